From an optimization exercise on the open Yosys and OpenROAD flow, aimed at small area; shortcuts taken in it are not production practice. At most, simulation tests tie the RTL to the original design; equivalence was not proved. The runs stand in the order in which they began. Some may have run side by side, so a run need not build on the results above it, and the first need not be the original design. The series may have gaps, and a smaller design here may also do less where the tests do not look. No functional check of the RTL was part of runs 1 to 3. In runs 6 to 12 the design's own scripts or RTL, not TritonCTS, make the clock network. The clock input has no modelled driver; a real chip could not lean on it and would need a root buffer or a full tree. Power is estimated from default activity; no workload was simulated.

`design/flow/design.v`:
```
`timescale 1ns / 1ps
module matrix (
	input clk, rst,          
	input enable,
	input [3:0] in,          
	input [3:0] row,
	output buzzer,
	output [3:0] col,
	output [3:0] ctrl,
	output [7:0] segment
);
reg a0, a1, a2;
reg [2:0] c;
reg [9:0] h;
wire m4_3 = a1 & ~a0;
wire m5_4 = c[2] & ~c[1];
wire tick_disp = ~a2 & m4_3 & m5_4;
wire h_wrap = (h == 10'd1000);
wire started = (h != 10'd0);
wire tick_sec = a2 & m4_3 & m5_4 & (h == 10'd500);
always @(posedge clk) begin
	if (rst) begin
		a0 <= 1'b0; a1 <= 1'b0; a2 <= 1'b0;
		c <= 3'b000;
		h <= 10'd0;
	end
	else begin
		a0 <= ~a1;
		a1 <= a0;
		a2 <= a2 ^ m4_3;
		c <= {c[1:0], ~(c[2] | c[1])};
		if (tick_disp) begin
			if (h_wrap) h <= 10'd1;
			else h <= h + 10'd1;
		end
	end
end
wire [2:0] p = h[2:0];
wire [1:0] cidx = {a1, a1 ^ a0};
assign col = 4'b0001 << cidx;
reg [3:0] val;
always @(posedge clk) begin
	if (rst) val <= 4'h0;
	else if (row[0]) val <= {2'd0, cidx};
	else if (row[1]) val <= {2'd1, cidx};
	else if (row[2]) val <= {2'd2, cidx};
	else if (row[3]) val <= {2'd3, cidx};
end
reg [3:0] d0, d1, d2, d3;
reg buz, count;
wire ld_any = tick_sec & ~enable;
wire s0 = (in == 4'b0001), s1 = (in == 4'b0010), s2 = (in == 4'b0100), s3 = (in == 4'b1000);
wire arm = ld_any & ~(s0 | s1 | s2 | s3);
wire dec = tick_sec & enable & count;
wire b0 = (d0 == 4'd0);
wire [3:0] x1 = d1 - b0;
wire b1 = (x1 == 4'd15);
wire [3:0] x2 = d2 - b1;
wire b2 = (x2 == 4'd15);
wire [3:0] x3 = d3 - b2;
wire b3 = (x3 == 4'd15);
wire [3:0] v0 = b0 ? 4'd9 : d0 - 4'd1;
wire [3:0] v1 = b1 ? 4'd5 : x1;
wire [3:0] v2 = b2 ? 4'd9 : x2;
wire [3:0] v3 = b3 ? 4'd9 : x3;
wire zero = ({d3, d2, d1, d0} == 16'h0001);
always @(posedge clk) begin
	if (rst) begin
		d0 <= 4'd0; d1 <= 4'd0; d2 <= 4'd0; d3 <= 4'd0;
		buz <= 1'b0; count <= 1'b0;
	end
	else begin
		if (ld_any & s0) d0 <= val; else if (dec) d0 <= v0;
		if (ld_any & s1) d1 <= val; else if (dec) d1 <= v1;
		if (ld_any & s2) d2 <= val; else if (dec) d2 <= v2;
		if (ld_any & s3) d3 <= val; else if (dec) d3 <= v3;
		if (arm) begin buz <= 1'b0; count <= 1'b1; end
		else if (dec & zero) begin buz <= 1'b1; count <= 1'b0; end
	end
end
assign buzzer = buz;
reg [3:0] digit;
always @(*) begin
	case (p[1:0])
		2'b00: digit = d0;
		2'b01: digit = d1;
		2'b10: digit = d2;
		default: digit = d3;
	endcase
end
reg [3:0] sc;
always @(posedge clk) begin
	if (rst) sc <= 4'd15;
	else if (tick_disp && digit <= 4'd9) sc <= digit;
end
wire [1:0] lastp = p[1:0] - 2'd1;
assign ctrl = started ? ~(4'b0001 << lastp) : 4'b1111;
wire [6:0] seg =
	(sc == 4'd0) ? 7'b1111110 :
	(sc == 4'd1) ? 7'b0110000 :
	(sc == 4'd2) ? 7'b1101101 :
	(sc == 4'd3) ? 7'b1111001 :
	(sc == 4'd4) ? 7'b0110011 :
	(sc == 4'd5) ? 7'b1011011 :
	(sc == 4'd6) ? 7'b1011111 :
	(sc == 4'd7) ? 7'b1110000 :
	(sc == 4'd8) ? 7'b1111111 :
	(sc == 4'd9) ? 7'b1111011 : 7'b0000000;
assign segment = {seg, 1'b0};
endmodule
```
`design/flow/flow/run.sh`:
```
#!/bin/bash
# Own layout flow: the standard ORFS flow, with three changes:
#  - synthesis maps with an area-oriented ABC script (flow/area.abc) instead of
#    ORFS's; everything before and after ABC is ORFS's synthesis unchanged, so the
#    registers are the standard synthesis's;
#  - the port buffers are buf_1 cells;
#  - CTS inserts no dummy loads.
set -euo pipefail
W=$(pwd)
# ORFS synth.tcl with only the ABC script swapped
sed -e "s#log_cmd abc {\*}\$abc_args#lset abc_args 1 $W/flow/area.abc; log_cmd abc {*}\$abc_args#" \
	"$FLOW_HOME/scripts/synth.tcl" > "$W/own_synth.tcl"
grep -q "flow/area.abc" "$W/own_synth.tcl"
sed -e "s#source \$::env(SCRIPTS_DIR)/synth.tcl#source $W/own_synth.tcl#" \
	"$W/synth_recipe.tcl" > "$W/own_synth_recipe.tcl"
grep -q "own_synth.tcl" "$W/own_synth_recipe.tcl"
CTS="-sink_clustering_enable -repair_clock_nets -dont_use_dummy_load"
if [[ -f "$W/flow/cts_args" ]]; then CTS=$(cat "$W/flow/cts_args"); fi
bash "$W/standard.sh" \
	SYNTH_SCRIPT="$W/own_synth_recipe.tcl" \
	BUFFER_PORTS_ARGS="-buffer_cell sky130_fd_sc_hd__buf_1" \
	CTS_ARGS="$CTS" \
	finish > "$W/flow_make.log" 2>&1
```
`design/flow/constraint.sdc`:
```
create_clock -name core_clock -period 10.0 [get_ports {clk}]
set_input_delay 2.0000 -clock core_clock [delete_from_list [all_inputs] [get_ports {clk}]]
set_output_delay 2.0000 -clock core_clock [all_outputs]
set_load 0.01 [all_outputs]
```
`design/flow/config.mk`:
```
export PLATFORM = sky130hd
export DESIGN_NAME = matrix
export DESIGN_NICKNAME = matrix
export VERILOG_FILES = /design/flow/design.v
export SDC_FILE = /design/flow/constraint.sdc
export NUM_CORES = 4
export LEC_CHECK = 0
export ABC_AREA = 1
export CAP_MARGIN = 20
export CORE_MARGIN = 2
export CORE_UTILIZATION = 40
export SLEW_MARGIN = 20
```
`design/flow/standard.sh`:
```
#!/bin/bash
# synth_recipe.tcl (not shown) runs the flow's synth.tcl, then flattens the netlist and writes it again
# the make line also repeats each setting of config.mk as NAME=value (left out here)
make -C /OpenROAD-flow-scripts/flow DESIGN_CONFIG=/design/flow/config.mk WORK_HOME=/design/flow/orfs CLKGATE_MAP_FILE= SYNTH_SCRIPT=/design/flow/synth_recipe.tcl "${@:-finish}"
```
`design/flow/flow/area.abc`:
```
strash
&get -n
&deepsyn -T 30
&put
dch -f
amap
topo
```
==> summary.txt, run 1 <==
gr usage total=17.55%; layout cells sized above 1=1.923%; CTS Sinks=42; EDFF count, synth=0; max_cap viols=0; hold_ws=0.4398 ns; CTS tree=done; hold_buf cts=0; 1st-iter DRT viols=119; HPWL after DPL=3.957 mm; Mapped Cells=281; clk slew on worst S/H paths=0.08 ns; Top cell by count, worst path=ha_1; Total Wirelength=5.066 mm; vias in the first global route=1,909; fmax=263.3 MHz; Rows=27; fin crit share=37.98%; highest layer used for signal routing=met4; die height=78.52 um; mux cell area share after synthesis=0%; met2 wire length=2.298 mm; Core Region=5439 sq um; post-synthesis adder-cell area fraction=9.577%; Metal-1 WL=2.448 mm; Power Density=115.7 nW/um^2; clock skew=0.01770 ns; Synth Area in Compound Gates=22.03%; Worst setup EP type=register; Clk Latency, worst-skew pair=0.30 ns; Syn Nets=309; RSZ-0062 raised after global routing=no; post-synthesis cell type count=36; Worst EP required=10.16 ns; startpoint types=register; Crit Path Max Fanout=5; total grt overflow=0; worst hold stages=1; main combinational cell family by area after synthesis=simple AND/OR/NAND/NOR gates; total CTS buffers=5; H-tree depth=2; residual DRC count=0; Pleak=0.8914 nW; Synth Warn #=1; Max Root-Sink Buffers=2; Resize count post-CTS=0; reg2reg path depth=14; full die area=6165 sq um; fin. max-slew vios=0; TNS Setup=0 ns; crit-path max cell delay=0.48 ns; # Post-CTS Setup Buffers=0; Detail Route Antenna Nets=0; Slowest cell on crit path=nor4_1; Synth Register Bits=42; WL per Instance=13.19 um; largest net degree at the start of global routing=20; async set-reset flop share out of synthesis=0%; WS Path Type=reg -> reg; Least-Margin Pin Slew=0.5633 ns; sequential share of the synthesized area=37.86%; initial antenna violation count=0; Hold/Removal Path Class=reg -> reg; dpl cells=379; mapped cell area=2221 sq um; count of final setup violators=0; ys flop type=dfxtp_1; CP Data Arrival Time=3.96 ns; port bufs=26; worst-path cell chain=nor4_1, ha_1, ha_1, nor4_1, ha_1, ha_1, nor4_1, ha_1, nand3_1, nor2_1, a21oi_1, or2_0, o21ai_0, o221ai_1; drt pass-1 iters=4; Avg Cell Area, Syn=7.903 sq um; final hold viol count=0; diodes inserted=0; maximum vdd drop=0.00005826 V; via count=2,094; Final Util=45.55%; xor/xnor share of the synthesized area=0%; synth-to-layout area growth=11.55%; Initial Util=40.83%; Nets=342; die width=78.52 um; Slew HR=61.48%; Ports=28; Post-Layout Cell Count=384; routed wl met3=247 um; outcome=finished clean; vias per std cell=5.453; Routability Congestion=0.8148; root buffer cell=clkbuf_8; fin crit period=3.798 ns; first-pass GRT wire length=8.549 mm; Synth Area in Simple Gates=23.61%
==> metal layers <==
metal | vias up | global-route usage [%]
met2 | 55 | 29.06
met4 | 0 | 6.842
met1 | 928 | 22.20
met3 | 7 | 3.793
met5 | - | 0
li1 | 1104 | -
==> where the power goes <==
part | total (mW) | switching (mW) | internal, mW
logic | 0.0158 | 0.0106 | 0.00518
clock network | 0.0986 | 0.0535 | 0.0450
registers | 0.172 | 0.00232 | 0.170
==> flip-flops by register name (all words and copies together), names as in the netlist, 3 cells and up <==
register / cells
d1: 4
d2: 4
d0: 4
d3: 4
val: 4
sc: 4
c: 3
h: 10
==> worst max-delay path, delay by kind of cell (launching register included) <==
| family | cells | cell delay, ns |
|---|---|---|
| AOI/OAI and AO/OA | 3 | 0.34 |
| and+or+nand+nor | 6 | 1.69 |
| adders and majority gates | 5 | 1.28 |
| DFF | 1 | 0.35 |
==> layout make-up <==
class,instances,area (sq um)
sequential,42,840.8
tap,72,90.09
fill,569,2962
timing repair buffer,27,105.1
clock buffer,5,68.82
multi-input combinational,200,1230
inverter,38,142.6
==> kinds of logic (layout without fill, tap and decap cells) <==
| kind of cell | count (synthesis) | count (layout) |
|---|---|---|
| AND/OR/NAND/NOR | 111 | 111 |
| AO/OA/AOI/OAI | 71 | 71 |
| flip-flops | 42 | 42 |
| buffers and inverters | 39 | 70 |
| adder cells (fa/ha/maj) | 17 | 17 |
| other | 1 | 1 |
==> final timing paths <==
check,from,end,slack [ns]
worst max-delay path,d0[3],d3[2],6.20
worst min-delay path,c[1],c[0],0.44
worst max register to register,d0[3],d3[2],6.20
worst min register to register,c[1],c[0],0.44
==> cell usage after synthesis, drive strengths merged, types with 3 or more instances <==
library cell  instances  area [sq um]
nor2                 43         161.4
dfxtp                42         840.8
clkinv               38         142.6
a21oi                19         95.09
ha                   17         212.7
nand2                16         60.06
nand3                12         60.06
nor3                 12         60.06
o21ai                10         50.05
o221ai                9         78.83
nor4                  6         37.54
o22ai                 6         37.54
a211oi                5         37.54
nand4                 5         31.28
or2                   5         31.28
or3                   5         31.28
a222oi                4         40.04
o22a                  3         26.28
==> layout by cell type (no fill, tap or decap), types with 3 or more instances in the layout <==
cell type	count
a211oi_1	5
a21oi_1	19
a222oi_1	4
buf_1	26
clkbuf_8	5
clkinv_1	38
dfxtp_1	42
ha_1	17
nand2_1	16
nand3_1	12
nand4_1	5
nor2_1	43
nor3_1	12
nor4_1	6
o21ai_0	10
o221ai_1	9
o22a_1	3
o22ai_1	6
or2_0	5
or3_1	5
==> stage by stage <==
stage	worst slack, ns	instance area (sq um)	power (mW)
final	6.202	2477	0.2867
after global placement	6.222	2409	0.1920
after floorplan	6.654	2221	0.1852
after detailed placement	6.279	2409	0.1921
after global routing	5.724	2477	0.2987
after CTS	6.249	2477	0.2904
==> inputs of run 2 (changes only) <==
==> design/flow/flow/run.sh (replaced) <==
#!/bin/bash
# Own layout flow: the standard ORFS flow (standard.sh), with these changes:
#  - synthesis maps with an area-oriented ABC script (flow/area.abc) and without
#    the adder-cell step; everything else in synthesis is ORFS's, unchanged, so the
#    registers are the standard synthesis's;
#  - the port buffers are buf_1 cells;
#  - CTS uses the arguments in flow/cts_args (no dummy loads).
# Each tool's output goes to the ORFS logs under orfs/logs/; make's to flow_make.log.
set -euo pipefail
W=$(pwd)
sed -e "s#log_cmd abc {\*}\$abc_args#set abc_args [list -script $W/flow/area.abc {*}\$lib_args {*}\$lib_dont_use_args]; log_cmd abc {*}\$abc_args#" \
	"$FLOW_HOME/scripts/synth.tcl" > "$W/own_synth.tcl"
grep -q "flow/area.abc" "$W/own_synth.tcl"
sed -e "s#source \$::env(SCRIPTS_DIR)/synth.tcl#source $W/own_synth.tcl#" \
	"$W/synth_recipe.tcl" > "$W/own_synth_recipe.tcl"
grep -q "own_synth.tcl" "$W/own_synth_recipe.tcl"
bash "$W/standard.sh" \
	SYNTH_SCRIPT="$W/own_synth_recipe.tcl" \
	ADDER_MAP_FILE= \
	BUFFER_PORTS_ARGS="-buffer_cell sky130_fd_sc_hd__buf_1" \
	CTS_ARGS="$(cat "$W/flow/cts_args")" \
	finish > "$W/flow_make.log" 2>&1
==> design/flow/flow/cts_args (new file) <==
-sink_clustering_enable -sink_clustering_size 50 -sink_clustering_max_diameter 500 -buf_list {sky130_fd_sc_hd__clkbuf_4 sky130_fd_sc_hd__clkbuf_8} -repair_clock_nets -dont_use_dummy_load
==> run 2 against run 1 <==
Sequential power about the same. Clock-buffer cell count did not move. Cell count rose by 2.1%. Still clean. Combinational power is 8% lower. Via count down 1.8%. Power down 0.78%. Non-clock buffer count is the same. Clock skew is 0.0054 ns lower. Flip-flop and latch count is the same. Hold slack got worse by 0.017 ns. Sequential share of layout area up 2.5 points.
==> summary.txt, run 2 <==
outcome=finished clean; total CTS buffers=5 (unchanged); die height=75.67 um (-3.6%); synth-to-layout area growth=12.36%; fin crit period=3.620 ns (-0.1782 ns); Synth Warn #=1 (unchanged); Detail Route Antenna Nets=0 (unchanged); largest area contributor in the netlist=dfxtp_1; reg2reg start=a1; Crit Path Max Fanout=4 (-1); die width=75.67 um (-3.6%); post-synthesis cell type count=33 (-8.3%); final hold viol count=0 (unchanged); fin crit share=36.20% (-1.8 points); synth top area cells=dfxtp_1 41%, nor2_1 12%, clkinv_1 7.7%, o21ai_0 6.1%, nand2_1 4.9%; 1st-iter DRT viols=112 (-5.9%); post-synth top area share=40.93% (+3.1 points); vias in the first global route=1,830 (-4.1%); Worst EP required=8.00 ns (-2.16 ns); Nets=335 (-2.0%); startpoint types=register; Resize count post-CTS=0 (unchanged); most frequent cells after synthesis=64 x nor2_1, 42 x clkinv_1, 42 x dfxtp_1; fmax=276.3 MHz (+4.9%); R2R setup slack=6.58 ns (+0.38 ns); share of power burned in the clock network=34.6% (+0.2 points); reg2reg path depth=14 (unchanged); Ports=28 (unchanged); H-tree depth=2 (unchanged); Slowest cell on crit path=dfxtp_1; async set-reset flop share out of synthesis=0% (unchanged); Max Root-Sink Buffers=2 (unchanged); worst hold stages=1 (unchanged); Initial Util=40.74% (-0.088 points); Syn Nets=302 (-2.3%); full die area=5725 sq um (-7.1%); diodes inserted=0 (unchanged); # Post-CTS Setup Buffers=0 (unchanged); ys flop type=dfxtp_1; Sequential Power Share=60.3% (+0.2 points); hold path startpoint=c[2]; clk slew on worst S/H paths=0.08 ns (about the same); Synth Register Bits=42 (unchanged); Pint=0.2194 mW (-0.34%); CTS tree=done; via count=2,057 (-1.8%); max FFs per register=10 (unchanged); residual DRC count=0 (unchanged); commonest non-fill, non-tap cell in the layout=nor2_1; layout cells sized above 1=1.863% (-0.060 points); Mapped Cells=291 (+3.6%); Power Density=123.2 nW/um^2 (+6.5%); most frequent cells in the layout=64 x nor2_1, 42 x clkinv_1, 42 x dfxtp_1; FILL cells=537 (-5.6%); count of final setup violators=0 (unchanged); port bufs=26 (unchanged); Core Region=5042 sq um (-7.3%); HPWL after DPL=3.958 mm (about the same); Clk Latency, worst-skew pair=0.29 ns (about the same); Hold/Removal Path Class=reg -> reg; CP Data Arrival Time=1.62 ns (-2.34 ns); Worst setup EP type=output port; max_cap viols=0 (unchanged); maximum vdd drop=0.00007688 V (+32%); largest net degree at the start of global routing=19 (-5.0%); hold_buf cts=0 (unchanged); Avg Cell Area, Syn=7.060 sq um (-11%); initial antenna violation count=0 (unchanged); switching share of power=22.85% (-0.34 points); Routability Congestion=0.9350 (+15%); Worst path top cell family by delay=compound AO/OA/AOI/OAI gates; CTS Sinks=42 (unchanged); sequential share of the synthesized area=40.93% (+3.1 points); first-pass GRT wire length=8.383 mm (-1.9%); worst hold endpoint=c[0]; hold_ws=0.4232 ns (-0.01658 ns); root buffer cell=clkbuf_8; worst-path cell chain=clkinv_1, o21ai_0, o21ai_0, clkinv_1, nor2_1, a22oi_1, buf_1; Least-Margin Pin Slew=0.7930 ns (+0.2297 ns); fin. max-slew vios=0 (unchanged); mapped cell area=2054 sq um (-7.5%); largest reg by FF count=h; crit-path max cell delay=0.39 ns (-0.09 ns); Pleak=0.7752 nW (-13%); Combinational Power Share=5.1% (-0.4 points); EDFF count, synth=0 (unchanged); clock skew=0.01234 ns (-0.005355 ns); RSZ-0062 raised after global routing=no; Total Wirelength=4.989 mm (-1.5%); CP bufs+invs=3 (+3); Rows=26 (-3.7%); Slew HR=46.58% (-15 points); WS Path Type=reg -> out; drt pass-1 iters=4 (unchanged); vias per std cell=5.247 (-3.8%); WL per Instance=12.73 um (-3.5%); gr usage total=19.66% (+2.1 points); total grt overflow=0 (unchanged); r2r endpoint=d0[2]; switching power=0.06498 mW (-2.3%); most common cell in the netlist=nor2_1; Final Util=45.78% (+0.23 points); TNS Setup=0 ns (unchanged)
run 2: changes by cell type after synthesis, sizes merged, moves of 3 or more:
cell,previous run,this run
a211oi,5,9
a21oi,19,8
a222oi,4,0
clkinv,38,42
ha,17,0
nand2,16,27
nand3,12,4
nand4,5,2
nor2,43,64
nor3,12,17
o21ai,10,25
o221ai,9,2
run 2: per-layer routing:
metal / vias up / part of all wire [%] / track usage [%] / routed length, um
met5: - / 0 / 0 / 0
met4: 0 / 1.8 / 6.823 / 91
met3: 10 / 5.3 / 3.968 / 262
met2: 56 / 44 / 31.98 / 2220
met1: 913 / 48 / 26.04 / 2414
li1: 1078 / - / - / -
run 2: worst max path at each step:
stage,startpoint,endpoint,cells past startpoint
3_3_place_gp,enable,d0[2],11
6_report,sc[0],segment[6],7
5_1_grt,enable,d0[2],11
4_1_cts,sc[0],segment[6],7
2_1_floorplan,enable,d0[2],10
3_5_place_dp,enable,d0[2],11
run 2: layout make-up:
class / count / area [sq um] / share of cell area [%]
clock buffer: 5 / 68.82 / 2.981
inverter: 42 / 157.7 / 6.829
multi-input combinational: 206 / 1049 / 45.42
sequential: 42 / 840.8 / 36.42
tap: 70 / 87.58 / 3.794
timing repair buffer: 27 / 105.1 / 4.553
run 2: cells by family (layout without fill, tap and decap cells):
group	after synthesis	after routing	synth area share, %
DFF	42	42	40.93
AOI/OAI and AO/OA	71	71	22.29
other	1	1	0.1825
buffers and inverters	43	74	8.039
and+or+nand+nor	134	134	28.56
run 2: power groups by stage:
stage	logic [mW]	registers [mW]	clock network, mW
after floorplan	0.00868	0.175	0
after global placement	0.0146	0.175	0
after detailed placement	0.0147	0.175	0
after CTS	0.0147	0.172	0.100
after global routing	0.0169	0.172	0.107
final	0.0146	0.172	0.0983
run 2: metrics by stage:
stage                     power [mW]  std cells  setup WS [ns]  area (sq um)
after global placement        0.1900        387          6.284          2240
after floorplan               0.1837        291          6.518          2054
after global routing          0.2956        392          6.160          2308
after CTS                     0.2867        392          6.330          2308
after detailed placement      0.1901        387          6.161          2240
final                         0.2844        392          6.380          2308
run 2: worst register-to-register path, stage by stage, from the launching register on:
cell and delay, ns:
dfxtp_1 0.38, clkinv_1 0.12, nor2_1 0.27, nand3_1 0.20, or3_1 0.35, or3_1 0.36, nor2_1 0.38, clkinv_1 0.18
nor2_1 0.15, clkinv_1 0.10, nor2_1 0.17, a21oi_1 0.06, or3_1 0.36, o32ai_1 0.14, o21bai_1 0.15
==> inputs of run 3 (changes only) <==
==> design/flow/flow/cts_args (replaced) <==
-sink_clustering_enable -repair_clock_nets -dont_use_dummy_load
==> run 3 against run 2 <==
Still clean on timing, DRC and antenna. Fmax is the same. Clock-buffer cell count unchanged. Final area unchanged. Utilization unchanged. Via count stayed put. Global-route usage is the same. Non-clock buffer count unchanged. Cell count did not move. Hold slack did not move. Area after synthesis did not move. Combinational power barely moved. Largest power group unchanged.
==> summary.txt, run 3 <==
worst-path cell chain=clkinv_1, o21ai_0, o21ai_0, clkinv_1, nor2_1, a22oi_1, buf_1; Worst setup EP type=output port; CTS tree=done; Detail Route Antenna Nets=0 (unchanged); HPWL after DPL=3.958 mm (unchanged); hold_buf cts=0 (unchanged); sequential share of the synthesized area=40.93% (unchanged); count of final setup violators=0 (unchanged); 1st-iter DRT viols=112 (unchanged); root buffer cell=clkbuf_8; vias in the first global route=1,830 (unchanged); Worst EP required=8.00 ns (about the same); clock skew=0.01234 ns (unchanged); WL per Instance=12.73 um (unchanged); Resize count post-CTS=0 (unchanged); Pleak=0.7752 nW (unchanged); maximum vdd drop=0.00007688 V (unchanged); Synth Register Bits=42 (unchanged); EDFF count, synth=0 (unchanged); die width=75.67 um (unchanged); largest area contributor in the netlist=dfxtp_1; WS Path Type=reg -> out; crit-path max cell delay=0.39 ns (about the same); via count=2,057 (unchanged); FILL cells=537 (unchanged); async set-reset flop share out of synthesis=0% (unchanged); layout cells sized above 1=1.863% (unchanged); Ports=28 (unchanged); Mapped Cells=291 (unchanged); diodes inserted=0 (unchanged); CP Data Arrival Time=1.62 ns (about the same); Clk Latency, worst-skew pair=0.29 ns (about the same); vias per std cell=5.247 (unchanged); commonest non-fill, non-tap cell in the layout=nor2_1; full die area=5725 sq um (unchanged); final hold viol count=0 (unchanged); Total Wirelength=4.989 mm (unchanged); max_cap viols=0 (unchanged); RSZ-0062 raised after global routing=no; total grt overflow=0 (unchanged); post-synthesis cell type count=33 (unchanged); Rows=26 (unchanged); fin crit period=3.620 ns (unchanged); clk slew on worst S/H paths=0.08 ns (about the same); residual DRC count=0 (unchanged); fin. max-slew vios=0 (unchanged); gr usage total=19.66% (unchanged); synth top area cells=dfxtp_1 41%, nor2_1 12%, clkinv_1 7.7%, o21ai_0 6.1%, nand2_1 4.9%; startpoint types=register; fmax=276.3 MHz (unchanged); H-tree depth=2 (unchanged); Syn Nets=302 (unchanged); Slew HR=46.58% (unchanged); # Post-CTS Setup Buffers=0 (unchanged); Least-Margin Pin Slew=0.7930 ns (unchanged); most frequent cells after synthesis=64 x nor2_1, 42 x clkinv_1, 42 x dfxtp_1; drt pass-1 iters=4 (unchanged); CTS Sinks=42 (unchanged); Synth Warn #=1 (unchanged); TNS Setup=0 ns (unchanged); post-synth top area share=40.93% (unchanged); Final Cell Area=2308 sq um (unchanged); die height=75.67 um (unchanged); Total Power=0.2844 mW (unchanged); fin crit share=36.20% (unchanged); mapped cell area=2054 sq um (unchanged); max FFs per register=10 (unchanged); port bufs=26 (unchanged); ys flop type=dfxtp_1; initial antenna violation count=0 (unchanged); largest reg by FF count=h; dpl cells=387 (unchanged); largest net degree at the start of global routing=19 (unchanged); most frequent cells in the layout=64 x nor2_1, 42 x clkinv_1, 42 x dfxtp_1; Routability Congestion=0.9350 (unchanged); synth-to-layout area growth=12.36% (unchanged); multi-input logic area=1049 sq um (unchanged); Initial Util=40.74% (unchanged); Slowest cell on crit path=dfxtp_1; Post-Layout Cell Count=392 (unchanged); Max Root-Sink Buffers=2 (unchanged); Avg Cell Area, Syn=7.060 sq um (unchanged); Crit Path Max Fanout=4 (unchanged); first-pass GRT wire length=8.383 mm (unchanged); total CTS buffers=5 (unchanged); Nets=335 (unchanged); R2R setup slack=6.58 ns (about the same); Power Density=123.2 nW/um^2 (unchanged); most common cell in the netlist=nor2_1; Hold/Removal Path Class=reg -> reg; outcome=finished clean; post-place instance area=2240 sq um (unchanged); Core Region=5042 sq um (unchanged); register area=840.8 sq um (unchanged)
## run 3: worst paths after layout
check / startpoint / to / cells after the start
worst max-delay path: sc[0] / segment[6] / 7
worst min-delay path: c[2] / c[0] / 1
worst max register to register: a1 / d0[2] / 14
worst min register to register: c[2] / c[0] / 1
## run 3: cell type report
type	count	share of cell area, %
clock buffers	5	2.981
inverters	42	6.829
multi-input cells	206	45.42
flip-flops and latches	42	36.42
well taps	70	3.794
repair buffers	27	4.553
## run 3: kinds of logic after synthesis
kind of cell           synth area share [%]
AND/OR/NAND/NOR                       28.56
other                                0.1825
buffers and inverters                 8.039
flip-flops                            40.93
AO/OA/AOI/OAI                         22.29
## run 3: layer usage
metal	vias up	routed length (um)	global-route usage [%]
met1	913	2414	26.04
met3	10	262	3.968
li1	1078	-	-
met5	-	0	0
met4	0	91	6.823
met2	56	2220	31.98
## run 3: through the flow
| step | setup WS (ns) | utilization, % | hold WS, ns |
|---|---|---|---|
| 2_1_floorplan | 6.518 | - | 0.3976 |
| 3_3_place_gp | 6.284 | 44.42 | 0.4199 |
| 3_5_place_dp | 6.161 | 44.42 | 0.4209 |
| 4_1_cts | 6.330 | 45.78 | 0.4295 |
| 5_1_grt | 6.160 | 45.78 | 0.4569 |
| 6_report | 6.380 | 45.78 | 0.4232 |
## run 3: where the power goes
part / internal (mW) / switching, mW / total, mW / leakage (nW)
logic: 0.00465 / 0.00993 / 0.0146 / 0.399
registers: 0.170 / 0.00182 / 0.172 / 0.341
clock network: 0.0450 / 0.0532 / 0.0983 / 0.0359
total: 0.219 / 0.0650 / 0.284 / 0.775
## run 3: worst max-delay path: cells and delay by family (launching register included)
family	cells	cell delay, ns
AO/OA/AOI/OAI	3	0.50
flip-flops	1	0.39
AND/OR/NAND/NOR	1	0.05
buffers and inverters	3	0.39
==> inputs of run 4 (changes only) <==
--- a/design/flow/design.v
+++ b/design/flow/design.v
@@ -13,4 +13,6 @@
 reg [2:0] c;
 reg [9:0] h;
+wire m4_0 = ~a1 & ~a0;
+wire m4_2 = a1 & a0;
 wire m4_3 = a1 & ~a0;
 wire m5_4 = c[2] & ~c[1];
@@ -36,5 +38,4 @@
 	end
 end
-wire [2:0] p = h[2:0];
 wire [1:0] cidx = {a1, a1 ^ a0};
 assign col = 4'b0001 << cidx;
@@ -47,32 +48,40 @@
 	else if (row[3]) val <= {2'd3, cidx};
 end
-reg [3:0] d0, d1, d2, d3;
+reg [3:0] s0, s1, s2, s3;
 reg buz, count;
+reg decw;       
+reg borrow;     
 wire ld_any = tick_sec & ~enable;
-wire s0 = (in == 4'b0001), s1 = (in == 4'b0010), s2 = (in == 4'b0100), s3 = (in == 4'b1000);
-wire arm = ld_any & ~(s0 | s1 | s2 | s3);
+wire ld0 = ld_any & (in == 4'b0001);
+wire ld1 = ld_any & (in == 4'b0010);
+wire ld2 = ld_any & (in == 4'b0100);
+wire ld3 = ld_any & (in == 4'b1000);
+wire arm = ld_any & ~(ld0 | ld1 | ld2 | ld3);
 wire dec = tick_sec & enable & count;
-wire b0 = (d0 == 4'd0);
-wire [3:0] x1 = d1 - b0;
-wire b1 = (x1 == 4'd15);
-wire [3:0] x2 = d2 - b1;
-wire b2 = (x2 == 4'd15);
-wire [3:0] x3 = d3 - b2;
-wire b3 = (x3 == 4'd15);
-wire [3:0] v0 = b0 ? 4'd9 : d0 - 4'd1;
-wire [3:0] v1 = b1 ? 4'd5 : x1;
-wire [3:0] v2 = b2 ? 4'd9 : x2;
-wire [3:0] v3 = b3 ? 4'd9 : x3;
-wire zero = ({d3, d2, d1, d0} == 16'h0001);
+wire zero = ({s3, s2, s1, s0} == 16'h0001);
+wire active = dec | decw;
+wire bin = dec | borrow;
+wire [3:0] x = s0 - {3'b000, bin};
+wire bout = (x == 4'd15);
+wire [3:0] nv = bout ? (m4_0 ? 4'd5 : 4'd9) : x;
+always @(posedge clk) begin
+	s0 <= ld1 ? val : s1;
+	s1 <= ld2 ? val : s2;
+	s2 <= ld3 ? val : s3;
+	if (~started) s3 <= 4'd0;
+	else if (ld0) s3 <= val;
+	else if (active) s3 <= nv;
+	else s3 <= s0;
+end
 always @(posedge clk) begin
 	if (rst) begin
-		d0 <= 4'd0; d1 <= 4'd0; d2 <= 4'd0; d3 <= 4'd0;
-		buz <= 1'b0; count <= 1'b0;
+		decw <= 1'b0;
+		borrow <= 1'b0;
+		buz <= 1'b0;
+		count <= 1'b0;
 	end
 	else begin
-		if (ld_any & s0) d0 <= val; else if (dec) d0 <= v0;
-		if (ld_any & s1) d1 <= val; else if (dec) d1 <= v1;
-		if (ld_any & s2) d2 <= val; else if (dec) d2 <= v2;
-		if (ld_any & s3) d3 <= val; else if (dec) d3 <= v3;
+		decw <= dec | (decw & ~m4_2);
+		borrow <= active & bout;
 		if (arm) begin buz <= 1'b0; count <= 1'b1; end
 		else if (dec & zero) begin buz <= 1'b1; count <= 1'b0; end
@@ -82,9 +91,9 @@
 reg [3:0] digit;
 always @(*) begin
-	case (p[1:0])
-		2'b00: digit = d0;
-		2'b01: digit = d1;
-		2'b10: digit = d2;
-		default: digit = d3;
+	case (h[1:0])
+		2'b00: digit = s0;
+		2'b01: digit = s1;
+		2'b10: digit = s2;
+		default: digit = s3;
 	endcase
 end
@@ -94,5 +103,5 @@
 	else if (tick_disp && digit <= 4'd9) sc <= digit;
 end
-wire [1:0] lastp = p[1:0] - 2'd1;
+wire [1:0] lastp = h[1:0] - 2'd1;
 assign ctrl = started ? ~(4'b0001 << lastp) : 4'b1111;
 wire [6:0] seg =
==> run 4 against run 3 <==
Utilization up 1.7 points. Area after synthesis decreased by 8.3%. Cell count shrank 15%. Combinational power decreased by 3%. Via count fell by 13%. Sequential share of layout area is 5.4 points higher. Synthesized cell count shrank 14%. Final area shrank 8.7%. Critical endpoint is now segment[2].
==> summary.txt, run 4 <==
outcome=finished clean; port bufs=26 (unchanged); most common cell in the netlist=nor2_1; Worst setup EP type=output port; fin crit share=35.73% (-0.47 points); via count=1,780 (-13%); dpl cells=327 (-16%); Mapped Cells=250 (-14%); Final Util=47.44% (+1.7 points); fin crit period=3.573 ns (-0.04694 ns); post-synthesis cell type count=30 (-9.1%); total CTS buffers=5 (unchanged); post-synth top area share=46.75% (+5.8 points); Avg Cell Area, Syn=7.537 sq um (+6.8%); Crit Path Max Fanout=4 (unchanged); synth-to-layout area growth=11.89%; largest reg by FF count=h; fmax=279.9 MHz (+1.3%); FILL cells=472 (-12%); multi-input logic area=894.6 sq um (-15%); Global Route met1 Usage=24.27% (-1.8 points); busiest grt layer=met2; largest area contributor in the netlist=dfxtp_1; Max Root-Sink Buffers=2 (unchanged); Ports=28 (unchanged); vias in the first global route=1,541 (-16%); Synth Register Bits=44 (+4.8%); Total Wirelength=4.059 mm (-19%); HPWL after DPL=3.206 mm (-19%); root buffer cell=clkbuf_8; final hold viol count=0 (unchanged); gr usage total=17.18% (-2.5 points); Combinational Power Share=4.9% (-0.2 points); residual DRC count=0 (unchanged); M3 GR Usage=4.144% (+0.18 points); die width=72.64 um (-4.0%); startpoint types=register; hold_buf cts=0 (unchanged); switching power=0.06411 mW (-1.3%); 1st-iter DRT viols=69 (-38%); M2 GR Usage=25.86% (-6.1 points); Power Density=138.2 nW/um^2 (+12%); clock skew=0.01395 ns (+0.001602 ns); mapped cell area=1884 sq um (-8.3%); WS Path Type=reg -> out; initial antenna violation count=0 (unchanged); switching share of power=21.99% (-0.85 points); Post-Layout Cell Count=332 (-15%); maximum vdd drop=0.00007695 V (about the same); first-pass GRT wire length=7.134 mm (-15%); die height=72.64 um (-4.0%); share of power burned in the clock network=33.6% (-1.0 points); Worst EP required=8.00 ns (about the same); commonest non-fill, non-tap cell in the layout=nor2_1; Pleak=0.7266 nW (-6.3%); most frequent cells in the layout=53 x nor2_1, 44 x dfxtp_1, 28 x nor3_1; Core Region=4444 sq um (-12%); register area=880.8 sq um (+4.8%); Initial Util=42.40% (+1.7 points); sequential share of the synthesized area=46.75% (+5.8 points); Synth Warn #=1 (unchanged); Slew HR=46.10% (-0.48 points); Sequential Power Share=61.6% (+1.3 points); Least-Margin Pin Slew=0.8024 ns (+0.009380 ns); RSZ-0062 raised after global routing=no; count of final setup violators=0 (unchanged); # Post-CTS Setup Buffers=0 (unchanged); hold_ws=0.4308 ns (+0.007635 ns); CTS tree=done; CP Data Arrival Time=1.57 ns (-0.05 ns); Hold/Removal Path Class=reg -> reg; largest net degree at the start of global routing=15 (-4); total grt overflow=0 (unchanged); Rows=24 (-7.7%); ys flop type=dfxtp_1; most frequent cells after synthesis=53 x nor2_1, 44 x dfxtp_1, 28 x nor3_1; full die area=5276 sq um (-7.8%); async set-reset flop share out of synthesis=0% (unchanged); clk slew on worst S/H paths=0.07 ns (about the same); Syn Nets=261 (-14%); Nets=293 (-13%); synth top area cells=dfxtp_1 47%, nor2_1 11%, nor3_1 7.4%, clkinv_1 5.4%, a21oi_1 4.8%; Total Power=0.2915 mW (+2.5%); Resize count post-CTS=0 (unchanged); Detail Route Antenna Nets=0 (unchanged); R2R setup slack=6.76 ns (+0.18 ns); max_cap viols=0 (unchanged); diodes inserted=0 (unchanged); max FFs per register=10 (unchanged); layout cells sized above 1=1.786% (-0.078 points); vias per std cell=5.361 (+2.2%); EDFF count, synth=0 (unchanged); drt pass-1 iters=4 (unchanged); Pint=0.2274 mW (+3.6%); H-tree depth=2 (unchanged); WL per Instance=12.23 um (-3.9%); CTS Sinks=44 (+4.8%); fin. max-slew vios=0 (unchanged); Clk Latency, worst-skew pair=0.29 ns (about the same); TNS Setup=0 ns (unchanged); Routability Congestion=0.7993 (-15%)
run 4: cell types whose count changed after synthesis, moves of 5 or more:
cell	delta
o21ai_0	-16
nand2_1	-9
a211oi_1	-5
a21oi_1	+10
nor2_1	-11
nor3_1	+11
clkinv_1	-15
run 4: layout make-up:
type / instances / area share, %
clock buffer: 5 / 3.264
sequential: 44 / 41.78
inverter: 27 / 4.807
multi-input combinational: 178 / 42.43
timing repair buffer: 26 / 4.629
tap: 52 / 3.086
run 4: power groups by stage:
stage	clock network (mW)	registers, mW	logic (mW)
finish	0.0978	0.179	0.0142
global route	0.110	0.180	0.0164
CTS	0.101	0.179	0.0143
detailed placement	0	0.184	0.0142
global placement	0	0.183	0.0141
floorplan	0	0.183	0.00858
run 4: per-layer routing:
| metal | vias up | part of all wire [%] | wire, um |
|---|---|---|---|
| met5 | - | 0 | 0 |
| met4 | 0 | 1.4 | 56 |
| met3 | 6 | 4.7 | 190 |
| met2 | 36 | 43 | 1741 |
| met1 | 809 | 51 | 2070 |
| li1 | 929 | - | - |
run 4: stage by stage:
step / instance area (sq um) / setup WS [ns]
finish: 2108 / 6.427
global route: 2108 / 6.257
CTS: 2108 / 6.406
detailed placement: 2039 / 6.404
global placement: 2039 / 6.389
floorplan: 1884 / 6.664
run 4: path summary, 6_finish.rpt:
| path | startpoint | endpoint | depth (start not counted) |
|---|---|---|---|
| worst max-delay path | sc[2] | segment[2] | 8 |
| worst min-delay path | c[1] | c[0] | 1 |
| worst max register to register | a1 | s3[3] | 10 |
| worst min register to register | c[1] | c[0] | 1 |
run 4: cells by family after synthesis:
logic type      share of synthesized area [%]
compound gates                          17.33
buf+inv                                 5.777
flops                                   46.75
other cells                            0.1990
simple gates                            29.95
run 4: critical path, stage by stage, from the launching register on:
cell      delay [ns]
dfxtp_1         0.33
clkinv_1        0.08
nand2_1         0.08
nand2_1         0.09
clkinv_1        0.09
a31oi_1         0.20
clkinv_1        0.08
a211oi_1        0.16
buf_1           0.17
==> inputs of run 5 (changes only) <==
--- a/design/flow/design.v
+++ b/design/flow/design.v
@@ -18,12 +18,12 @@
 wire m5_4 = c[2] & ~c[1];
 wire tick_disp = ~a2 & m4_3 & m5_4;
-wire h_wrap = (h == 10'd1000);
-wire started = (h != 10'd0);
-wire tick_sec = a2 & m4_3 & m5_4 & (h == 10'd500);
+wire h_wrap = &h[9:5] & &h[2:0];
+wire notstarted = &h[9:5] & h[3];
+wire tick_sec = a2 & m4_3 & m5_4 & (h == 10'd499);
 always @(posedge clk) begin
 	if (rst) begin
 		a0 <= 1'b0; a1 <= 1'b0; a2 <= 1'b0;
 		c <= 3'b000;
-		h <= 10'd0;
+		h <= 10'd1023;
 	end
 	else begin
@@ -33,5 +33,5 @@
 		c <= {c[1:0], ~(c[2] | c[1])};
 		if (tick_disp) begin
-			if (h_wrap) h <= 10'd1;
+			if (h_wrap) h <= 10'd0;
 			else h <= h + 10'd1;
 		end
@@ -69,5 +69,5 @@
 	s1 <= ld2 ? val : s2;
 	s2 <= ld3 ? val : s3;
-	if (~started) s3 <= 4'd0;
+	if (notstarted) s3 <= 4'd0;
 	else if (ld0) s3 <= val;
 	else if (active) s3 <= nv;
@@ -75,15 +75,19 @@
 end
 always @(posedge clk) begin
+	decw <= dec | (decw & ~m4_2);
+	borrow <= active & bout;
+end
+always @(posedge clk) begin
 	if (rst) begin
-		decw <= 1'b0;
-		borrow <= 1'b0;
 		buz <= 1'b0;
 		count <= 1'b0;
 	end
-	else begin
-		decw <= dec | (decw & ~m4_2);
-		borrow <= active & bout;
-		if (arm) begin buz <= 1'b0; count <= 1'b1; end
-		else if (dec & zero) begin buz <= 1'b1; count <= 1'b0; end
+	else if (arm) begin
+		buz <= 1'b0;
+		count <= 1'b1;
+	end
+	else if (dec & zero) begin
+		buz <= 1'b1;
+		count <= 1'b0;
 	end
 end
@@ -92,28 +96,23 @@
 always @(*) begin
 	case (h[1:0])
-		2'b00: digit = s0;
-		2'b01: digit = s1;
-		2'b10: digit = s2;
-		default: digit = s3;
+		2'b00: digit = s1;
+		2'b01: digit = s2;
+		2'b10: digit = s3;
+		default: digit = s0;
 	endcase
 end
 reg [3:0] sc;
 always @(posedge clk) begin
-	if (rst) sc <= 4'd15;
-	else if (tick_disp && digit <= 4'd9) sc <= digit;
+	if (tick_disp && !(digit[3] && (digit[2] || digit[1]))) sc <= digit;
 end
-wire [1:0] lastp = h[1:0] - 2'd1;
-assign ctrl = started ? ~(4'b0001 << lastp) : 4'b1111;
-wire [6:0] seg =
-	(sc == 4'd0) ? 7'b1111110 :
-	(sc == 4'd1) ? 7'b0110000 :
-	(sc == 4'd2) ? 7'b1101101 :
-	(sc == 4'd3) ? 7'b1111001 :
-	(sc == 4'd4) ? 7'b0110011 :
-	(sc == 4'd5) ? 7'b1011011 :
-	(sc == 4'd6) ? 7'b1011111 :
-	(sc == 4'd7) ? 7'b1110000 :
-	(sc == 4'd8) ? 7'b1111111 :
-	(sc == 4'd9) ? 7'b1111011 : 7'b0000000;
-assign segment = {seg, 1'b0};
+assign ctrl = notstarted ? 4'b1111 : ~(4'b0001 << h[1:0]);
+wire w = sc[3], xx = sc[2], y = sc[1], z = sc[0];
+wire sa = w | y | ~(xx ^ z);
+wire sb = ~xx | ~(y ^ z);
+wire sc_ = xx | ~y | z;
+wire sd = w | (~xx & ~z) | (~xx & y) | (y & ~z) | (xx & ~y & z);
+wire se = ~z & (~xx | y);
+wire sf = w | (~y & ~z) | (xx & ~y) | (xx & ~z);
+wire sg = w | (xx ^ y) | (y & ~z);
+assign segment = notstarted ? 8'd0 : {sa, sb, sc_, sd, se, sf, sg, 1'b0};
 endmodule
==> run 5 against run 4 <==
Final area increased by 0.18%. Clock power increased by 0.4%. First-iteration DRC count increased by 36%. Die area increased by 0.19%.
==> summary.txt, run 5 <==
outcome=finished clean; die width=72.71 um (about the same); post-synth top area share=42.41% (-4.3 points); largest reg by FF count=h; CTS tree=done; largest net degree at the start of global routing=15 (unchanged); Routability Congestion=0.8836 (+11%); Power Density=141.2 nW/um^2 (+2.1%); Mapped Cells=246 (-1.6%); diodes inserted=0 (unchanged); H-tree depth=2 (unchanged); 1st-iter DRT viols=94 (+36%); final hold viol count=0 (unchanged); fmax=243.5 MHz (-13%); Worst path top cell family by delay=simple AND/OR/NAND/NOR gates; Avg Cell Area, Syn=7.675 sq um (+1.8%); fin crit period=4.106 ns (+0.5335 ns); hold_ws=0.4373 ns (+0.006437 ns); Final Util=47.52% (+0.084 points); Hold/Removal Path Class=reg -> reg; Total Power=0.2982 mW (+2.3%); Worst EP required=8.00 ns (about the same); most frequent cells after synthesis=64 x nor2_1, 40 x dfxtp_1, 28 x clkinv_1; vias per std cell=5.110 (-4.7%); Slew HR=35.82% (-10 points); Resize count post-CTS=0 (unchanged); post-place instance area=2043 sq um (+0.18%); layout cells sized above 1=1.812% (+0.026 points); mapped cell area=1888 sq um (+0.20%); sequential share of the synthesized area=48.77% (+2.0 points); via count=1,676 (-5.8%); total CTS buffers=5 (unchanged); WS Path Type=reg -> out; first-pass GRT wire length=6.596 mm (-7.5%); commonest non-fill, non-tap cell in the layout=nor2_1; hold_buf cts=0 (unchanged); async set-reset flop share out of synthesis=0% (unchanged); port bufs=26 (unchanged); Rows=24 (unchanged); Post-Layout Cell Count=328 (-1.2%); Top cell by count, worst path=nor2_1; maximum vdd drop=0.00009246 V (+20%); EDFF count, synth=4 (+4); Worst setup EP type=output port; clk slew on worst S/H paths=0.08 ns (about the same); multi-input logic area=854.6 sq um (-4.5%); Syn Nets=257 (-1.5%); synth top area cells=dfxtp_1 42%, nor2_1 13%, edfxtp_1 6.4%, a21oi_1 6.1%, clkinv_1 5.6%; Ports=28 (unchanged); CTS Sinks=44 (unchanged); WL per Instance=11.81 um (-3.4%); Max Root-Sink Buffers=2 (unchanged); TNS Setup=0 ns (unchanged); worst slack, placed=6.075 ns (-0.3290 ns); # Post-CTS Setup Buffers=0 (unchanged); Initial Util=42.48% (+0.084 points); Detail Route Antenna Nets=0 (unchanged); crit-path max cell delay=0.39 ns (+0.06 ns); Final WS setup=5.894 ns (-0.5335 ns); initial antenna violation count=0 (unchanged); root buffer cell=clkbuf_8; Slowest cell on crit path=dfxtp_1; Least-Margin Pin Slew=0.9554 ns (+0.1530 ns); drt pass-1 iters=4 (unchanged); Pleak=0.7698 nW (+5.9%); Synth Warn #=1 (unchanged); HPWL after DPL=2.963 mm (-7.6%); most frequent cells in the layout=64 x nor2_1, 40 x dfxtp_1, 28 x clkinv_1; startpoint types=register; synth-to-layout area growth=11.86% (about the same); die height=72.71 um (about the same); fin. max-slew vios=0 (unchanged); most common cell in the netlist=nor2_1; Nets=289 (-1.4%); gr usage total=16.11% (-1.1 points); CP bufs+invs=2 (-2); full die area=5286 sq um (+0.19%); post-synthesis cell type count=26 (-13%); dpl cells=323 (-1.2%); vias in the first global route=1,494 (-3.0%); register area=920.9 sq um (+4.5%); Final Cell Area=2112 sq um (+0.18%); total grt overflow=0 (unchanged); Synth Register Bits=44 (unchanged); fin crit share=41.06% (+5.3 points); clock skew=0.01954 ns (+0.005595 ns); Crit Path Max Fanout=6 (+2); Total Wirelength=3.873 mm (-4.6%); RSZ-0062 raised after global routing=no; largest area contributor in the netlist=dfxtp_1; max FFs per register=10 (unchanged); ys flop type=dfxtp_1; worst-path cell chain=nand4_1, nor2b_1, nand2_1, clkinv_1, nor2_1, o21a_1, or2_0, nor2_1, nor2_1, buf_1; FILL cells=465 (-1.5%); CP Data Arrival Time=2.11 ns (+0.54 ns); count of final setup violators=0 (unchanged); max_cap viols=0 (unchanged); Clk Latency, worst-skew pair=0.30 ns (about the same); Core Region=4444 sq um (unchanged); residual DRC count=0 (unchanged)
==> run 5: final timing paths <==
kind              startpoint    endpoint  slack (ns)  cells past startpoint
hold / removal          c[2]        c[0]        0.44                      1
hold reg to reg         c[2]        c[0]        0.44                      1
setup reg to reg          a1       s3[3]        6.28                     17
setup / recovery        h[6]  segment[7]        5.89                     10
==> run 5: where the power goes <==
group          leakage (nW)  internal, mW  total (mW)  switching, mW
logic                 0.370       0.00582      0.0178         0.0119
clock network        0.0359        0.0450      0.0982         0.0532
registers             0.364         0.180       0.182        0.00199
total                 0.770         0.231       0.298         0.0671
==> run 5: logic make-up after synthesis <==
logic type             synth area share [%]
AO/OA/AOI/OAI                         16.90
other                                0.1986
flip-flops                            48.77
buffers and inverters                 5.964
AND/OR/NAND/NOR                       28.16
==> run 5: final cells by class <==
cell class                      count  share of cell area [%]
Inverter                           28                   4.976
Multi-Input combinational cell    173                   40.46
Tap cell                           52                   3.081
Clock buffer                        5                   3.258
Timing Repair Buffer               26                   4.621
Sequential cell                    44                   43.60
==> run 5: metal layers <==
metal  vias to the layer above  part of all wire (%)  track usage [%]
met5                         -                     0                0
met4                         0                   3.0            8.025
li1                        903                     -                -
met1                       724                    50            21.33
met3                        10                   5.2            3.867
met2                        39                    42            24.55
==> inputs of run 6 (changes only) <==
--- a/design/flow/flow/run.sh
+++ b/design/flow/flow/run.sh
@@ -5,5 +5,6 @@
 #    registers are the standard synthesis's;
 #  - the port buffers are buf_1 cells;
-#  - CTS uses the arguments in flow/cts_args (no dummy loads).
+#  - the clock tree is built by flow/own_cts.tcl (a root buffer and three
+#    leaf buffers) in place of TritonCTS; the rest of the CTS step is ORFS's.
 # Each tool's output goes to the ORFS logs under orfs/logs/; make's to flow_make.log.
 set -euo pipefail
@@ -19,4 +20,4 @@
 	ADDER_MAP_FILE= \
 	BUFFER_PORTS_ARGS="-buffer_cell sky130_fd_sc_hd__buf_1" \
-	CTS_ARGS="$(cat "$W/flow/cts_args")" \
+	PRE_CTS_TCL="$W/flow/own_cts.tcl" \
 	finish > "$W/flow_make.log" 2>&1
==> design/flow/flow/own_cts.tcl (new file) <==
# Replaces TritonCTS with a two-level clock tree: the clock port drives one
# root clkbuf_1, which drives three leaf clkbuf_8; each leaf drives the
# flip-flops of one third of them (split by y), and sits at their centre.
# equal-count grid over the flip-flop positions, and sits at their centre.
rename clock_tree_synthesis __orig_clock_tree_synthesis
proc __cts_buf {block master name x y} {
  set inst [odb::dbInst_create $block $master $name]
  $inst setLocation $x $y
  $inst setPlacementStatus PLACED
  return $inst
}
proc __cts_split {items idx k} {
  set items [lsort -integer -index $idx $items]
  set n [llength $items]
  set out {}
  for {set i 0} {$i < $k} {incr i} {
    lappend out [lrange $items [expr {$i * $n / $k}] [expr {($i + 1) * $n / $k - 1}]]
  }
  return $out
}
proc clock_tree_synthesis {args} {
  set block [ord::get_db_block]
  set db [ord::get_db]
  set leaf_master [$db findMaster sky130_fd_sc_hd__clkbuf_8]
  set root_master [$db findMaster sky130_fd_sc_hd__clkbuf_1]
  set clk_net [$block findNet clk]
  $clk_net setSigType CLOCK
  set sinks {}
  foreach it [$clk_net getITerms] {
    set bb [[$it getInst] getBBox]
    lappend sinks [list $it [expr {([$bb xMin] + [$bb xMax]) / 2}] [expr {([$bb yMin] + [$bb yMax]) / 2}]]
  }
  set groups {}
  foreach col [__cts_split $sinks 1 1] {
    foreach cell [__cts_split $col 2 3] { lappend groups $cell }
  }
  set root_net [odb::dbNet_create $block clknet_root]
  $root_net setSigType CLOCK
  set cx 0; set cy 0; set k 0
  foreach g $groups {
    set sx 0; set sy 0
    set net [odb::dbNet_create $block clknet_leaf_$k]
    $net setSigType CLOCK
    foreach s $g {
      set it [lindex $s 0]
      set sx [expr {$sx + [lindex $s 1]}]
      set sy [expr {$sy + [lindex $s 2]}]
      $it disconnect
      $it connect $net
    }
    set x [expr {$sx / [llength $g]}]
    set y [expr {$sy / [llength $g]}]
    set b [__cts_buf $block $leaf_master clkbuf_leaf_$k $x $y]
    [$b findITerm A] connect $root_net
    [$b findITerm X] connect $net
    set cx [expr {$cx + $x}]; set cy [expr {$cy + $y}]
    incr k
  }
  set r [__cts_buf $block $root_master clkbuf_root [expr {$cx / $k}] [expr {$cy / $k}]]
  [$r findITerm A] connect $clk_net
  [$r findITerm X] connect $root_net
  puts "own CTS: root sky130_fd_sc_hd__clkbuf_1, $k leaves sky130_fd_sc_hd__clkbuf_8, [llength $sinks] clock pins"
}
removed: design/flow/flow/cts_args
==> run 6 against run 5 <==
Critical endpoint unchanged. First-iteration DRC count down 12%. Final area down 1.1%. Largest cell class unchanged. Area after synthesis did not move. Still clean. Die area unchanged. Combinational power barely moved. Utilization fell by 0.53 points.
==> summary.txt, run 6 <==
Worst EP required=8.00 ns (about the same); Routability Congestion=0.8836 (unchanged); full die area=5286 sq um (unchanged); final hold viol count=0 (unchanged); post-synthesis adder-cell area fraction=0% (unchanged); most frequent cells in the layout=64 x nor2_1, 40 x dfxtp_1, 28 x clkinv_1; mux cell area share after synthesis=0% (unchanged); gr usage total=15.01% (-1.1 points); WL per Instance=11.61 um (-1.7%); r2r endpoint=s3[3]; ys flop type=dfxtp_1; max_cap viols=0 (unchanged); dpl cells=323 (unchanged); Pint=0.2143 mW (-7.3%); Slew HR=36.95% (+1.1 points); drt pass-1 iters=4 (unchanged); commonest non-fill, non-tap cell in the layout=nor2_1; synth-to-layout area growth=10.60%; hold_buf cts=0 (unchanged); fin. max-slew vios=0 (unchanged); initial antenna violation count=0 (unchanged); Slowest cell on crit path=dfxtp_1; outcome=finished clean; Mapped Cells=246 (unchanged); Rows=24 (unchanged); CP startpoint=h[6]; reg2reg path depth=17 (unchanged); M2 GR Usage=24.14% (-0.40 points); crit-path max cell delay=0.40 ns (about the same); reg2reg start=a1; CP Data Arrival Time=2.28 ns (+0.17 ns); residual DRC count=0 (unchanged); Hold/Removal Path Class=reg -> reg; Top cell by count, worst path=nor2_1; mapped cell area=1888 sq um (unchanged); Sequential Power Share=65.3% (+4.2 points); Avg Cell Area, Syn=7.675 sq um (unchanged); Total Wirelength=3.795 mm (-2.0%); Combinational Power Share=6.3% (+0.3 points); switching share of power=23.22% (+0.71 points); xor/xnor share of the synthesized area=0% (unchanged); TNS Setup=0 ns (unchanged); Ports=28 (unchanged); via count=1,677 (+0.060%); Pleak=0.7566 nW (-1.7%); post-synthesis cell type count=26 (unchanged); largest reg by FF count=h; largest area contributor in the netlist=dfxtp_1; Initial Util=42.48% (unchanged); share of power burned in the clock network=28.4% (-4.5 points); Least-Margin Pin Slew=0.9386 ns (-0.01678 ns); M3 GR Usage=0.8287% (-3.0 points); Worst setup EP type=output port; synth top area cells=dfxtp_1 42%, nor2_1 13%, edfxtp_1 6.4%, a21oi_1 6.1%, clkinv_1 5.6%; 1st-iter DRT viols=83 (-12%); Core Region=4444 sq um (unchanged); Final Util=46.99% (-0.53 points); RSZ-0062 raised after global routing=no; Global Route met1 Usage=22.28% (+0.95 points); maximum vdd drop=0.00006177 V (-33%); R2R setup slack=6.28 ns (about the same); die width=72.71 um (unchanged); Detail Route Antenna Nets=0 (unchanged); Resize count post-CTS=0 (unchanged); most frequent cells after synthesis=64 x nor2_1, 40 x dfxtp_1, 28 x clkinv_1; Synth Register Bits=44 (unchanged); Syn Nets=257 (unchanged); diodes inserted=0 (unchanged); worst-path cell chain=nand4_1, nor2b_1, nand2_1, clkinv_1, nor2_1, o21a_1, or2_0, nor2_1, nor2_1, buf_1; largest net degree at the start of global routing=16 (+1); switching power=0.06478 mW (-3.5%); clk slew on worst S/H paths=0.10 ns (+0.02 ns); main combinational cell family by area after synthesis=simple AND/OR/NAND/NOR gates; Synth Area in Simple Gates=28.16% (unchanged); fin crit period=4.276 ns (+0.1692 ns); FILL cells=463 (-0.43%); vias in the first global route=1,463 (-2.1%); count of final setup violators=0 (unchanged); startpoint types=register; port bufs=26 (unchanged); Crit Path Max Fanout=6 (unchanged); HPWL after DPL=2.963 mm (unchanged); WS Path Type=reg -> out; busiest grt layer=met2; first-pass GRT wire length=6.603 mm (+0.11%); Nets=288 (-0.35%); async set-reset flop share out of synthesis=0% (unchanged); most common cell in the netlist=nor2_1; max FFs per register=10 (unchanged); clock skew=0.008647 ns (-0.01089 ns); vias per std cell=5.128 (+0.37%); sequential share of the synthesized area=48.77% (unchanged); total grt overflow=0 (unchanged); fin crit share=42.76% (+1.7 points); Power Density=133.6 nW/um^2 (-5.4%); post-synth top area share=42.41% (unchanged); EDFF count, synth=4 (unchanged); die height=72.71 um (unchanged); Post-Layout Cell Count=327 (-0.30%); # Post-CTS Setup Buffers=0 (unchanged); layout cells sized above 1=1.091% (-0.72 points); crit path to=segment[7]; Clk Latency, worst-skew pair=0.46 ns (+0.16 ns); Synth Warn #=1 (unchanged); Synth Area in Compound Gates=16.90% (unchanged); fmax=233.9 MHz (-4.0%)
==> run 6: final cells by class <==
class / count / area (sq um) / share of cell area, %
Multi-Input combinational cell: 173 / 854.6 / 40.92
Buffer: 4 / 45.04 / 2.157
Inverter: 28 / 105.1 / 5.033
Timing Repair Buffer: 26 / 97.59 / 4.673
Tap cell: 52 / 65.06 / 3.116
Sequential cell: 44 / 920.9 / 44.10
==> run 6: critical path: cells and delay by family, from the launching register on <==
kind	cells	cell delay [ns]
and+or+nand+nor	7	1.04
DFF	1	0.40
AOI/OAI and AO/OA	1	0.10
buffers and inverters	2	0.28
==> run 6: per-layer routing <==
layer | up-vias | routed length (um)
li1 | 900 | -
met1 | 730 | 1903
met2 | 39 | 1587
met3 | 8 | 207
met4 | 0 | 97
met5 | - | 0
==> run 6: worst min path at each step <==
stage                     start   end  slack (ns)  cells after the start
after floorplan            c[2]  c[0]        0.40                      1
final                      c[2]  c[0]        0.44                      1
after CTS                  c[2]  c[0]        0.43                      1
after global routing       c[0]  c[1]        0.47                      1
after detailed placement   c[2]  c[0]        0.42                      1
after global placement     c[0]  c[1]        0.42                      1
==> run 6: cells by family (layout without fill, tap and decap cells) <==
kind of cell | count (synthesis) | count (layout)
DFF | 44 | 44
buffers and inverters | 29 | 58
other | 1 | 1
AOI/OAI and AO/OA | 54 | 54
and+or+nand+nor | 118 | 118
==> run 6: through the flow <==
step | setup slack [ns] | area [sq um] | power (mW) | hold WS [ns]
floorplan | 6.323 | 1888 | 0.1972 | 0.3976
global placement | 6.142 | 2043 | 0.2040 | 0.4165
CTS | 6.071 | 2088 | 0.2640 | 0.4269
detailed placement | 6.075 | 2043 | 0.2042 | 0.4248
finish | 5.724 | 2088 | 0.2790 | 0.4384
global route | 5.428 | 2088 | 0.2943 | 0.4735
==> run 6: power by group through the flow <==
stage                     logic [mW]  clock network, mW  registers [mW]
after floorplan               0.0113                  0           0.186
after global placement        0.0177                  0           0.186
after detailed placement      0.0179                  0           0.186
after CTS                     0.0180             0.0597           0.186
after global routing          0.0202             0.0913           0.183
final                         0.0177             0.0791           0.182
==> inputs of run 7 (changes only) <==
--- a/design/flow/flow/own_cts.tcl
+++ b/design/flow/flow/own_cts.tcl
@@ -2,5 +2,4 @@
 # root clkbuf_1, which drives three leaf clkbuf_8; each leaf drives the
 # flip-flops of one third of them (split by y), and sits at their centre.
-# equal-count grid over the flip-flop positions, and sits at their centre.
 rename clock_tree_synthesis __orig_clock_tree_synthesis
 proc __cts_buf {block master name x y} {
==> run 7 against run 6 <==
First-iteration DRC count unchanged. Die area did not move. Combinational power hardly changed. Cell count unchanged. Fmax unchanged. Synthesized cell count stayed put. Area after synthesis unchanged. Wire length is the same. Still clean on timing, DRC and antenna. Worst setup slack stayed put.
==> summary.txt, run 7 <==
outcome=finished clean; Pleak=0.7566 nW (unchanged); Rows=24 (unchanged); most frequent cells in the layout=64 x nor2_1, 40 x dfxtp_1, 28 x clkinv_1; WS Path Type=reg -> out; Detail Route Antenna Nets=0 (unchanged); Core Region=4444 sq um (unchanged); largest area contributor in the netlist=dfxtp_1; Top cell by count, worst path=nor2_1; Least-Margin Pin Slew=0.9386 ns (unchanged); Mapped Cells=246 (unchanged); largest reg by FF count=h; CP Data Arrival Time=2.28 ns (about the same); die width=72.71 um (unchanged); Power Density=133.6 nW/um^2 (unchanged); Hold/Removal Path Class=reg -> reg; Clk Latency, worst-skew pair=0.46 ns (about the same); via count=1,677 (unchanged); fin crit period=4.276 ns (unchanged); drt pass-1 iters=4 (unchanged); initial antenna violation count=0 (unchanged); max FFs per register=10 (unchanged); post-synthesis cell type count=26 (unchanged); Worst path top cell family by delay=simple AND/OR/NAND/NOR gates; Synth Warn #=1 (unchanged); worst slack, placed=6.075 ns (unchanged); Nets=288 (unchanged); Syn Nets=257 (unchanged); clk slew on worst S/H paths=0.10 ns (about the same); Slowest cell on crit path=dfxtp_1; 1st-iter DRT viols=83 (unchanged); diodes inserted=0 (unchanged); Crit Path Max Fanout=6 (unchanged); fin. max-slew vios=0 (unchanged); fin crit share=42.76% (unchanged); layout cells sized above 1=1.091% (unchanged); hold_buf cts=0 (unchanged); synth top area cells=dfxtp_1 42%, nor2_1 13%, edfxtp_1 6.4%, a21oi_1 6.1%, clkinv_1 5.6%; Avg Cell Area, Syn=7.675 sq um (unchanged); clock skew=0.008647 ns (unchanged); count of final setup violators=0 (unchanged); fmax=233.9 MHz (unchanged); Synth Register Bits=44 (unchanged); synth-to-layout area growth=10.60% (unchanged); async set-reset flop share out of synthesis=0% (unchanged); startpoint types=register; Initial Util=42.48% (unchanged); post-synth top area share=42.41% (unchanged); most common cell in the netlist=nor2_1; RSZ-0062 raised after global routing=no; Worst EP required=8.00 ns (about the same); HPWL after DPL=2.963 mm (unchanged); max_cap viols=0 (unchanged); CP bufs+invs=2 (unchanged); Slew HR=36.95% (unchanged); mapped cell area=1888 sq um (unchanged); Final WS setup=5.724 ns (unchanged); ys flop type=dfxtp_1; vias in the first global route=1,463 (unchanged); Routability Congestion=0.8836 (unchanged); sequential share of the synthesized area=48.77% (unchanged); vias per std cell=5.128 (unchanged); Ports=28 (unchanged); largest net degree at the start of global routing=16 (unchanged); first-pass GRT wire length=6.603 mm (unchanged); full die area=5286 sq um (unchanged); Total Wirelength=3.795 mm (unchanged); EDFF count, synth=4 (unchanged); worst-path cell chain=nand4_1, nor2b_1, nand2_1, clkinv_1, nor2_1, o21a_1, or2_0, nor2_1, nor2_1, buf_1; port bufs=26 (unchanged); # Post-CTS Setup Buffers=0 (unchanged); total grt overflow=0 (unchanged); WL per Instance=11.61 um (unchanged); residual DRC count=0 (unchanged); maximum vdd drop=0.00006177 V (unchanged); gr usage total=15.01% (unchanged); die height=72.71 um (unchanged); TNS Setup=0 ns (unchanged); commonest non-fill, non-tap cell in the layout=nor2_1; Resize count post-CTS=0 (unchanged); final hold viol count=0 (unchanged); crit-path max cell delay=0.40 ns (about the same); Worst setup EP type=output port; most frequent cells after synthesis=64 x nor2_1, 40 x dfxtp_1, 28 x clkinv_1
## run 7: cell families after synthesis
logic type      after synthesis  share of synthesized area, %
flops                        44                         48.77
simple gates                118                         28.16
buf+inv                      29                         5.964
compound gates               54                         16.90
other cells                   1                        0.1986
## run 7: final timing paths
check / startpoint / end / slack (ns) / cells past startpoint
worst max-delay path: h[6] / segment[7] / 5.72 / 10
worst min-delay path: c[2] / c[0] / 0.44 / 1
worst max register to register: a1 / s3[3] / 6.28 / 17
worst min register to register: c[2] / c[0] / 0.44 / 1
## run 7: through the flow
step           total power [mW]  instance area, sq um  util, %  hold WS [ns]  std cells
2_1_floorplan            0.1972                  1888        -        0.3976        246
3_3_place_gp             0.2040                  2043    45.97        0.4165        323
3_5_place_dp             0.2042                  2043    45.97        0.4248        323
4_1_cts                  0.2640                  2088    46.99        0.4269        327
5_1_grt                  0.2943                  2088    46.99        0.4735        327
6_report                 0.2790                  2088    46.99        0.4384        327
## run 7: final cells by class
type                       instances  area [sq um]
fill                             463          2356
sequential                        44         920.9
multi-input combinational        173         854.6
inverter                          28         105.1
timing repair buffer              26         97.59
tap                               52         65.06
buffer                             4         45.04
## run 7: routing by layer
layer / GRT usage [%] / wire length (um) / vias to the layer above
li1: - / - / 900
met1: 22.28 / 1903 / 730
met2: 24.14 / 1587 / 39
met3: 0.8287 / 207 / 8
met4: 3.292 / 97 / 0
met5: 0 / 0 / -
## run 7: where the power goes
part | leakage [nW] | internal (mW) | switching [mW]
Clock | 0.0228 | 0.0282 | 0.0509
Sequential | 0.364 | 0.180 | 0.00198
Combinational | 0.370 | 0.00582 | 0.0119
Total | 0.757 | 0.214 | 0.0648
==> inputs of run 8 (changes only) <==
--- a/design/flow/design.v
+++ b/design/flow/design.v
@@ -69,8 +69,5 @@
 	s1 <= ld2 ? val : s2;
 	s2 <= ld3 ? val : s3;
-	if (notstarted) s3 <= 4'd0;
-	else if (ld0) s3 <= val;
-	else if (active) s3 <= nv;
-	else s3 <= s0;
+	s3 <= {4{~notstarted}} & (({4{ld0}} & val) | ({4{active}} & nv) | ({4{~ld0 & ~active}} & s0));
 end
 always @(posedge clk) begin
@@ -93,16 +90,11 @@
 end
 assign buzzer = buz;
-reg [3:0] digit;
-always @(*) begin
-	case (h[1:0])
-		2'b00: digit = s1;
-		2'b01: digit = s2;
-		2'b10: digit = s3;
-		default: digit = s0;
-	endcase
-end
+wire [3:0] sel = {h[1:0] == 2'b10, h[1:0] == 2'b01, h[1:0] == 2'b00, h[1:0] == 2'b11};
+wire [3:0] ok = {~(s3[3] & (s3[2] | s3[1])), ~(s2[3] & (s2[2] | s2[1])), ~(s1[3] & (s1[2] | s1[1])), ~(s0[3] & (s0[2] | s0[1]))};
+wire [3:0] digit = ({4{sel[0]}} & s0) | ({4{sel[1]}} & s1) | ({4{sel[2]}} & s2) | ({4{sel[3]}} & s3);
+wire ld_sc = tick_disp & |(sel & ok);
 reg [3:0] sc;
 always @(posedge clk) begin
-	if (tick_disp && !(digit[3] && (digit[2] || digit[1]))) sc <= digit;
+	if (ld_sc) sc <= digit;
 end
 assign ctrl = notstarted ? 4'b1111 : ~(4'b0001 << h[1:0]);
==> run 8 against run 7 <==
Still clean. Combinational power rose by about 20%. Synthesized cell count rose by 1.2%. Critical path depth fell by 4. Area after synthesis rose by 1.3%. Power rose by 1.6%. Hold slack got worse by 0.020 ns. Via count rose by 4.4%. Fmax rose by 0.57%. Utilization fell by 1.4 points. Final area rose by 1.7%.
==> summary.txt, run 8 <==
worst-path cell chain=nand4_1, nand2b_1, nor2_1, clkinv_1, nand3_1, buf_1; maximum vdd drop=0.00005033 V (-19%); post-synthesis cell type count=32 (+23%); fin crit period=4.251 ns (-0.02411 ns); register area=920.9 sq um (unchanged); 1st-iter DRT viols=149 (+80%); clk slew on worst S/H paths=0.10 ns (about the same); Worst setup EP type=output port; layout cells sized above 1=1.434% (+0.34 points); most frequent cells in the layout=66 x nor2_1, 40 x dfxtp_1, 32 x clkinv_1; FILL cells=476 (+2.8%); gr usage total=15.95% (+0.94 points); largest area contributor in the netlist=dfxtp_1; largest net degree at the start of global routing=16 (unchanged); vias in the first global route=1,513 (+3.4%); largest reg by FF count=h; R2R setup slack=6.76 ns (+0.48 ns); sequential share of the synthesized area=48.14% (-0.64 points); most frequent cells after synthesis=66 x nor2_1, 40 x dfxtp_1, 32 x clkinv_1; Pint=0.2159 mW (+0.75%); hold path startpoint=c[2]; Resize count post-CTS=0 (unchanged); port bufs=26 (unchanged); count of final setup violators=0 (unchanged); Synth Register Bits=44 (unchanged); Slowest cell on crit path=nor2_1; Slew HR=60.10% (+23 points); Avg Cell Area, Syn=7.683 sq um (+0.10%); total grt overflow=0 (unchanged); ys flop type=dfxtp_1; Crit Path Max Fanout=8 (+2); Nets=292 (+1.4%); post-synth top area share=41.86% (-0.55 points); outcome=finished clean; WS Path Type=reg -> out; TNS Setup=0 ns (unchanged); die width=73.16 um (+0.62%); startpoint types=register; switching power=0.06770 mW (+4.5%); Power Density=133.6 nW/um^2 (about the same); Combinational Power Share=7.5% (+1.2 points); final hold viol count=0 (unchanged); fmax=235.2 MHz (+0.57%); r2r endpoint=s3[0]; fin. max-slew vios=0 (unchanged); synth top area cells=dfxtp_1 42%, nor2_1 13%, clkinv_1 6.3%, edfxtp_1 6.3%, o21ai_0 4.4%; drt pass-1 iters=4 (unchanged); CP bufs+invs=2 (unchanged); Syn Nets=260 (+1.2%); Clk Latency, worst-skew pair=0.41 ns (-0.05 ns); Routability Congestion=0.8649 (-2.1%); # Post-CTS Setup Buffers=0 (unchanged); Worst EP required=8.00 ns (about the same); most common cell in the netlist=nor2_1; Sequential Power Share=64.4% (-0.9 points); share of power burned in the clock network=28.1% (-0.3 points); WL per Instance=12.51 um (+7.8%); first-pass GRT wire length=6.934 mm (+5.0%); die height=73.16 um (+0.62%); multi-input logic area=864.6 sq um (+1.2%); async set-reset flop share out of synthesis=0% (unchanged); commonest non-fill, non-tap cell in the layout=nor2_1; clock skew=0.01039 ns (+0.001741 ns); full die area=5352 sq um (+1.2%); reg2reg start=h[0]; EDFF count, synth=4 (unchanged); Least-Margin Pin Slew=0.5931 ns (-0.3455 ns); max FFs per register=10 (unchanged); crit-path max cell delay=0.45 ns (+0.05 ns); HPWL after DPL=3.266 mm (+10%); fin crit share=42.51% (-0.24 points); residual DRC count=0 (unchanged); Hold/Removal Path Class=reg -> reg; vias per std cell=5.258 (+2.5%); reg2reg path depth=9 (-8); Worst path top cell family by delay=simple AND/OR/NAND/NOR gates; worst hold endpoint=c[0]; RSZ-0062 raised after global routing=no; Detail Route Antenna Nets=0 (unchanged); synth-to-layout area growth=10.99%; CP Data Arrival Time=2.25 ns (-0.03 ns); Total Wirelength=4.166 mm (+9.8%); Mapped Cells=249 (+1.2%); Rows=25 (+4.2%); initial antenna violation count=0 (unchanged); diodes inserted=0 (unchanged); Initial Util=41.05% (-1.4 points); via count=1,751 (+4.4%); Total Power=0.2836 mW (+1.6%); Core Region=4661 sq um (+4.9%); Pleak=0.7782 nW (+2.9%); worst hold stages=1 (unchanged); Synth Warn #=1 (unchanged); switching share of power=23.87% (+0.66 points); max_cap viols=0 (unchanged); Ports=28 (unchanged); hold_buf cts=0 (unchanged); mapped cell area=1913 sq um (+1.3%)
-- run 8: cell types whose count changed in the layout (fill, tap and decap cells not counted), moves of 3 or more --
cell      delta
a21oi_1      -7
clkinv_1     +4
nor3_1       -5
o21a_1       -3
o21ai_0      +7
-- run 8: worst register-to-register path, stage by stage, from the launching register on --
cell and delay, ns:
dfxtp_1 0.47, nand2_1 0.23, or4_1 0.51, or4_1 0.46, nor4_1 0.57, clkinv_1 0.27, nor2_1 0.20, nor2_1 0.06
a211oi_1 0.28, nor2_1 0.08
-- run 8: how the worst max path moves through the flow --
stage / slack (ns) / endpoint / cells after the start / start
floorplan: 6.51 / segment[7] / 7 / h[5]
global placement: 6.16 / ctrl[0] / 6 / h[5]
detailed placement: 6.17 / ctrl[0] / 6 / h[5]
CTS: 6.16 / ctrl[0] / 6 / h[5]
global route: 5.47 / ctrl[0] / 6 / h[5]
finish: 5.75 / ctrl[0] / 6 / h[5]
-- run 8: kinds of logic after synthesis --
logic type             Yosys count  share of synthesized area (%)
other                            1                         0.1960
buffers and inverters           33                          6.671
AOI/OAI and AO/OA               57                          18.12
and+or+nand+nor                114                          26.88
DFF                             44                          48.14
-- run 8: cell type report --
| class | instances | share of cell area [%] |
|---|---|---|
| buffer | 4 | 2.121 |
| inverter | 32 | 5.657 |
| multi-input combinational | 172 | 40.72 |
| sequential | 44 | 43.37 |
| tap | 54 | 3.182 |
| timing repair buffer | 27 | 4.950 |
-- run 8: power by group through the flow --
stage / registers [mW] / logic, mW / clock network (mW)
global placement: 0.187 / 0.0212 / 0
global route: 0.183 / 0.0244 / 0.0891
floorplan: 0.186 / 0.0136 / 0
CTS: 0.187 / 0.0215 / 0.0597
finish: 0.183 / 0.0212 / 0.0796
detailed placement: 0.187 / 0.0214 / 0
-- run 8: routing by layer --
layer  share of wire [%]  vias to the layer above  global-route usage (%)
met2                  45                       47                   25.73
met5                   0                        -                       0
met3                 3.9                        6                   1.381
li1                    -                      931                       -
met1                  50                      767                   23.26
met4                 1.6                        0                   3.292
-- run 8: through the flow --
stage / std cells / hold slack [ns] / worst slack [ns] / utilization, % / cell area (sq um)
2_1_floorplan: 249 / 0.3912 / 6.507 / - / 1913
3_3_place_gp: 329 / 0.4134 / 6.157 / 44.59 / 2078
3_5_place_dp: 329 / 0.4100 / 6.167 / 44.59 / 2078
4_1_cts: 333 / 0.4100 / 6.165 / 45.56 / 2123
5_1_grt: 333 / 0.4453 / 5.470 / 45.56 / 2123
6_report: 333 / 0.4182 / 5.749 / 45.56 / 2123
==> inputs of run 9 (changes only) <==
==> design/flow/flow/run.sh (replaced) <==
#!/bin/bash
# Own layout flow: the standard ORFS flow (standard.sh), with these changes:
#  - synthesis maps with an area-oriented ABC script (flow/area.abc, run with
#    several seeds by flow/own_abc.tcl, keeping the smallest result) and without
#    the adder-cell step; everything else in synthesis is ORFS's, unchanged, so
#    the registers are the standard synthesis's;
#  - the port buffers are buf_1 cells;
#  - the clock tree is built by flow/own_cts.tcl (a root buffer and three
#    leaf buffers) in place of TritonCTS; the rest of the CTS step is ORFS's.
# Each tool's output goes to the ORFS logs under orfs/logs/; make's to flow_make.log.
set -euo pipefail
W=$(pwd)
sed -e "s#log_cmd abc {\*}\$abc_args#own_abc_best#" \
	"$FLOW_HOME/scripts/synth.tcl" > "$W/own_synth.tcl"
grep -q "own_abc_best" "$W/own_synth.tcl"
sed -e "s#source \$::env(SCRIPTS_DIR)/synth.tcl#source $W/flow/own_abc.tcl; source $W/own_synth.tcl#" \
	"$W/synth_recipe.tcl" > "$W/own_synth_recipe.tcl"
grep -q "own_synth.tcl" "$W/own_synth_recipe.tcl"
bash "$W/standard.sh" \
	SYNTH_SCRIPT="$W/own_synth_recipe.tcl" \
	ADDER_MAP_FILE= \
	BUFFER_PORTS_ARGS="-buffer_cell sky130_fd_sc_hd__buf_1" \
	PRE_CTS_TCL="$W/flow/own_cts.tcl" \
	finish > "$W/flow_make.log" 2>&1
==> design/flow/flow/own_abc.tcl (new file) <==
# Area-oriented technology mapping for the own flow. ABC's &deepsyn is a
# randomised search, so the mapping (flow/area.abc) is run with several seeds
# and the smallest mapped netlist is kept. Only the combinational logic
# changes: the flip-flops are already mapped when this runs.
set ::own_abc_dir [file dirname [file normalize [info script]]]
proc own_abc_area {} {
  global lib_args
  set r [tee -q -s result.string stat {*}$lib_args]
  if { ![regexp {Chip area for module[^:]*:\s*([0-9.]+)} $r -> a] } {
    error "own_abc_area: no chip area in stat output"
  }
  return $a
}
proc own_abc_best {} {
  global lib_args lib_dont_use_args
  set template [read [open [file join $::own_abc_dir area.abc]]]
  design -save own_pre_abc
  set best ""
  foreach seed {0 1 2 3 4 5 6 7} {
    set script [file join $::env(OBJECTS_DIR) own_area_seed$seed.abc]
    set f [open $script w]
    puts -nonewline $f [string map [list "&deepsyn -T 30" "&deepsyn -T 30 -S $seed"] $template]
    close $f
    design -load own_pre_abc
    log_cmd abc -script $script {*}$lib_args {*}$lib_dont_use_args
    set a [own_abc_area]
    puts "own_abc: seed $seed area $a"
    if { $best eq "" || $a < $best } {
      set best $a
      design -save own_best_abc
    }
  }
  design -load own_best_abc
  puts "own_abc: kept area $best"
}
--- a/design/flow/flow/own_cts.tcl
+++ b/design/flow/flow/own_cts.tcl
@@ -1,5 +1,2 @@
-# Replaces TritonCTS with a two-level clock tree: the clock port drives one
-# root clkbuf_1, which drives three leaf clkbuf_8; each leaf drives the
-# flip-flops of one third of them (split by y), and sits at their centre.
 rename clock_tree_synthesis __orig_clock_tree_synthesis
 proc __cts_buf {block master name x y} {
@@ -22,5 +19,4 @@
   set db [ord::get_db]
   set leaf_master [$db findMaster sky130_fd_sc_hd__clkbuf_8]
-  set root_master [$db findMaster sky130_fd_sc_hd__clkbuf_1]
   set clk_net [$block findNet clk]
   $clk_net setSigType CLOCK
@@ -34,7 +30,5 @@
     foreach cell [__cts_split $col 2 3] { lappend groups $cell }
   }
-  set root_net [odb::dbNet_create $block clknet_root]
-  $root_net setSigType CLOCK
-  set cx 0; set cy 0; set k 0
+  set k 0
   foreach g $groups {
     set sx 0; set sy 0
@@ -51,12 +45,8 @@
     set y [expr {$sy / [llength $g]}]
     set b [__cts_buf $block $leaf_master clkbuf_leaf_$k $x $y]
-    [$b findITerm A] connect $root_net
+    [$b findITerm A] connect $clk_net
     [$b findITerm X] connect $net
-    set cx [expr {$cx + $x}]; set cy [expr {$cy + $y}]
     incr k
   }
-  set r [__cts_buf $block $root_master clkbuf_root [expr {$cx / $k}] [expr {$cy / $k}]]
-  [$r findITerm A] connect $clk_net
-  [$r findITerm X] connect $root_net
-  puts "own CTS: root sky130_fd_sc_hd__clkbuf_1, $k leaves sky130_fd_sc_hd__clkbuf_8, [llength $sinks] clock pins"
+  puts "own CTS: $k clkbuf_8 on the clock port, [llength $sinks] clock pins"
 }
==> run 9 against run 8 <==
Area after synthesis decreased by 2.0%. Final area decreased by 2.4%. Clock power decreased by 11%. Critical path depth increased by 2. Cell count decreased by 2.7%. Worst setup slack improved by 0.40 ns. Sequential power about the same. Utilization increased by 1.1 points. Critical path type unchanged.
==> summary.txt, run 9 <==
worst hold stages=1 (unchanged); Worst setup EP type=output port; drt pass-1 iters=5 (+1); hold_buf cts=0 (unchanged); Routability Congestion=0.7758 (-10%); most frequent cells in the layout=67 x nor2_1, 40 x dfxtp_1, 28 x clkinv_1; Ports=28 (unchanged); outcome=finished clean; Pleak=0.7414 nW (-4.7%); clock skew=0.006373 ns (-0.004015 ns); Worst path top cell family by delay=simple AND/OR/NAND/NOR gates; Initial Util=42.20% (+1.2 points); Total Wirelength=3.911 mm (-6.1%); largest reg by FF count=h; crit path to=segment[7]; initial antenna violation count=0 (unchanged); Resize count post-CTS=0 (unchanged); CP Data Arrival Time=1.85 ns (-0.40 ns); FILL cells=468 (-1.7%); CP bufs+invs=1 (-1); Slew HR=34.17% (-26 points); final hold viol count=0 (unchanged); Hold/Removal Path Class=reg -> reg; crit-path max cell delay=0.38 ns (-0.07 ns); Top cell by count, worst path=nor2_1; first-pass GRT wire length=6.858 mm (-1.1%); Critical Path Stages=8 (+2); Synth Warn #=1 (unchanged); TNS Setup=0 ns (unchanged); most frequent cells after synthesis=67 x nor2_1, 40 x dfxtp_1, 28 x clkinv_1; R2R setup slack=6.67 ns (-0.09 ns); gr usage total=15.74% (-0.21 points); Least-Margin Pin Slew=0.9799 ns (+0.3868 ns); Worst EP required=8.00 ns (about the same); WL per Instance=12.07 um (-3.5%); synth top area cells=dfxtp_1 43%, nor2_1 13%, edfxtp_1 6.4%, a21oi_1 5.9%, clkinv_1 5.6%; startpoint types=register; largest area contributor in the netlist=dfxtp_1; fin crit period=3.850 ns (-0.4010 ns); die height=72.48 um (-0.93%); Crit Path Max Fanout=7 (-1); diodes inserted=0 (unchanged); mapped cell area=1876 sq um (-2.0%); RSZ-0062 raised after global routing=no; async set-reset flop share out of synthesis=0% (unchanged); Core Region=4444 sq um (-4.6%); WS Path Type=reg -> out; Avg Cell Area, Syn=7.687 sq um (about the same); count of final setup violators=0 (unchanged); port bufs=26 (unchanged); Detail Route Antenna Nets=0 (unchanged); die width=72.48 um (-0.93%); 1st-iter DRT viols=111 (-26%); Rows=24 (-4.0%); Power Density=132.3 nW/um^2 (-0.92%); fin. max-slew vios=0 (unchanged); Slowest cell on crit path=dfxtp_1; maximum vdd drop=0.00006132 V (+22%); Synth Register Bits=44 (unchanged); full die area=5253 sq um (-1.9%); Nets=285 (-2.4%); Post-Layout Cell Count=324 (-2.7%); reg2reg start=a1; largest net degree at the start of global routing=16 (unchanged); dpl cells=321 (-2.4%); post-synth top area share=42.70% (+0.84 points); reg2reg path depth=11 (+2); most common cell in the netlist=nor2_1; synth-to-layout area growth=10.47%; clk slew on worst S/H paths=0.09 ns (about the same); Syn Nets=255 (-1.9%); layout cells sized above 1=1.103% (-0.33 points); fmax=259.7 MHz (+10%); Clk Latency, worst-skew pair=0.15 ns (-0.26 ns); vias in the first global route=1,536 (+1.5%); # Post-CTS Setup Buffers=0 (unchanged); total grt overflow=0 (unchanged); vias per std cell=5.182 (-1.4%); post-synthesis cell type count=28 (-13%); r2r endpoint=s3[3]; max_cap viols=0 (unchanged); via count=1,679 (-4.1%); ys flop type=dfxtp_1; sequential share of the synthesized area=49.10% (+0.96 points); commonest non-fill, non-tap cell in the layout=nor2_1; worst-path cell chain=nand4_1, or2_0, nor2_1, nor2_1, o21a_1, nor2_1, o21ai_0, buf_1; CP startpoint=h[5]; HPWL after DPL=3.127 mm (-4.2%); EDFF count, synth=4 (unchanged); max FFs per register=10 (unchanged); Mapped Cells=244 (-2.0%); residual DRC count=0 (unchanged); fin crit share=38.50% (-4.0 points)
run 9: layout make-up:
class                      count  area (sq um)  area share [%]
sequential                    44         920.9           44.44
multi-input combinational    171         842.1           40.64
inverter                      28         105.1           5.072
timing repair buffer          26         97.59           4.710
tap                           52         65.06           3.140
buffer                         3         41.29           1.993
run 9: power breakdown:
part,switching [mW],internal (mW)
Clock,0.0431,0.0277
Combinational,0.0141,0.00684
Sequential,0.00197,0.180
Total,0.0592,0.215
run 9: worst min-delay path by stage:
stage          startpoint  endpoint  slack, ns
2_1_floorplan        c[2]      c[0]       0.39
3_3_place_gp         c[2]      c[0]       0.42
3_5_place_dp         c[2]      c[0]       0.41
4_1_cts              c[2]      c[0]       0.41
5_1_grt              c[2]      c[0]       0.45
6_report             c[2]      c[0]       0.42
run 9: kinds of logic after synthesis:
group / count (synthesis) / synth area share, %
DFF: 44 / 49.10
AOI/OAI and AO/OA: 58 / 18.28
buffers and inverters: 29 / 6.004
and+or+nand+nor: 112 / 26.42
other: 1 / 0.1999
run 9: routing by layer:
metal / part of all wire (%) / global-route usage (%) / vias up
li1: - / - / 888
met1: 50 / 22.64 / 740
met2: 44 / 27.12 / 46
met3: 4.4 / 0.9722 / 5
met4: 1.3 / 1.646 / 0
met5: 0 / 0 / -
run 9: stage by stage:
| step | setup slack (ns) | hold WS [ns] | utilization (%) | power, mW | instance area, sq um |
|---|---|---|---|---|---|
| after floorplan | 6.348 | 0.3901 | - | 0.1995 | 1876 |
| after global placement | 6.149 | 0.4159 | 45.69 | 0.2074 | 2031 |
| after detailed placement | 6.088 | 0.4067 | 45.69 | 0.2078 | 2031 |
| after CTS | 6.077 | 0.4067 | 46.62 | 0.2618 | 2072 |
| after global routing | 5.883 | 0.4488 | 46.62 | 0.2893 | 2072 |
| final | 6.150 | 0.4175 | 46.62 | 0.2742 | 2072 |
==> inputs of run 10 (changes only) <==
--- a/design/flow/design.v
+++ b/design/flow/design.v
@@ -69,5 +69,8 @@
 	s1 <= ld2 ? val : s2;
 	s2 <= ld3 ? val : s3;
-	s3 <= {4{~notstarted}} & (({4{ld0}} & val) | ({4{active}} & nv) | ({4{~ld0 & ~active}} & s0));
+	if (notstarted) s3 <= 4'd0;
+	else if (ld0) s3 <= val;
+	else if (active) s3 <= nv;
+	else s3 <= s0;
 end
 always @(posedge clk) begin
@@ -90,11 +93,16 @@
 end
 assign buzzer = buz;
-wire [3:0] sel = {h[1:0] == 2'b10, h[1:0] == 2'b01, h[1:0] == 2'b00, h[1:0] == 2'b11};
-wire [3:0] ok = {~(s3[3] & (s3[2] | s3[1])), ~(s2[3] & (s2[2] | s2[1])), ~(s1[3] & (s1[2] | s1[1])), ~(s0[3] & (s0[2] | s0[1]))};
-wire [3:0] digit = ({4{sel[0]}} & s0) | ({4{sel[1]}} & s1) | ({4{sel[2]}} & s2) | ({4{sel[3]}} & s3);
-wire ld_sc = tick_disp & |(sel & ok);
+reg [3:0] digit;
+always @(*) begin
+	case (h[1:0])
+		2'b00: digit = s1;
+		2'b01: digit = s2;
+		2'b10: digit = s3;
+		default: digit = s0;
+	endcase
+end
 reg [3:0] sc;
 always @(posedge clk) begin
-	if (ld_sc) sc <= digit;
+	if (tick_disp && !(digit[3] && (digit[2] || digit[1]))) sc <= digit;
 end
 assign ctrl = notstarted ? 4'b1111 : ~(4'b0001 << h[1:0]);
==> run 10 against run 9 <==
Still clean on timing, DRC and antenna. First-iteration DRC count is 35% lower. Area after synthesis about the same. Critical path depth increased by 2. Critical endpoint unchanged.
==> summary.txt, run 10 <==
outcome=finished clean; worst slack, placed=6.243 ns (+0.1556 ns); Resize count post-CTS=0 (unchanged); drt pass-1 iters=6 (+1); register area=920.9 sq um (unchanged); Worst setup EP type=output port; gr usage total=15.83% (+0.084 points); total grt overflow=0 (unchanged); async set-reset flop share out of synthesis=0% (unchanged); Pleak=0.7625 nW (+2.8%); largest area contributor in the netlist=dfxtp_1; Synth Warn #=1 (unchanged); diodes inserted=0 (unchanged); 1st-iter DRT viols=72 (-35%); WL per Instance=12.19 um (+1.0%); reg2reg path depth=16 (+5); Synth Register Bits=44 (unchanged); max FFs per register=10 (unchanged); Total Wirelength=3.951 mm (+1.0%); EDFF count, synth=4 (unchanged); Clk Latency, worst-skew pair=0.15 ns (about the same); RSZ-0062 raised after global routing=no; most frequent cells in the layout=73 x nor2_1, 40 x dfxtp_1, 27 x clkinv_1; clock skew=0.007865 ns (+0.001493 ns); vias in the first global route=1,467 (-4.5%); initial antenna violation count=0 (unchanged); layout cells sized above 1=1.103% (unchanged); Worst EP required=8.00 ns (about the same); fin crit period=3.922 ns (+0.07207 ns); Nets=285 (unchanged); maximum vdd drop=0.00005635 V (-8.1%); most common cell in the netlist=nor2_1; Routability Congestion=0.8487 (+9.4%); Syn Nets=255 (unchanged); fmax=254.9 MHz (-1.8%); hold_buf cts=0 (unchanged); post-place instance area=2029 sq um (about the same); multi-input logic area=844.6 sq um (+0.30%); Hold/Removal Path Class=reg -> reg; Core Region=4444 sq um (unchanged); full die area=5249 sq um (about the same); post-synthesis cell type count=30 (+7.1%); synth-to-layout area growth=10.48% (about the same); Initial Util=42.17% (about the same); Final WS setup=6.078 ns (-0.07207 ns); WS Path Type=reg -> out; Power Density=131.1 nW/um^2 (-0.91%); die width=72.45 um (about the same); FILL cells=479 (+2.4%); fin crit share=39.22% (+0.72 points); synth top area cells=dfxtp_1 43%, nor2_1 15%, edfxtp_1 6.4%, clkinv_1 5.4%, a21oi_1 5.1%; hold path startpoint=c[2]; largest reg by FF count=h; sequential share of the synthesized area=49.13% (about the same); Ports=28 (unchanged); Mapped Cells=244 (unchanged); worst hold endpoint=c[0]; ys flop type=dfxtp_1; TNS Setup=0 ns (unchanged); Final Cell Area=2071 sq um (about the same); die height=72.45 um (about the same); largest net degree at the start of global routing=16 (unchanged); Avg Cell Area, Syn=7.682 sq um (about the same); first-pass GRT wire length=6.789 mm (-1.0%); # Post-CTS Setup Buffers=0 (unchanged); HPWL after DPL=3.130 mm (about the same); clk slew on worst S/H paths=0.09 ns (about the same); residual DRC count=0 (unchanged); fin. max-slew vios=0 (unchanged); port bufs=26 (unchanged); max_cap viols=0 (unchanged); most frequent cells after synthesis=73 x nor2_1, 40 x dfxtp_1, 27 x clkinv_1; Least-Margin Pin Slew=0.8786 ns (-0.1013 ns); r2r endpoint=s3[2]; worst hold stages=1 (unchanged); count of final setup violators=0 (unchanged); Rows=24 (unchanged); post-synth top area share=42.72% (about the same); reg2reg start=a1; commonest non-fill, non-tap cell in the layout=nor2_1; via count=1,662 (-1.0%); Crit Path Max Fanout=7 (unchanged); final hold viol count=0 (unchanged); hold_ws=0.4308 ns (+0.01333 ns); startpoint types=register; vias per std cell=5.130 (-1.0%); CP Data Arrival Time=1.92 ns (+0.07 ns); Detail Route Antenna Nets=0 (unchanged); mapped cell area=1874 sq um (about the same); Slew HR=40.98% (+6.8 points); R2R setup slack=6.58 ns (-0.09 ns)
## run 10: changes by cell type in the layout (fill, tap and decap cells not counted), moves of 2 or more
cell	change
a21oi_1	-3
a221o_1	-2
nor2_1	+6
nor4_1	+2
o21ai_0	-4
## run 10: cell type report
type	count	share of cell area [%]
inverters	27	4.894
repair buffers	26	4.713
plain buffers	3	1.994
flip-flops and latches	44	44.47
multi-input cells	172	40.79
well taps	52	3.142
## run 10: cells by family after synthesis
logic type             after synthesis  synth area share [%]
AOI/OAI and AO/OA                   52                 16.62
buffers and inverters               28                 5.808
DFF                                 44                 49.13
other                                1                0.2001
and+or+nand+nor                    119                 28.24
## run 10: per-stage QoR
stage | cells | utilization (%) | power, mW
floorplan | 244 | - | 0.1966
global placement | 321 | 45.66 | 0.2034
detailed placement | 321 | 45.66 | 0.2034
CTS | 324 | 46.59 | 0.2575
global route | 324 | 46.59 | 0.2854
finish | 324 | 46.59 | 0.2715
## run 10: worst max-delay path by stage
stage,from,end,slack [ns],depth (start not counted)
floorplan,h[7],segment[7],6.36,8
global placement,h[7],segment[7],6.25,10
detailed placement,h[7],segment[7],6.24,10
CTS,h[7],segment[7],6.23,10
global route,h[7],segment[7],5.86,10
finish,h[7],segment[7],6.08,10
## run 10: routing by layer
metal  GRT usage (%)  wire length, um  up-vias
li1                -                -      894
met1           23.54             2045      734
met2           26.50             1739       31
met3          0.8333              121        3
met4           1.440               44        0
met5               0                0        -
## run 10: report_power, final
part	leakage [nW]	internal, mW	switching, mW
clock network	0.0216	0.0277	0.0446
logic	0.378	0.00552	0.0115
registers	0.363	0.180	0.00196
total	0.763	0.213	0.0580
## run 10: worst max-delay path, cell delays in order (launching register included)
cell and delay, ns:
dfxtp_1 0.37, nand4_1 0.12, nor2b_1 0.25, nand2_1 0.17, clkinv_1 0.18, nor2_1 0.09
o21a_1 0.10, or2_0 0.23, nor2_1 0.10, nor2_1 0.04, buf_1 0.12
==> inputs of run 11 (changes only) <==
--- a/design/flow/flow/own_abc.tcl
+++ b/design/flow/flow/own_abc.tcl
@@ -17,5 +17,5 @@
   design -save own_pre_abc
   set best ""
-  foreach seed {0 1 2 3 4 5 6 7} {
+  foreach seed {0 1 2 3 4 5 6 7 8 9 10 11 12 13 14 15} {
     set script [file join $::env(OBJECTS_DIR) own_area_seed$seed.abc]
     set f [open $script w]
==> run 11 against run 10 <==
Still clean. Combinational power hardly changed. Via count stayed put. Wire length stayed put.
==> summary.txt, run 11 <==
largest reg by FF count=h; fin crit period=3.922 ns (unchanged); sequential share of the synthesized area=49.13% (unchanged); synth top area cells=dfxtp_1 43%, nor2_1 15%, edfxtp_1 6.4%, clkinv_1 5.4%, a21oi_1 5.1%; Resize count post-CTS=0 (unchanged); WL per Instance=12.19 um (unchanged); layout cells sized above 1=1.103% (unchanged); most common cell in the netlist=nor2_1; via count=1,662 (unchanged); initial antenna violation count=0 (unchanged); Syn Nets=255 (unchanged); max_cap viols=0 (unchanged); # Post-CTS Setup Buffers=0 (unchanged); Synth Warn #=1 (unchanged); most frequent cells after synthesis=73 x nor2_1, 40 x dfxtp_1, 27 x clkinv_1; fin crit share=39.22% (unchanged); Combinational Power Share=6.3% (about the same); Clk Latency, worst-skew pair=0.15 ns (about the same); async set-reset flop share out of synthesis=0% (unchanged); worst hold endpoint=c[0]; Power Density=131.1 nW/um^2 (unchanged); Core Region=4444 sq um (unchanged); diodes inserted=0 (unchanged); count of final setup violators=0 (unchanged); worst-path cell chain=nand4_1, nor2b_1, nand2_1, clkinv_1, nor2_1, o21a_1, or2_0, nor2_1, nor2_1, buf_1; Sequential Power Share=67.1% (about the same); Slew HR=40.98% (unchanged); outcome=finished clean; post-synthesis cell type count=30 (unchanged); ys flop type=dfxtp_1; RSZ-0062 raised after global routing=no; Worst EP required=8.00 ns (about the same); port bufs=26 (unchanged); Synth Register Bits=44 (unchanged); residual DRC count=0 (unchanged); most frequent cells in the layout=73 x nor2_1, 40 x dfxtp_1, 27 x clkinv_1; final hold viol count=0 (unchanged); hold path startpoint=c[2]; worst hold stages=1 (unchanged); switching share of power=21.37% (unchanged); Crit Path Max Fanout=7 (unchanged); CP Data Arrival Time=1.92 ns (about the same); WS Path Type=reg -> out; crit-path max cell delay=0.37 ns (about the same); fin. max-slew vios=0 (unchanged); Initial Util=42.17% (unchanged); EDFF count, synth=4 (unchanged); dpl cells=321 (unchanged); max FFs per register=10 (unchanged); Nets=285 (unchanged); TNS Setup=0 ns (unchanged); reg2reg start=a1; Top cell by count, worst path=nor2_1; Hold/Removal Path Class=reg -> reg; 1st-iter DRT viols=72 (unchanged); fmax=254.9 MHz (unchanged); drt pass-1 iters=6 (unchanged); hold_buf cts=0 (unchanged); Least-Margin Pin Slew=0.8786 ns (unchanged); die height=72.45 um (unchanged); Post-Layout Cell Count=324 (unchanged); largest area contributor in the netlist=dfxtp_1; startpoint types=register; Ports=28 (unchanged); Worst setup EP type=output port; R2R setup slack=6.58 ns (about the same); Rows=24 (unchanged); Mapped Cells=244 (unchanged); vias per std cell=5.130 (unchanged); Pleak=0.7625 nW (unchanged); commonest non-fill, non-tap cell in the layout=nor2_1; r2r endpoint=s3[2]; vias in the first global route=1,467 (unchanged); gr usage total=15.83% (unchanged); Slowest cell on crit path=dfxtp_1; Routability Congestion=0.8487 (unchanged); CP bufs+invs=2 (unchanged); Avg Cell Area, Syn=7.682 sq um (unchanged); Total Wirelength=3.951 mm (unchanged); clk slew on worst S/H paths=0.09 ns (about the same); mapped cell area=1874 sq um (unchanged); first-pass GRT wire length=6.789 mm (unchanged); total grt overflow=0 (unchanged); Pint=0.2135 mW (unchanged); share of power burned in the clock network=26.6% (about the same); Worst path top cell family by delay=simple AND/OR/NAND/NOR gates; synth-to-layout area growth=10.48% (unchanged); Detail Route Antenna Nets=0 (unchanged); post-synth top area share=42.72% (unchanged); die width=72.45 um (unchanged); reg2reg path depth=16 (unchanged); clock skew=0.007865 ns (unchanged); maximum vdd drop=0.00005635 V (unchanged); largest net degree at the start of global routing=16 (unchanged); full die area=5249 sq um (unchanged); HPWL after DPL=3.130 mm (unchanged); switching power=0.05803 mW (unchanged)
-- run 11: cell counts after synthesis --
No cell type changed its count.
-- run 11: final cells by class --
cell class                      instances  area (sq um)
Multi-Input combinational cell        172         844.6
Timing Repair Buffer                   26         97.59
Fill cell                             479          2374
Sequential cell                        44         920.9
Inverter                               27         101.3
Tap cell                               52         65.06
Buffer                                  3         41.29
-- run 11: cell families (layout without fill, tap and decap cells) --
kind of cell | Yosys count | in the layout | share of synthesized area, %
other cells | 1 | 1 | 0.2001
simple gates | 119 | 119 | 28.24
compound gates | 52 | 52 | 16.62
flops | 44 | 44 | 49.13
buf+inv | 28 | 56 | 5.808
-- run 11: power by group through the flow --
| stage | registers [mW] | logic [mW] | clock network, mW |
|---|---|---|---|
| 2_1_floorplan | 0.186 | 0.0107 | 0 |
| 3_3_place_gp | 0.186 | 0.0170 | 0 |
| 3_5_place_dp | 0.186 | 0.0171 | 0 |
| 4_1_cts | 0.186 | 0.0172 | 0.0539 |
| 5_1_grt | 0.183 | 0.0194 | 0.0833 |
| 6_report | 0.182 | 0.0170 | 0.0723 |
-- run 11: worst max-delay path by stage --
stage | from | endpoint | slack (ns) | cells after the start
detailed placement | h[7] | segment[7] | 6.24 | 10
global placement | h[7] | segment[7] | 6.25 | 10
floorplan | h[7] | segment[7] | 6.36 | 8
global route | h[7] | segment[7] | 5.86 | 10
CTS | h[7] | segment[7] | 6.23 | 10
finish | h[7] | segment[7] | 6.08 | 10
-- run 11: per-stage QoR --
stage / power [mW] / hold WS [ns] / utilization (%) / setup WS (ns) / area [sq um]
finish: 0.2715 / 0.4308 / 46.59 / 6.078 / 2071
detailed placement: 0.2034 / 0.4153 / 45.66 / 6.243 / 2029
global placement: 0.2034 / 0.4126 / 45.66 / 6.253 / 2029
CTS: 0.2575 / 0.4217 / 46.59 / 6.232 / 2071
global route: 0.2854 / 0.4652 / 46.59 / 5.861 / 2071
floorplan: 0.1966 / 0.3976 / - / 6.363 / 1874
-- run 11: worst register-to-register path: cells and delay by family, from the launching register on --
kind / cells / cell delay [ns]
flops: 1 / 0.42
simple gates: 9 / 1.98
compound gates: 4 / 0.54
buf+inv: 3 / 0.40
-- run 11: metal layers --
metal / global-route usage (%) / vias up / share of wire, %
met1: 23.54 / 734 / 52
met3: 0.8333 / 3 / 3.1
met4: 1.440 / 0 / 1.1
li1: - / 894 / -
met5: 0 / - / 0
met2: 26.50 / 31 / 44
==> inputs of run 12 (changes only) <==
--- a/design/flow/flow/own_abc.tcl
+++ b/design/flow/flow/own_abc.tcl
@@ -17,5 +17,5 @@
   design -save own_pre_abc
   set best ""
-  foreach seed {0 1 2 3 4 5 6 7 8 9 10 11 12 13 14 15} {
+  foreach seed {0 1 2 3 4 5 6 7} {
     set script [file join $::env(OBJECTS_DIR) own_area_seed$seed.abc]
     set f [open $script w]
--- a/design/flow/flow/own_cts.tcl
+++ b/design/flow/flow/own_cts.tcl
@@ -18,5 +18,5 @@
   set block [ord::get_db_block]
   set db [ord::get_db]
-  set leaf_master [$db findMaster sky130_fd_sc_hd__clkbuf_8]
+  set leaf_master [$db findMaster sky130_fd_sc_hd__clkbuf_4]
   set clk_net [$block findNet clk]
   $clk_net setSigType CLOCK
@@ -27,6 +27,6 @@
   }
   set groups {}
-  foreach col [__cts_split $sinks 1 1] {
-    foreach cell [__cts_split $col 2 3] { lappend groups $cell }
+  foreach col [__cts_split $sinks 1 2] {
+    foreach cell [__cts_split $col 2 2] { lappend groups $cell }
   }
   set k 0
@@ -49,4 +49,4 @@
     incr k
   }
-  puts "own CTS: $k clkbuf_8 on the clock port, [llength $sinks] clock pins"
+  puts "own CTS: $k clkbuf_4 on the clock port, [llength $sinks] clock pins"
 }
==> run 12 against run 11 <==
Sequential power about the same. Highest routed layer unchanged. Area after synthesis unchanged. Clock power down 13%. Fmax down 1.8%. Hold slack better by 0.0036 ns. Largest cell class unchanged. First-iteration DRC count down 14%. Register-to-register slack worse by 0.05 ns. Utilization down 0.25 points. Critical path depth unchanged. Largest power group unchanged. Via count up 1.4%. Synthesized cell count unchanged.
==> summary.txt, run 12 <==
Routability Congestion=0.8487 (unchanged); largest area contributor in the netlist=dfxtp_1; most frequent cells after synthesis=73 x nor2_1, 40 x dfxtp_1, 27 x clkinv_1; via count=1,685 (+1.4%); Resize count post-CTS=0 (unchanged); clk slew on worst S/H paths=0.12 ns (+0.03 ns); Hold/Removal Path Class=reg -> reg; Mapped Cells=244 (unchanged); crit-path max cell delay=0.38 ns (about the same); Core Region=4444 sq um (unchanged); die width=72.45 um (unchanged); fin. max-slew vios=0 (unchanged); Crit Path Max Fanout=7 (unchanged); Slowest cell on crit path=dfxtp_1; largest net degree at the start of global routing=14 (-2); post-place instance area=2029 sq um (unchanged); CP startpoint=h[7]; reg2reg start=a1; diodes inserted=0 (unchanged); 1st-iter DRT viols=62 (-14%); Worst setup EP type=output port; full die area=5249 sq um (unchanged); fin crit share=39.92% (+0.70 points); Post-Layout Cell Count=325 (+0.31%); outcome=finished clean; Ports=28 (unchanged); CP Data Arrival Time=1.99 ns (+0.07 ns); clock skew=0.01271 ns (+0.004846 ns); Slew HR=42.24% (+1.3 points); async set-reset flop share out of synthesis=0% (unchanged); vias in the first global route=1,507 (+2.7%); residual DRC count=0 (unchanged); hold path startpoint=c[2]; Synth Warn #=1 (unchanged); port bufs=26 (unchanged); Clk Latency, worst-skew pair=0.17 ns (+0.02 ns); dpl cells=321 (unchanged); most frequent cells in the layout=73 x nor2_1, 40 x dfxtp_1, 27 x clkinv_1; worst-path cell chain=nand4_1, nor2b_1, nand2_1, clkinv_1, nor2_1, o21a_1, or2_0, nor2_1, nor2_1, buf_1; Sequential Power Share=69.6% (+2.5 points); share of power burned in the clock network=23.9% (-2.7 points); Initial Util=42.17% (unchanged); first-pass GRT wire length=6.900 mm (+1.6%); CP bufs+invs=2 (unchanged); # Post-CTS Setup Buffers=0 (unchanged); total grt overflow=0 (unchanged); WL per Instance=12.32 um (+1.0%); final hold viol count=0 (unchanged); fmax=250.5 MHz (-1.8%); Pleak=0.7594 nW (-0.42%); post-synth top area share=42.72% (unchanged); max_cap viols=0 (unchanged); Nets=286 (+0.35%); Avg Cell Area, Syn=7.682 sq um (unchanged); drt pass-1 iters=5 (-1); Worst EP required=8.00 ns (about the same); TNS Setup=0 ns (unchanged); switching share of power=21.72% (+0.35 points); post-synthesis cell type count=30 (unchanged); Syn Nets=255 (unchanged); Top cell by count, worst path=nor2_1; Least-Margin Pin Slew=0.8598 ns (-0.01879 ns); most common cell in the netlist=nor2_1; WS Path Type=reg -> out; startpoint types=register; EDFF count, synth=4 (unchanged); Worst path top cell family by delay=simple AND/OR/NAND/NOR gates; Final Cell Area=2059 sq um (-0.54%); count of final setup violators=0 (unchanged); RSZ-0062 raised after global routing=no; Combinational Power Share=6.5% (+0.2 points); fin crit period=3.992 ns (+0.07002 ns); ys flop type=dfxtp_1; layout cells sized above 1=1.465% (+0.36 points); synth-to-layout area growth=9.880%; HPWL after DPL=3.130 mm (unchanged); Pint=0.2051 mW (-3.9%); maximum vdd drop=0.00006174 V (+9.6%); Detail Route Antenna Nets=0 (unchanged); Rows=24 (unchanged); Synth Register Bits=44 (unchanged); switching power=0.05690 mW (-1.9%); vias per std cell=5.185 (+1.1%); synth top area cells=dfxtp_1 43%, nor2_1 15%, edfxtp_1 6.4%, clkinv_1 5.4%, a21oi_1 5.1%; hold_buf cts=0 (unchanged); gr usage total=16.00% (+0.17 points); Power Density=127.2 nW/um^2 (-3.0%); Final Util=46.34% (-0.25 points); FILL cells=480 (+0.21%); commonest non-fill, non-tap cell in the layout=nor2_1; mapped cell area=1874 sq um (unchanged); largest reg by FF count=h; max FFs per register=10 (unchanged); die height=72.45 um (unchanged); initial antenna violation count=0 (unchanged); Total Wirelength=4.003 mm (+1.3%); sequential share of the synthesized area=49.13% (unchanged)
-- run 12: cells by family after synthesis --
kind of cell | Yosys count | share of synthesized area [%]
other | 1 | 0.2001
AND/OR/NAND/NOR | 119 | 28.24
flip-flops | 44 | 49.13
buffers and inverters | 28 | 5.808
AO/OA/AOI/OAI | 52 | 16.62
-- run 12: final timing paths --
check                                   to  slack, ns  depth (start not counted)
worst min register to register        c[0]       0.43                          1
worst max register to register       s3[2]       6.53                         16
worst min-delay path                  c[0]       0.43                          1
worst max-delay path            segment[7]       6.01                         10
-- run 12: cell type report --
class | count | area (sq um) | share of cell area (%)
plain buffers | 4 | 30.03 | 1.458
inverters | 27 | 101.3 | 4.921
multi-input cells | 172 | 844.6 | 41.01
flip-flops and latches | 44 | 920.9 | 44.71
well taps | 52 | 65.06 | 3.159
repair buffers | 26 | 97.59 | 4.739
-- run 12: through the flow --
step	power (mW)	setup WS, ns	hold slack, ns
floorplan	0.1966	6.363	0.3976
global placement	0.2034	6.253	0.4126
detailed placement	0.2034	6.243	0.4153
CTS	0.2494	6.213	0.4217
global route	0.2738	5.811	0.4680
finish	0.2620	6.008	0.4344
-- run 12: layer usage --
layer | global-route usage [%] | part of all wire, % | vias to the layer above
li1 | - | - | 897
met1 | 22.42 | 49 | 740
met5 | 0 | 0 | -
met2 | 28.03 | 45 | 45
met3 | 1.389 | 4.7 | 3
met4 | 1.440 | 0.87 | 0
-- run 12: worst register-to-register path, cell delays in order, from the launching register on --
cell and delay, ns:
dfxtp_1 0.43, clkinv_1 0.11, nor2_1 0.22, clkinv_1 0.19
or4_1 0.45, nor4_1 0.43, nand4_1 0.21, clkinv_1 0.10
nor2_1 0.06, nor2_1 0.14, nand2_1 0.11, nor3_1 0.30
nor2_1 0.10, a21oi_1 0.11, o311ai_0 0.16, o221ai_1 0.17
o21ai_0 0.10
-- run 12: power groups by stage --
stage	sequential (mW)	combinational, mW	clock [mW]
6_report	0.182	0.0170	0.0627
5_1_grt	0.183	0.0195	0.0714
4_1_cts	0.186	0.0173	0.0458
3_5_place_dp	0.186	0.0171	0
3_3_place_gp	0.186	0.0170	0
2_1_floorplan	0.186	0.0107	0

## separate check: timing with driven ports
The flow's constraints put no driver on any port. The routed layouts listed below were extracted and timed again, unchanged, in two steps. Step 1, drivers: a clkbuf_16 drives clk and a buf_2 each remaining input, both assumed. Step 2 moves the port delays by t, midway between the first and last clock arrival at a register: inputs arrive t later, outputs are due t later. That takes back most of the time a late clock gives input paths. Slacks: ideal / step 1 / step 2; pairs: ideal / step 1.
run	shift t [ns]	setup slack, ns	latest minus earliest clock arrival (ns)	cell pins on the clock port's net
run 1	0.315	6.202 / 6.202 / 6.202	0.018 / 0.018	1
run 2	0.315	6.380 / 6.351 / 6.121	0.013 / 0.012	1
run 3	0.315	6.380 / 6.351 / 6.121	0.013 / 0.012	1
run 4	0.312	6.427 / 6.401 / 6.391	0.014 / 0.014	1
run 5	0.315	5.894 / 5.867 / 6.088	0.020 / 0.020	1
run 6	0.477	5.724 / 5.702 / 6.090	0.009 / 0.009	1
run 7	0.477	5.724 / 5.702 / 6.090	0.009 / 0.009	1
run 8	0.434	5.749 / 5.723 / 6.157	0.010 / 0.010	1
run 9	0.193	6.150 / 6.105 / 6.069	0.007 / 0.007	3
run 10	0.192	6.078 / 6.035 / 6.227	0.008 / 0.007	3
run 11	0.192	6.078 / 6.035 / 6.227	0.008 / 0.007	3
run 12	0.212	6.008 / 5.963 / 6.176	0.013 / 0.013	4
After both steps setup and hold are still met in every run listed.
